Source: an optimization exercise on an open RTL-to-GDS flow (aim: small area). Production flows keep margins and buffers that such runs may drop. At most, simulation tests tie the RTL to the original design; equivalence was not proved. The runs stand in the order in which they began. Some may have run side by side, so a run need not build on the results above it, and the first need not be the original design. Not every run is shown, and edits may drop behaviour that the tests do not exercise. No functional check of the RTL was part of run 3. Power and IR drop assume default switching activity.

==> design/flow/design.v <==
module modbus_rtu_master (
	input         clk,
	input         reset,
	input         RX,
	input  [15:0] data_300_1,
	input  [15:0] data_301_1,
	input  [15:0] data_302_1,
	input  [15:0] data_303_1,
	input  [15:0] data_304_1,
	input  [15:0] data_305_1,
	input  [15:0] data_306_1,
	input  [15:0] data_307_1,
	input  [15:0] data_308_1,
	input  [15:0] data_309_1,
	input  [15:0] data_300_2,
	input  [15:0] data_301_2,
	input  [15:0] data_302_2,
	input  [15:0] data_303_2,
	input  [15:0] data_304_2,
	input  [15:0] data_305_2,
	input  [15:0] data_306_2,
	input  [15:0] data_307_2,
	input  [15:0] data_308_2,
	input  [15:0] data_309_2,
	output [15:0] data_340_1,
	output [15:0] data_341_1,
	output [15:0] data_342_1,
	output [15:0] data_343_1,
	output [15:0] data_344_1,
	output [15:0] data_345_1,
	output [15:0] data_346_1,
	output [15:0] data_347_1,
	output [15:0] data_348_1,
	output [15:0] data_349_1,
	output [15:0] data_340_2,
	output [15:0] data_341_2,
	output [15:0] data_342_2,
	output [15:0] data_343_2,
	output [15:0] data_344_2,
	output [15:0] data_345_2,
	output [15:0] data_346_2,
	output [15:0] data_347_2,
	output [15:0] data_348_2,
	output [15:0] data_349_2,
	output        TX,
	output        DE,
	output        connection,
	output [15:0] error_code,
	output [15:0] error_cnt
);
reg rx_meta, rx_syn;
always @(posedge clk) begin
	if (reset) begin
		rx_meta <= 1'b0;
		rx_syn  <= 1'b0;
	end
	else begin
		rx_meta <= RX;
		rx_syn  <= rx_meta;
	end
end
reg [4:0] f_pos, f_neg;
reg       rx_f;
always @(posedge clk) begin
	if (reset) begin
		f_pos <= 5'd0;
		f_neg <= 5'd0;
		rx_f  <= 1'b0;
	end
	else begin
		if (rx_syn) begin
			f_neg <= 5'd0;
			f_pos <= f_pos + 5'd1;
		end
		else begin
			f_neg <= f_neg + 5'd1;
			f_pos <= 5'd0;
		end
		if (f_pos > 5'd20) begin
			rx_f  <= 1'b1;
			f_pos <= 5'd20;
		end
		if (f_neg > 5'd20) begin
			rx_f  <= 1'b0;
			f_neg <= 5'd20;
		end
	end
end
reg        DE_r;
reg  [3:0] urx_st;
reg  [6:0] urx_cnt;
reg        urx_prev, urx_run, urx_rf, update_rx;
reg  [7:0] rxb;
reg  [15:0] crc;
reg        crc_init, crc_act;
reg  [2:0] crc_k;
reg  [3:0] rs;
reg  [7:0] adr_rx, n_data, data_hi;
reg  [6:0] nod;
reg  [2:0] ack_cnt;
reg  [3:0] ecb;
reg        lo_ok, crc_validate, reset_crc_rx, answer, rprev0, rprev1, sm, ss;
reg  [15:0] error_code_r, error_cnt_r;
reg        connection_r;
reg [17:0] tC;
reg        tR;
reg  [4:0] ts;
reg        start_tx, reset_crc_tx, start_delay, sdd, tprev0, tprev1, sel;
reg  [3:0] num_reg;
reg  [1:0] dd_cnt;
reg [15:0] dbuf;
reg  [3:0] utx_st;
reg  [6:0] utx_cnt;
reg        TX_r, busy, utx_prev, utx_run;
wire urx_rst = reset | DE_r;
always @(posedge clk) begin
	if (urx_rst) begin
		urx_st    <= 4'd0;
		urx_cnt   <= 7'd0;
		urx_prev  <= 1'b0;
		urx_run   <= 1'b0;
		urx_rf    <= 1'b0;
		update_rx <= 1'b0;
	end
	else begin
		urx_prev <= rx_f;
		urx_cnt  <= urx_run ? urx_cnt + 7'd1 : 7'd0;
		if (urx_cnt == 7'd80) begin
			urx_cnt <= 7'd0;
			urx_st  <= urx_st + 4'd1;
			urx_rf  <= 1'b0;
		end
		case (urx_st)
			4'd0: if (!rx_f && urx_prev) begin
				urx_run <= 1'b1;
				urx_cnt <= 7'd40;
			end
			4'd1: update_rx <= 1'b0;
			4'd2, 4'd3, 4'd4, 4'd5, 4'd6, 4'd7, 4'd8, 4'd9:
				if (!urx_rf) urx_rf <= 1'b1;
			4'd10: begin
				if (rx_f) update_rx <= 1'b1;
				urx_run <= 1'b0;
				urx_st  <= 4'd0;
			end
			default: urx_st <= 4'd0;
		endcase
	end
end
wire urx_sample = !urx_rst && urx_st >= 4'd2 && urx_st <= 4'd9 && !urx_rf;
wire reset_eff = DE_r ? reset_crc_tx : reset_crc_rx;
wire rx_edge   = update_rx && !rprev1;
wire rx_ev     = rx_edge && !reset_crc_rx;
wire utx_bit   = utx_st >= 4'd2 && utx_st <= 4'd9;
wire tx_step   = DE_r && utx_bit && utx_cnt == 7'd0;
wire do_step   = !reset_eff && (crc_act || tx_step);
reg  [7:0] cur_byte;
wire [2:0] utx_idx = utx_st[2:0] - 3'd2;
wire tx_bit    = cur_byte[utx_idx];
wire sbit      = crc_act ? rxb[0] : tx_bit;
wire [15:0] cb = crc_init ? 16'hFFFF : crc;
wire [15:0] cn = {1'b0, cb[15:1]} ^ ((cb[0] ^ sbit) ? 16'hA001 : 16'h0000);
always @(posedge clk) begin
	if (reset || reset_eff) begin
		crc_init <= 1'b1;
		crc_act  <= 1'b0;
	end
	else begin
		if (rx_ev) begin
			crc_act <= 1'b1;
			crc_k   <= 3'd0;
		end
		else if (crc_act) begin
			crc_k <= crc_k + 3'd1;
			if (crc_k == 3'd7) crc_act <= 1'b0;
		end
		if (do_step) crc_init <= 1'b0;
	end
end
always @(posedge clk) begin
	if (do_step) crc <= cn;
end
always @(posedge clk) begin
	if (urx_sample)
		rxb <= {rx_f, rxb[7:1]};
	else if (do_step && crc_act)
		rxb <= {rxb[0], rxb[7:1]};
end
localparam [3:0] R_IDLE = 4'd0, ID_DEF = 4'd1, FUNC_DEF = 4'd2,
                 ERROR_0 = 4'd3, ERROR_1 = 4'd4, ERROR_2 = 4'd5, ACK = 4'd6,
                 READ_0 = 4'd7, READ_1 = 4'd8, READ_2 = 4'd9, READ_3 = 4'd10,
                 READ_4 = 4'd11, READ_5 = 4'd12;
wire symb_clr   = rx_edge && rs >= FUNC_DEF && rs <= READ_4;
wire main_fire  = tR && tC[16] && tC[13] && tC[12] && tC[11] && tC[7] && !tC[0];
wire symb_fire  = !tR && tC[17] && tC[16] && tC[15] && tC[13] && tC[11] && tC[8] && tC[7] && !tC[0];
wire delay_done = &tC[12:8] && tC[6];
always @(posedge clk) begin
	if (reset) begin
		tC <= 18'd0;
		tR <= 1'b0;
	end
	else begin
		tR <= sm;
		if (sm)
			tC <= (tR ? tC : 18'd0) + 18'd1;
		else if (ss)
			tC <= symb_clr ? 18'd0 : (tR ? 18'd0 : tC) + 18'd1;
		else if (start_delay)
			tC <= delay_done ? 18'd0 : tC + 18'd1;
		else
			tC <= 18'd0;
	end
end
always @(posedge clk) begin
	if (reset) begin
		error_cnt_r  <= 16'h0000;
		sm           <= 1'b0;
		ss           <= 1'b0;
		rs           <= R_IDLE;
		adr_rx       <= 8'h00;
		n_data       <= 8'h00;
		crc_validate <= 1'b0;
		reset_crc_rx <= 1'b0;
		error_code_r <= 16'h0000;
		connection_r <= 1'b0;
		answer       <= 1'b0;
		ecb          <= 4'h0;
		lo_ok        <= 1'b0;
		ack_cnt      <= 3'b000;
		nod          <= 7'h00;
		rprev0       <= 1'b0;
		rprev1       <= 1'b0;
	end
	else begin
		answer <= 1'b0;
		rprev0 <= DE_r;
		rprev1 <= update_rx;
		if (main_fire) begin
			error_cnt_r       <= error_cnt_r + 16'h0001;
			rs                <= R_IDLE;
			error_code_r[3:0] <= 4'b0001;
			sm                <= 1'b0;
			connection_r      <= 1'b0;
		end
		if (symb_fire) begin
			error_cnt_r       <= error_cnt_r + 16'h0001;
			rs                <= R_IDLE;
			error_code_r[3:0] <= 4'b0010;
			ss                <= 1'b0;
			connection_r      <= 1'b0;
			n_data            <= 8'h00;
		end
		case (rs)
			R_IDLE: begin
				ss           <= 1'b0;
				crc_validate <= 1'b0;
				answer       <= 1'b1;
				if (!DE_r && rprev0) begin
					rs           <= ID_DEF;
					sm           <= 1'b1;
					reset_crc_rx <= 1'b0;
				end
				else
					reset_crc_rx <= 1'b1;
			end
			ID_DEF: if (rx_edge) begin
				rs     <= FUNC_DEF;
				sm     <= 1'b0;
				ss     <= 1'b1;
				adr_rx <= rxb;
			end
			FUNC_DEF: if (rx_edge) begin
				if (rxb == 8'h10)
					rs <= ACK;
				else if (rxb == 8'h03)
					rs <= READ_0;
				else
					rs <= ERROR_0;
			end
			ERROR_0: if (rx_edge) begin
				ecb <= rxb[3:0];
				rs  <= ERROR_1;
			end
			ERROR_1: if (rx_edge) begin
				lo_ok        <= rxb == crc[7:0];
				reset_crc_rx <= 1'b1;
				rs           <= ERROR_2;
			end
			ERROR_2: if (rx_edge) begin
				if (lo_ok && rxb == crc[15:8])
					error_code_r <= {adr_rx, ecb, 4'b0000};
				else
					error_code_r[3:0] <= 4'b0100;
				error_cnt_r  <= error_cnt_r + 16'h0001;
				connection_r <= 1'b0;
				rs           <= R_IDLE;
			end
			ACK: if (rx_edge) begin
				if (ack_cnt == 3'b101) begin
					ack_cnt      <= 3'b000;
					rs           <= R_IDLE;
					reset_crc_rx <= 1'b1;
				end
				else
					ack_cnt <= ack_cnt + 3'b001;
			end
			READ_0: if (rx_edge) begin
				nod    <= rxb[7:1];
				n_data <= 8'h00;
				rs     <= READ_1;
			end
			READ_1: if (rx_edge) begin
				n_data <= n_data + 8'h01;
				rs     <= READ_2;
			end
			READ_2: if (rx_edge) begin
				if (n_data == {1'b0, nod})
					rs <= READ_3;
				else
					rs <= READ_1;
			end
			READ_3: if (rx_edge) begin
				lo_ok        <= rxb == crc[7:0];
				reset_crc_rx <= 1'b1;
				rs           <= READ_4;
			end
			READ_4: if (rx_edge) begin
				if (lo_ok && rxb == crc[15:8]) begin
					crc_validate <= 1'b1;
					n_data       <= 8'h01;
					error_code_r <= 16'h0000;
					connection_r <= 1'b1;
					rs           <= READ_5;
				end
				else begin
					error_cnt_r       <= error_cnt_r + 16'h0001;
					error_code_r[3:0] <= 4'b0100;
					connection_r      <= 1'b0;
					rs                <= R_IDLE;
				end
			end
			READ_5: begin
				if (n_data == {1'b0, nod})
					rs <= R_IDLE;
				else
					n_data <= n_data + 8'h01;
			end
			default: rs <= R_IDLE;
		endcase
	end
end
always @(posedge clk) begin
	if (rx_edge && rs == READ_1) data_hi <= rxb;
end
reg [159:0] rbuf;
wire buf_we = rx_edge && rs == READ_2 && !symb_fire;
always @(posedge clk) begin
	if (buf_we && n_data == 8'd1) rbuf[15:0] <= {data_hi, rxb};
	if (buf_we && n_data == 8'd2) rbuf[31:16] <= {data_hi, rxb};
	if (buf_we && n_data == 8'd3) rbuf[47:32] <= {data_hi, rxb};
	if (buf_we && n_data == 8'd4) rbuf[63:48] <= {data_hi, rxb};
	if (buf_we && n_data == 8'd5) rbuf[79:64] <= {data_hi, rxb};
	if (buf_we && n_data == 8'd6) rbuf[95:80] <= {data_hi, rxb};
	if (buf_we && n_data == 8'd7) rbuf[111:96] <= {data_hi, rxb};
	if (buf_we && n_data == 8'd8) rbuf[127:112] <= {data_hi, rxb};
	if (buf_we && n_data == 8'd9) rbuf[143:128] <= {data_hi, rxb};
	if (buf_we && n_data == 8'd10) rbuf[159:144] <= {data_hi, rxb};
end
reg [3:0] cp_idx;
reg       cp_sl;
always @(posedge clk) begin
	if (crc_validate && (adr_rx == 8'd1 || adr_rx == 8'd2) && n_data >= 8'd1 && n_data <= 8'd10) begin
		cp_idx <= n_data[3:0];
		cp_sl  <= adr_rx[1];
	end
	else
		cp_idx <= 4'd0;
end
reg [15:0] data_340_1_r;
reg [15:0] data_340_2_r;
reg [15:0] data_341_1_r;
reg [15:0] data_341_2_r;
reg [15:0] data_342_1_r;
reg [15:0] data_342_2_r;
reg [15:0] data_343_1_r;
reg [15:0] data_343_2_r;
reg [15:0] data_344_1_r;
reg [15:0] data_344_2_r;
reg [15:0] data_345_1_r;
reg [15:0] data_345_2_r;
reg [15:0] data_346_1_r;
reg [15:0] data_346_2_r;
reg [15:0] data_347_1_r;
reg [15:0] data_347_2_r;
reg [15:0] data_348_1_r;
reg [15:0] data_348_2_r;
reg [15:0] data_349_1_r;
reg [15:0] data_349_2_r;
always @(posedge clk) begin
	if (reset) data_340_1_r <= 16'h0000;
	else if (cp_idx == 4'd1 && cp_sl == 1'b0) data_340_1_r <= rbuf[15:0];
end
assign data_340_1 = data_340_1_r;
always @(posedge clk) begin
	if (reset) data_340_2_r <= 16'h0000;
	else if (cp_idx == 4'd1 && cp_sl == 1'b1) data_340_2_r <= rbuf[15:0];
end
assign data_340_2 = data_340_2_r;
always @(posedge clk) begin
	if (reset) data_341_1_r <= 16'h0000;
	else if (cp_idx == 4'd2 && cp_sl == 1'b0) data_341_1_r <= rbuf[31:16];
end
assign data_341_1 = data_341_1_r;
always @(posedge clk) begin
	if (reset) data_341_2_r <= 16'h0000;
	else if (cp_idx == 4'd2 && cp_sl == 1'b1) data_341_2_r <= rbuf[31:16];
end
assign data_341_2 = data_341_2_r;
always @(posedge clk) begin
	if (reset) data_342_1_r <= 16'h0000;
	else if (cp_idx == 4'd3 && cp_sl == 1'b0) data_342_1_r <= rbuf[47:32];
end
assign data_342_1 = data_342_1_r;
always @(posedge clk) begin
	if (reset) data_342_2_r <= 16'h0000;
	else if (cp_idx == 4'd3 && cp_sl == 1'b1) data_342_2_r <= rbuf[47:32];
end
assign data_342_2 = data_342_2_r;
always @(posedge clk) begin
	if (reset) data_343_1_r <= 16'h0000;
	else if (cp_idx == 4'd4 && cp_sl == 1'b0) data_343_1_r <= rbuf[63:48];
end
assign data_343_1 = data_343_1_r;
always @(posedge clk) begin
	if (reset) data_343_2_r <= 16'h0000;
	else if (cp_idx == 4'd4 && cp_sl == 1'b1) data_343_2_r <= rbuf[63:48];
end
assign data_343_2 = data_343_2_r;
always @(posedge clk) begin
	if (reset) data_344_1_r <= 16'h0000;
	else if (cp_idx == 4'd5 && cp_sl == 1'b0) data_344_1_r <= rbuf[79:64];
end
assign data_344_1 = data_344_1_r;
always @(posedge clk) begin
	if (reset) data_344_2_r <= 16'h0000;
	else if (cp_idx == 4'd5 && cp_sl == 1'b1) data_344_2_r <= rbuf[79:64];
end
assign data_344_2 = data_344_2_r;
always @(posedge clk) begin
	if (reset) data_345_1_r <= 16'h0000;
	else if (cp_idx == 4'd6 && cp_sl == 1'b0) data_345_1_r <= rbuf[95:80];
end
assign data_345_1 = data_345_1_r;
always @(posedge clk) begin
	if (reset) data_345_2_r <= 16'h0000;
	else if (cp_idx == 4'd6 && cp_sl == 1'b1) data_345_2_r <= rbuf[95:80];
end
assign data_345_2 = data_345_2_r;
always @(posedge clk) begin
	if (reset) data_346_1_r <= 16'h0000;
	else if (cp_idx == 4'd7 && cp_sl == 1'b0) data_346_1_r <= rbuf[111:96];
end
assign data_346_1 = data_346_1_r;
always @(posedge clk) begin
	if (reset) data_346_2_r <= 16'h0000;
	else if (cp_idx == 4'd7 && cp_sl == 1'b1) data_346_2_r <= rbuf[111:96];
end
assign data_346_2 = data_346_2_r;
always @(posedge clk) begin
	if (reset) data_347_1_r <= 16'h0000;
	else if (cp_idx == 4'd8 && cp_sl == 1'b0) data_347_1_r <= rbuf[127:112];
end
assign data_347_1 = data_347_1_r;
always @(posedge clk) begin
	if (reset) data_347_2_r <= 16'h0000;
	else if (cp_idx == 4'd8 && cp_sl == 1'b1) data_347_2_r <= rbuf[127:112];
end
assign data_347_2 = data_347_2_r;
always @(posedge clk) begin
	if (reset) data_348_1_r <= 16'h0000;
	else if (cp_idx == 4'd9 && cp_sl == 1'b0) data_348_1_r <= rbuf[143:128];
end
assign data_348_1 = data_348_1_r;
always @(posedge clk) begin
	if (reset) data_348_2_r <= 16'h0000;
	else if (cp_idx == 4'd9 && cp_sl == 1'b1) data_348_2_r <= rbuf[143:128];
end
assign data_348_2 = data_348_2_r;
always @(posedge clk) begin
	if (reset) data_349_1_r <= 16'h0000;
	else if (cp_idx == 4'd10 && cp_sl == 1'b0) data_349_1_r <= rbuf[159:144];
end
assign data_349_1 = data_349_1_r;
always @(posedge clk) begin
	if (reset) data_349_2_r <= 16'h0000;
	else if (cp_idx == 4'd10 && cp_sl == 1'b1) data_349_2_r <= rbuf[159:144];
end
assign data_349_2 = data_349_2_r;
localparam [4:0] T_IDLE = 5'd0, ST0 = 5'd1, ST1 = 5'd2, ST2 = 5'd3, ST3 = 5'd4,
                 ST4 = 5'd5, ST5 = 5'd6, ST6 = 5'd7, ST7 = 5'd8, ST8 = 5'd9,
                 ST9 = 5'd10, ST10 = 5'd11, ST11 = 5'd12, ST12 = 5'd13,
                 ST13 = 5'd14, ST14 = 5'd15, ST15 = 5'd16, ST16 = 5'd17,
                 ST17 = 5'd18, ST18 = 5'd19, ST19 = 5'd20, ST20 = 5'd21,
                 ST21 = 5'd22;
wire busy_fall = !busy && tprev0;
wire ans_rise  = answer && !tprev1;
always @(posedge clk) begin
	if (reset) begin
		start_tx     <= 1'b0;
		ts           <= T_IDLE;
		DE_r         <= 1'b1;
		num_reg      <= 4'd1;
		reset_crc_tx <= 1'b0;
		dd_cnt       <= 2'b00;
		start_delay  <= 1'b0;
		sdd          <= 1'b0;
		tprev0       <= 1'b0;
		tprev1       <= 1'b0;
		sel          <= 1'b0;
	end
	else begin
		if (start_delay && delay_done)
			start_delay <= 1'b0;
		if (sdd) begin
			if (&dd_cnt) begin
				dd_cnt <= 2'b00;
				sdd    <= 1'b0;
			end
			else
				dd_cnt <= dd_cnt + 2'b01;
		end
		tprev0 <= busy;
		tprev1 <= answer;
		case (ts)
			T_IDLE: begin
				if (!start_delay) ts <= ST0;
				reset_crc_tx <= 1'b0;
			end
			ST0, ST1, ST2, ST3, ST4, ST5, ST6, ST9, ST13, ST14, ST15, ST16, ST17, ST19: begin
				if (busy_fall) begin
					ts       <= ts + 5'd1;
					start_tx <= 1'b0;
				end
				else
					start_tx <= 1'b1;
			end
			ST7: begin
				if (busy_fall) begin
					ts       <= ST8;
					start_tx <= 1'b0;
				end
				else if (!sdd)
					start_tx <= 1'b1;
			end
			ST8: begin
				if (busy_fall) begin
					if (num_reg == 4'd10) begin
						ts           <= ST9;
						num_reg      <= 4'd1;
						reset_crc_tx <= 1'b1;
					end
					else begin
						num_reg <= num_reg + 4'd1;
						sdd     <= 1'b1;
						ts      <= ST7;
					end
					start_tx <= 1'b0;
				end
				else
					start_tx <= 1'b1;
			end
			ST10, ST20: begin
				if (busy_fall) begin
					ts       <= ts + 5'd1;
					start_tx <= 1'b0;
					DE_r     <= 1'b0;
				end
				else
					start_tx <= 1'b1;
			end
			ST11: if (ans_rise) begin
				DE_r        <= 1'b1;
				start_delay <= 1'b1;
				ts          <= ST12;
			end
			ST12: if (!start_delay) begin
				ts           <= ST13;
				reset_crc_tx <= 1'b0;
			end
			ST18: begin
				if (busy_fall) begin
					ts           <= ST19;
					start_tx     <= 1'b0;
					reset_crc_tx <= 1'b1;
				end
				else
					start_tx <= 1'b1;
			end
			ST21: if (ans_rise) begin
				DE_r        <= 1'b1;
				sel         <= ~sel;
				start_delay <= 1'b1;
				ts          <= T_IDLE;
			end
			default: ts <= T_IDLE;
		endcase
	end
end
reg [15:0] din_sel;
always @(*) begin
	case ({sel, num_reg})
	{1'b0, 4'd1}: din_sel = data_300_1;
	{1'b0, 4'd2}: din_sel = data_301_1;
	{1'b0, 4'd3}: din_sel = data_302_1;
	{1'b0, 4'd4}: din_sel = data_303_1;
	{1'b0, 4'd5}: din_sel = data_304_1;
	{1'b0, 4'd6}: din_sel = data_305_1;
	{1'b0, 4'd7}: din_sel = data_306_1;
	{1'b0, 4'd8}: din_sel = data_307_1;
	{1'b0, 4'd9}: din_sel = data_308_1;
	{1'b0, 4'd10}: din_sel = data_309_1;
	{1'b1, 4'd1}: din_sel = data_300_2;
	{1'b1, 4'd2}: din_sel = data_301_2;
	{1'b1, 4'd3}: din_sel = data_302_2;
	{1'b1, 4'd4}: din_sel = data_303_2;
	{1'b1, 4'd5}: din_sel = data_304_2;
	{1'b1, 4'd6}: din_sel = data_305_2;
	{1'b1, 4'd7}: din_sel = data_306_2;
	{1'b1, 4'd8}: din_sel = data_307_2;
	{1'b1, 4'd9}: din_sel = data_308_2;
	{1'b1, 4'd10}: din_sel = data_309_2;
	default: din_sel = 16'h0000;
	endcase
end
wire dsmp = (ts == ST6 && utx_st == 4'd10 && utx_cnt == 7'd80) || (sdd && dd_cnt == 2'd1);
always @(posedge clk) begin
	if (dsmp) dbuf <= din_sel;
end
always @(*) begin
	case (ts)
		ST0, ST13:   cur_byte = sel ? 8'h02 : 8'h01;
		ST1:         cur_byte = 8'h10;
		ST2, ST15:   cur_byte = 8'h01;
		ST3:         cur_byte = 8'h2C;
		ST5, ST18:   cur_byte = 8'h0A;
		ST6:         cur_byte = 8'h14;
		ST7:         cur_byte = dbuf[15:8];
		ST8:         cur_byte = dbuf[7:0];
		ST9, ST19:   cur_byte = crc[7:0];
		ST10, ST20:  cur_byte = crc[15:8];
		ST14:        cur_byte = 8'h03;
		ST16:        cur_byte = 8'h54;
		default:     cur_byte = 8'h00;
	endcase
end
always @(posedge clk) begin
	if (reset) begin
		utx_cnt  <= 7'd0;
		utx_st   <= 4'd0;
		TX_r     <= 1'b1;
		busy     <= 1'b0;
		utx_prev <= 1'b0;
		utx_run  <= 1'b0;
	end
	else begin
		utx_prev <= start_tx;
		utx_cnt  <= utx_run ? utx_cnt + 7'd1 : 7'd0;
		if (utx_cnt == 7'd80) begin
			utx_cnt <= 7'd0;
			utx_st  <= (utx_st == 4'd10) ? 4'd0 : utx_st + 4'd1;
		end
		case (utx_st)
			4'd0: begin
				TX_r <= 1'b1;
				busy <= 1'b0;
				if (start_tx && !utx_prev) begin
					utx_run <= 1'b1;
					utx_st  <= 4'd1;
				end
				else
					utx_run <= 1'b0;
			end
			4'd1: begin
				TX_r <= 1'b0;
				busy <= 1'b1;
			end
			4'd2, 4'd3, 4'd4, 4'd5, 4'd6, 4'd7, 4'd8, 4'd9:
				TX_r <= tx_bit;
			4'd10: TX_r <= 1'b1;
			default: utx_st <= 4'd0;
		endcase
	end
end
assign TX         = TX_r;
assign DE         = DE_r;
assign connection = connection_r;
assign error_code = error_code_r;
assign error_cnt  = error_cnt_r;
endmodule
==> design/flow/run.sh <==
#!/bin/bash
# synth_recipe.tcl (not shown) runs the flow's synth.tcl, then flattens the netlist and writes it again
# the make line also repeats each setting of config.mk as NAME=value (left out here)
make -C /OpenROAD-flow-scripts/flow DESIGN_CONFIG=/design/flow/config.mk WORK_HOME=/design/flow/orfs CLKGATE_MAP_FILE= SYNTH_SCRIPT=/design/flow/synth_recipe.tcl finish
==> design/flow/config.mk <==
export PLATFORM = sky130hd
export DESIGN_NAME = modbus_rtu_master
export DESIGN_NICKNAME = modbus_rtu_master
export VERILOG_FILES = /design/flow/design.v
export SDC_FILE = /design/flow/constraint.sdc
export NUM_CORES = 4
export LEC_CHECK = 0
export ABC_AREA = 1
export CAP_MARGIN = 20
export CORE_MARGIN = 2
export CORE_UTILIZATION = 40
export SLEW_MARGIN = 20
==> design/flow/constraint.sdc <==
create_clock -name core_clock -period 12.5 [get_ports {clk}]
set_input_delay 2.5000 -clock core_clock [delete_from_list [all_inputs] [get_ports {clk}]]
set_output_delay 2.5000 -clock core_clock [all_outputs]
set_load 0.01 [all_outputs]
==> results of run 1 <==
## cells by family (layout without fill, tap and decap cells)
group | after synthesis | in the layout | synth area share, %
other | 0 | 2 | 0
XOR/XNOR | 43 | 43 | 1.24
AO/OA/AOI/OAI | 868 | 868 | 15.8
buffers and inverters | 698 | 1378 | 8.91
adder cells (fa/ha/maj) | 31 | 31 | 1.27
AND/OR/NAND/NOR | 1377 | 1377 | 20.2
flip-flops | 694 | 694 | 52.6
## final cells by class
type	instances	area [sq um]	area share, %
diodes	2	5.00	0.0123
clock buffers	105	2150	5.29
clock inverters	35	465	1.14
inverters	512	1930	4.73
multi-input cells	2319	11800	28.9
flip-flops and latches	694	16000	39.4
well taps	978	1220	3.01
repair buffers	726	7150	17.6
## synthesized netlist by cell type (all sizes together), types with 4 or more instances
cell type	count	area [sq um]
nand2	608	2340
inv	507	1910
dfxtp	482	9650
a21oi	435	2180
nand3	383	1950
o21ai	273	1370
nor2	249	1010
edfxtp	212	6370
clkbuf	146	549
nand4	58	378
buf	40	239
nor3	38	200
o22ai	35	219
ha	31	388
xor2	26	228
a221oi	21	184
xnor2	17	149
a211oi	15	113
or2	15	93.8
a22o	13	114
o2111ai	13	114
a31oi	12	75.1
o211ai	11	87.6
o31ai	11	82.6
nor4	10	68.8
nand3b	6	45.0
a2111oi	5	43.8
a21boi	5	37.5
clkinv	5	18.8
nor3b	5	37.5
o221ai	4	35.0
## through the flow
stage	hold WS [ps]	utilization (%)	area, sq um	cells	setup slack (ps)
after global placement	400	50.3	38100	5229	7570
after floorplan	388	-	30400	3711	8810
after global routing	448	53.8	40700	5369	7990
final	403	53.8	40700	5371	8160
after CTS	406	53.8	40700	5369	8180
after detailed placement	397	50.3	38100	5229	7530
## report_power, final
group	switching, mW	internal [mW]	total (mW)	leakage [nW]
clock	0.953	1.35	2.30	1.27
combinational	0.141	0.138	0.279	7.54
sequential	0.0123	2.32	2.33	5.78
## cells in the final DEF, fill, tap and decap left out, drive strengths merged, types with 17 or more instances in the layout
cell type,n
clkdlybuf4s50,676
o22ai,35
ha,31
a21oi,435
xnor2,17
dfxtp,482
nand3,383
nor3,38
clkinv,26
nand2,608
edfxtp,212
nand4,58
xor2,26
clkbuf,105
nor2,249
buf,50
a221oi,21
o21ai,273
inv,512
## worst min path at each step
stage	slack, ps	cells after the start	end
final	400	2	rx_syn
after detailed placement	400	2	rx_syn
after CTS	410	2	rx_syn
after global placement	400	2	rx_syn
after floorplan	390	2	rx_syn
after global routing	450	2	rx_syn
## worst max-delay path, cell delays in order
cell     delay, ps
buf_6          320
buf_4          890
buf_4          840
a21oi_1         90
## per-layer routing
layer / vias up / global-route usage (%)
li1: 13700 / -
met4: 0 / 8.49
met1: 13100 / 36.1
met3: 138 / 4.15
met5: - / 0
met2: 874 / 45.6
==> results.toml, run 1 <==
[timing]
rsz0062_at_grt = "false"
finalHoldViolations = 0
setup_tns_ps = 0
post-route-period-util_pct = 34.7
slew_headroom_pct = 27.3
timing.fmax_mhz = 231
maxSlewViolCount = 0
fin_crit_ps = 4340
clock_skew_ps = 27.0
setup_viol = 0
tightest_slew_ps = 1090

[hold_path]
hp-class = "register to register"
hold_path.startpoint = "rx_meta"

[grt]
grt_pass1_vias = 26400
grt_overflow_total = 0
grt_max_degree = 97
antenna_found_initial = 0
grt_use_total_pct = 27.2
grt_pass1_wl_um = 164000

[critical_path]
cp-startpoint = "reset"
crit_arrival_ps = 4810
cp-start-kind = "primary input"
cp_max_fo = 96
path_class = "primary input to register"
r2r-end = "dbuf[9]"
r2r-start = "sel"
ff2ff_path_depth = 6
crit_path_end = "data_348_1_r[5]"
regToRegSetupSlack_ps = 8820
cp-end-kind = "register"
cp_data_required_time_ps = 12970

[placement]
port_buffers = 677
gp_congestion = 0.925
dpl.hpwl_um = 79000

[route]
vias_per_cell = 5.18
firstDrtPassIters = 6
met2WireLength_um = 52000
wl_met3_um = 5910
drt_iter0_markers = 2255
wl_per_cell_um = 20.3
top_layer_used = "met4"
antenna_left = 0
drc = 0
wl_um = 109000
vias = 27800
wl_met1_um = 48200

[synth]
synth_ff_type = "dfxtp_1"
synth_edf_count = 212
ys_types = 64
syn_area_sq_um = 30400
syn_avg_cell_area_sq_um = 8.20
ys_ff_latch = 694
synth_nets = 4065
syn_inst = 3711
synth-async-reset-ratio_pct = 0
yosysSeqAreaShare_pct = 52.6
yosys_warnings = 1

[final_layout]
drive_gt1_share_pct = 5.97
top_regs = "rbuf x160, tC x18"
area_growth_pct = 33.7
regMostFlops = "rbuf"
largest_reg_flops = 160
fill_cells = 7147
final_nets = 4682

[die]
ios = 678
dieArea_sq_um = 78300
row_count = 101
core_sq_um = 75700
die_width_um = 280
die_h_um = 280
initial_core_util_pct = 40.2

[clock_network]
cts_hold_buf = 0
clockBufferDepth = 3
clkTransAtPathRegs_ps = 60
cts_tree = "built"
cts_buffers = 75
h-tree-depth = 3
clock_sinks = 694
cts_setup_buffers = 0
clock-root-buffer = "clkbuf_16"
cts-resized-gates = 0
clock_latency_ps = 630

[run_status]
outcome = "complete, no violations"

[power]
p_leak_nw = 14.6
powerDensity_nw_per_um2 = 121
peakVddDrop_mv = 0.0856
power_mw = 4.91

[run]
maxCapViolCount = 0
==> run 2: changes to the inputs <==
==> design/flow/flow/run.sh (new file) <==
#!/bin/bash
set -euo pipefail
export BUFFER_PORTS_ARGS="-buffer_cell sky130_fd_sc_hd__buf_1"
bash standard.sh finish > standard_sh.log 2>&1
==> design/flow/standard.sh (new file) <==
#!/bin/bash
# synth_recipe.tcl (not shown) runs the flow's synth.tcl, then flattens the netlist and writes it again
# the make line also repeats each setting of config.mk as NAME=value (left out here)
make -C /OpenROAD-flow-scripts/flow DESIGN_CONFIG=/design/flow/config.mk WORK_HOME=/design/flow/orfs CLKGATE_MAP_FILE= SYNTH_SCRIPT=/design/flow/synth_recipe.tcl "${@:-finish}"
removed: design/flow/run.sh
==> results.toml, run 2 <==
[run_status]
outcome = "complete, but fails checks"
so.violations = "slew limit"

[synth]
yosysMostFrequentCell = "nand2_1"
yosys_warnings = 1
ys_ff_latch = 694
yosysSeqAreaShare_pct = 52.6
syn_inst = 3711
synth_top_area_share_pct = 31.7
syn_avg_cell_area_sq_um = 8.20
synth_xor_area_share_pct = 1.24
synth_ff_type = "dfxtp_1"
synth-async-reset-ratio_pct = 0
synth_top_cells_by_count = "nand2_1, inv_1, dfxtp_1, a21oi_1, nand3_1"
syn_area_sq_um = 30400
synth_top_cell_by_area = "dfxtp_1"
synth-compound-area-share_pct = 15.8
ys_top_cells_by_area = "dfxtp_1, edfxtp_1, nand2_1"
synth_fa_ha_area_share_pct = 1.27
synth_top_family_by_area = "simple AND/OR/NAND/NOR gates"
synth_edf_count = 212
ys_types = 64
yosys-mux-area-fraction_pct = 0
synthSimpleGateAreaFrac_pct = 20.2
synth_nets = 4065

[final_layout]
regArea_sq_um = 16000
final_common_cell = "buf_1"
layout_common_cells = "buf_1, nand2_1, inv_1, dfxtp_1, a21oi_1"
regMostFlops = "rbuf"
largest_reg_flops = 160
final_nets = 4681
drive_gt1_share_pct = 5.77
fill_cells = 7624
multi_input_area_sq_um = 11800
top_regs = "rbuf x160, tC x18"
area_growth_pct = 19.4

[critical_path]
path_cells = "clkbuf_4, inv_4, buf_4, o21ai_0, a21oi_1"
cp-end-kind = "register"
r2r-start = "tR"
cp_data_required_time_ps = 13040
path_class = "primary input to register"
r2r-end = "rbuf[30]"
regToRegSetupSlack_ps = 9450
ff2ff_path_depth = 9
cp_max_fo = 119
cpPeakStageDelay_ps = 830
critPathSlowestCell = "buf_4"
cp-start-kind = "primary input"
crit_arrival_ps = 4400

[route]
wl_met1_um = 46600
firstDrtPassIters = 6
drc = 0
wl_um = 106000
antenna_left = 0
vias_per_cell = 5.22
vias = 28000
drt_iter0_markers = 2270
wl_met3_um = 6790
wl_per_cell_um = 19.8
met2WireLength_um = 50000
top_layer_used = "met4"

[timing]
clock_skew_ps = 30.9
setup_viol = 0
fin_crit_ps = 3850
post-route-period-util_pct = 30.8
maxSlewViolCount = 130
finalHoldViolations = 0
setup_ws_ps = 8650
tightest_slew_ps = 1600
rsz0062_at_grt = "false"
slew_headroom_pct = -6.42
timing.fmax_mhz = 260
setup_tns_ps = 0

[clock_network]
clock_latency_ps = 630
clkTransAtPathRegs_ps = 60
cts-resized-gates = 0
cts_tree = "built"
cts_setup_buffers = 0
h-tree-depth = 3
clock-root-buffer = "clkbuf_16"
clockBufferDepth = 3
cts_hold_buf = 0
cts_buffers = 74
clock_sinks = 694

[hold_path]
hp-class = "register to register"
hold_end = "rx_syn"
hold_path.startpoint = "rx_meta"
worstHoldPathCells = 2

[die]
ios = 678
dieArea_sq_um = 78300
row_count = 101
die_width_um = 280
die_h_um = 280
core_sq_um = 75700
initial_core_util_pct = 40.2

[placement]
dpl.hpwl_um = 76400
place_ws_ps = 8040
gp_congestion = 0.984
port_buffers = 677

[grt]
grt_max_degree = 216
grt_pass1_vias = 25800
grt_use_total_pct = 26.2
grt_overflow_total = 0
antenna_found_initial = 5
grt_pass1_wl_um = 158000

[run]
maxCapViolCount = 0

[power]
powerDensity_nw_per_um2 = 131
p_leak_nw = 12.9
peakVddDrop_mv = 0.0863
run 2: routing by layer:
layer	GRT usage (%)	up-vias
li1	-	13700
met1	35.1	13200
met2	43.1	976
met3	4.29	155
met4	8.79	0
met5	0	-
run 2: layout make-up:
cell class,count,share of cell area [%]
clock inverters,27,1.06
repair buffers,726,8.05
flip-flops and latches,694,44.0
diodes,2,0.0138
inverters,512,5.30
clock buffers,108,5.80
well taps,978,3.37
multi-input cells,2319,32.4
run 2: worst max path at each step:
stage,start,to,slack (ps),cells after the start
after floorplan,reset,rxb[0],8810,4
after global placement,reset,rxb[4],8070,6
after detailed placement,reset,data_343_1_r[12],8040,5
after CTS,DE_r,DE,8580,1
after global routing,reset,data_343_1_r[14],8400,5
final,reset,data_342_1_r[8],8650,5
run 2: power by group:
group / internal (mW) / switching [mW] / total [mW]
clock network: 1.29 / 0.937 / 2.23
logic: 0.0729 / 0.141 / 0.214
registers: 2.32 / 0.0125 / 2.33
run 2: worst max-delay path: cells and delay by family:
| family | cells | cell delay [ps] |
|---|---|---|
| buffers and inverters | 3 | 1380 |
| AO/OA/AOI/OAI | 2 | 410 |
run 2: cell families after synthesis:
family                     after synthesis
buffers and inverters                  698
adders and majority gates               31
xor gates and xnor gates                43
and+or+nand+nor                       1377
AOI/OAI and AO/OA                      868
DFF                                    694
run 2: through the flow:
| stage | utilization, % | instances | area (sq um) | total power [mW] | hold slack, ps |
|---|---|---|---|---|---|
| 2_1_floorplan | - | 3711 | 30400 | 2.51 | 388 |
| 3_3_place_gp | 44.7 | 5229 | 33900 | 2.59 | 401 |
| 3_5_place_dp | 44.7 | 5229 | 33900 | 2.59 | 403 |
| 4_1_cts | 48.0 | 5364 | 36400 | 4.82 | 411 |
| 5_1_grt | 48.0 | 5366 | 36400 | 4.94 | 428 |
| 6_report | 48.0 | 5366 | 36400 | 4.78 | 406 |
==> run 3: changes to the inputs <==
--- a/design/flow/design.v
+++ b/design/flow/design.v
@@ -88,6 +88,6 @@
 end
 reg        DE_r;
+wire       urx_rst = reset | DE_r;
 reg  [3:0] urx_st;
-reg  [6:0] urx_cnt;
 reg        urx_prev, urx_run, urx_rf, update_rx;
 reg  [7:0] rxb;
@@ -111,11 +111,24 @@
 reg [15:0] dbuf;
 reg  [3:0] utx_st;
-reg  [6:0] utx_cnt;
 reg        TX_r, busy, utx_prev, utx_run;
-wire urx_rst = reset | DE_r;
+reg  [6:0] ucnt;
+wire [6:0] urx_cnt = rprev0 ? 7'd0 : ucnt;
+wire [6:0] utx_cnt = rprev0 ? ucnt : 7'd0;
+reg  [6:0] urx_cnt_n, utx_cnt_n;
+always @(*) begin
+	urx_cnt_n = urx_run ? urx_cnt + 7'd1 : 7'd0;
+	if (urx_cnt == 7'd80) urx_cnt_n = 7'd0;
+	if (urx_st == 4'd0 && !rx_f && urx_prev) urx_cnt_n = 7'd40;
+	if (urx_rst) urx_cnt_n = 7'd0;
+	utx_cnt_n = utx_run ? utx_cnt + 7'd1 : 7'd0;
+	if (utx_cnt == 7'd80) utx_cnt_n = 7'd0;
+	if (reset) utx_cnt_n = 7'd0;
+end
+always @(posedge clk) begin
+	ucnt <= DE_r ? utx_cnt_n : urx_cnt_n;
+end
 always @(posedge clk) begin
 	if (urx_rst) begin
 		urx_st    <= 4'd0;
-		urx_cnt   <= 7'd0;
 		urx_prev  <= 1'b0;
 		urx_run   <= 1'b0;
@@ -125,15 +138,10 @@
 	else begin
 		urx_prev <= rx_f;
-		urx_cnt  <= urx_run ? urx_cnt + 7'd1 : 7'd0;
 		if (urx_cnt == 7'd80) begin
-			urx_cnt <= 7'd0;
 			urx_st  <= urx_st + 4'd1;
 			urx_rf  <= 1'b0;
 		end
 		case (urx_st)
-			4'd0: if (!rx_f && urx_prev) begin
-				urx_run <= 1'b1;
-				urx_cnt <= 7'd40;
-			end
+			4'd0: if (!rx_f && urx_prev) urx_run <= 1'b1;
 			4'd1: update_rx <= 1'b0;
 			4'd2, 4'd3, 4'd4, 4'd5, 4'd6, 4'd7, 4'd8, 4'd9:
@@ -656,5 +664,4 @@
 always @(posedge clk) begin
 	if (reset) begin
-		utx_cnt  <= 7'd0;
 		utx_st   <= 4'd0;
 		TX_r     <= 1'b1;
@@ -665,7 +672,5 @@
 	else begin
 		utx_prev <= start_tx;
-		utx_cnt  <= utx_run ? utx_cnt + 7'd1 : 7'd0;
 		if (utx_cnt == 7'd80) begin
-			utx_cnt <= 7'd0;
 			utx_st  <= (utx_st == 4'd10) ? 4'd0 : utx_st + 4'd1;
 		end
==> design/flow/run.sh (new file) <==
#!/bin/bash
# synth_recipe.tcl (not shown) runs the flow's synth.tcl, then flattens the netlist and writes it again
# the make line also repeats each setting of config.mk as NAME=value (left out here)
make -C /OpenROAD-flow-scripts/flow DESIGN_CONFIG=/design/flow/config.mk WORK_HOME=/design/flow/orfs CLKGATE_MAP_FILE= SYNTH_SCRIPT=/design/flow/synth_recipe.tcl finish
--- a/design/flow/config.mk
+++ b/design/flow/config.mk
@@ -6,5 +6,4 @@
 export NUM_CORES = 4
 export LEC_CHECK = 0
-export ABC_AREA = 1
 export CAP_MARGIN = 20
 export CORE_MARGIN = 2
removed: design/flow/flow/run.sh
removed: design/flow/standard.sh
==> results.toml, run 3 <==
[final_layout]
layout_common_cells = "nand2_1, clkdlybuf4s50_1, dfxtp_1, a21oi_1, edfxtp_1"
final_util_pct = 55.1
largest_reg_flops = 160
final_nets = 4061
final_common_cell = "nand2_1"
top_regs = "rbuf x160, tC x18"
drive_gt1_share_pct = 5.76
regMostFlops = "rbuf"
area_growth_pct = 36.2

[power]
p_leak_nw = 12.7
peakVddDrop_mv = 0.104
powerDensity_nw_per_um2 = 127
power_mw = 4.92

[placement]
gp_congestion = 0.976
port_buffers = 677
dpl.hpwl_um = 82100

[synth]
syn_inst = 3101
synth_top_cell_by_area = "dfxtp_1"
yosys_warnings = 1
ys_ff_latch = 687
ys_top_cells_by_area = "dfxtp_1, edfxtp_1, nand2_1"
ys_types = 86
synth_top_cells_by_count = "nand2_1, dfxtp_1, a21oi_1, edfxtp_1, nor2_1"
synth_nets = 3455
synth_edf_count = 212
yosysSeqAreaShare_pct = 55.8
yosysMostFrequentCell = "nand2_1"
synth_ff_type = "dfxtp_1"
syn_avg_cell_area_sq_um = 9.17
synth_top_area_share_pct = 33.4
syn_area_sq_um = 28400
synth-async-reset-ratio_pct = 0

[route]
vias_per_cell = 5.51
drc = 0
antenna_left = 0
wl_um = 111000
firstDrtPassIters = 7
drt_iter0_markers = 2619
wl_per_cell_um = 23.6
vias = 26000

[critical_path]
cp_data_required_time_ps = 12950
crit_arrival_ps = 6300
cp-start-kind = "primary input"
cp_max_fo = 138
path_class = "primary input to register"
cp-end-kind = "register"

[hold_path]
hp-class = "register to register"

[timing]
slew_headroom_pct = 25.3
rsz0062_at_grt = "false"
setup_tns_ps = 0
finalHoldViolations = 0
post-route-period-util_pct = 46.8
maxSlewViolCount = 0
clock_skew_ps = 50.5
timing.fmax_mhz = 171
fin_crit_ps = 5850
tightest_slew_ps = 1120
setup_viol = 0

[grt]
grt_max_degree = 139
grt_pass1_vias = 24800
grt_pass1_wl_um = 162000
grt_use_total_pct = 29.4
antenna_found_initial = 11
grt_overflow_total = 0

[run]
maxCapViolCount = 0

[clock_network]
cts-resized-gates = 0
cts_tree = "built"
cts_hold_buf = 0
clock-root-buffer = "clkbuf_16"
cts_setup_buffers = 0
h-tree-depth = 3
clock_latency_ps = 640
cts_buffers = 73
clkTransAtPathRegs_ps = 60
clock_sinks = 687
clockBufferDepth = 3

[die]
initial_core_util_pct = 40.5
die_h_um = 271
core_sq_um = 70300
die_width_um = 271
row_count = 97
ios = 678
dieArea_sq_um = 73200

[run_status]
outcome = "complete, no violations"
[run 3: changes by cell type after synthesis, moves of 23 or more]
| cell | change |
|---|---|
| o21ai_0 | -217 |
| nor2b_1 | +32 |
| o22ai_1 | -29 |
| mux2i_1 | +31 |
| nand3_1 | -301 |
| and2_1 | +23 |
| a22oi_1 | +81 |
| nor2_1 | -58 |
| nand2b_1 | +23 |
| nand2_1 | +204 |
| inv_1 | -450 |
[run 3: area by class of cell]
cell class,count,area (sq um)
Timing Repair Buffer,719,7100
Tap cell,940,1180
Clock buffer,104,2130
Inverter,46,173
Clock inverter,32,475
Sequential cell,687,15900
Multi-Input combinational cell,2180,11800
Antenna cell,9,22.5
Fill cell,6169,31500
[run 3: stage by stage]
stage | setup slack, ps | instance area [sq um] | cells | hold slack [ps]
6_report | 6650 | 38700 | 4717 | 441
5_1_grt | 6470 | 38700 | 4714 | 461
4_1_cts | 6850 | 38700 | 4708 | 448
3_5_place_dp | 6170 | 36100 | 4572 | 435
3_3_place_gp | 6260 | 36000 | 4569 | 425
2_1_floorplan | 8520 | 28400 | 3101 | 414
[run 3: kinds of logic after synthesis]
group,Yosys count,synth area share [%]
AOI/OAI and AO/OA,740,16.1
xor gates and xnor gates,77,2.37
muxes,33,1.17
and+or+nand+nor,1299,20.0
DFF,687,55.8
buffers and inverters,234,3.21
adders and majority gates,31,1.36
[run 3: path summary, 6_finish.rpt]
kind	start	endpoint	slack, ps	cells past startpoint
worst max-delay path	reset	data_342_2_r[4]	6650	5
worst max register to register	num_reg[0]	dbuf[15]	9010	6
worst min register to register	rx_meta	rx_syn	440	1
worst min-delay path	rx_meta	rx_syn	440	1
[run 3: per-layer routing]
layer	up-vias	GRT usage (%)	share of wire, %
li1	12100	-	-
met2	1127	47.3	46
met1	12600	38.8	42
met3	188	6.76	7.8
met4	0	10.4	3.3
met5	-	0	0
[run 3: power by group]
part	switching (mW)	total, mW	internal, mW
Combinational	0.158	0.313	0.155
Clock	0.936	2.29	1.35
Sequential	0.0229	2.32	2.30
Total	1.12	4.92	3.81
[run 3: critical path, stage by stage]
cell     delay, ps
buf_8          610
buf_4          930
buf_4          880
buf_4          920
a21oi_1        130
==> run 4: changes to the inputs <==
--- a/design/flow/design.v
+++ b/design/flow/design.v
@@ -90,5 +90,5 @@
 wire       urx_rst = reset | DE_r;
 reg  [3:0] urx_st;
-reg        urx_prev, urx_run, urx_rf, update_rx;
+reg        urx_prev, urx_run, update_rx;
 reg  [7:0] rxb;
 reg  [15:0] crc;
@@ -99,5 +99,4 @@
 reg  [6:0] nod;
 reg  [2:0] ack_cnt;
-reg  [3:0] ecb;
 reg        lo_ok, crc_validate, reset_crc_rx, answer, rprev0, rprev1, sm, ss;
 reg  [15:0] error_code_r, error_cnt_r;
@@ -106,10 +105,10 @@
 reg        tR;
 reg  [4:0] ts;
-reg        start_tx, reset_crc_tx, start_delay, sdd, tprev0, tprev1, sel;
+reg        start_tx, start_delay, sdd, tprev0, tprev1, sel;
 reg  [3:0] num_reg;
 reg  [1:0] dd_cnt;
 reg [15:0] dbuf;
 reg  [3:0] utx_st;
-reg        TX_r, busy, utx_prev, utx_run;
+reg        TX_r, busy, utx_prev;
 reg  [6:0] ucnt;
 wire [6:0] urx_cnt = rprev0 ? 7'd0 : ucnt;
@@ -121,5 +120,5 @@
 	if (urx_st == 4'd0 && !rx_f && urx_prev) urx_cnt_n = 7'd40;
 	if (urx_rst) urx_cnt_n = 7'd0;
-	utx_cnt_n = utx_run ? utx_cnt + 7'd1 : 7'd0;
+	utx_cnt_n = (utx_st != 4'd0) ? utx_cnt + 7'd1 : 7'd0;
 	if (utx_cnt == 7'd80) utx_cnt_n = 7'd0;
 	if (reset) utx_cnt_n = 7'd0;
@@ -133,5 +132,4 @@
 		urx_prev  <= 1'b0;
 		urx_run   <= 1'b0;
-		urx_rf    <= 1'b0;
 		update_rx <= 1'b0;
 	end
@@ -140,11 +138,9 @@
 		if (urx_cnt == 7'd80) begin
 			urx_st  <= urx_st + 4'd1;
-			urx_rf  <= 1'b0;
 		end
 		case (urx_st)
 			4'd0: if (!rx_f && urx_prev) urx_run <= 1'b1;
 			4'd1: update_rx <= 1'b0;
-			4'd2, 4'd3, 4'd4, 4'd5, 4'd6, 4'd7, 4'd8, 4'd9:
-				if (!urx_rf) urx_rf <= 1'b1;
+			4'd2, 4'd3, 4'd4, 4'd5, 4'd6, 4'd7, 4'd8, 4'd9: ;
 			4'd10: begin
 				if (rx_f) update_rx <= 1'b1;
@@ -156,5 +152,6 @@
 	end
 end
-wire urx_sample = !urx_rst && urx_st >= 4'd2 && urx_st <= 4'd9 && !urx_rf;
+wire urx_sample = !urx_rst && urx_st >= 4'd2 && urx_st <= 4'd9 && urx_cnt == 7'd0;
+wire reset_crc_tx = ts >= 5'd10 && ts <= 5'd13 || ts >= 5'd20;
 wire reset_eff = DE_r ? reset_crc_tx : reset_crc_rx;
 wire rx_edge   = update_rx && !rprev1;
@@ -233,5 +230,4 @@
 		connection_r <= 1'b0;
 		answer       <= 1'b0;
-		ecb          <= 4'h0;
 		lo_ok        <= 1'b0;
 		ack_cnt      <= 3'b000;
@@ -286,8 +282,5 @@
 					rs <= ERROR_0;
 			end
-			ERROR_0: if (rx_edge) begin
-				ecb <= rxb[3:0];
-				rs  <= ERROR_1;
-			end
+			ERROR_0: if (rx_edge) rs <= ERROR_1;
 			ERROR_1: if (rx_edge) begin
 				lo_ok        <= rxb == crc[7:0];
@@ -297,5 +290,5 @@
 			ERROR_2: if (rx_edge) begin
 				if (lo_ok && rxb == crc[15:8])
-					error_code_r <= {adr_rx, ecb, 4'b0000};
+					error_code_r <= {adr_rx, data_hi[3:0], 4'b0000};
 				else
 					error_code_r[3:0] <= 4'b0100;
@@ -359,5 +352,5 @@
 end
 always @(posedge clk) begin
-	if (rx_edge && rs == READ_1) data_hi <= rxb;
+	if (rx_edge && (rs == READ_1 || rs == ERROR_0)) data_hi <= rxb;
 end
 reg [159:0] rbuf;
@@ -519,5 +512,4 @@
 		DE_r         <= 1'b1;
 		num_reg      <= 4'd1;
-		reset_crc_tx <= 1'b0;
 		dd_cnt       <= 2'b00;
 		start_delay  <= 1'b0;
@@ -543,5 +535,4 @@
 			T_IDLE: begin
 				if (!start_delay) ts <= ST0;
-				reset_crc_tx <= 1'b0;
 			end
 			ST0, ST1, ST2, ST3, ST4, ST5, ST6, ST9, ST13, ST14, ST15, ST16, ST17, ST19: begin
@@ -566,5 +557,4 @@
 						ts           <= ST9;
 						num_reg      <= 4'd1;
-						reset_crc_tx <= 1'b1;
 					end
 					else begin
@@ -594,5 +584,4 @@
 			ST12: if (!start_delay) begin
 				ts           <= ST13;
-				reset_crc_tx <= 1'b0;
 			end
 			ST18: begin
@@ -600,5 +589,4 @@
 					ts           <= ST19;
 					start_tx     <= 1'b0;
-					reset_crc_tx <= 1'b1;
 				end
 				else
@@ -668,5 +656,4 @@
 		busy     <= 1'b0;
 		utx_prev <= 1'b0;
-		utx_run  <= 1'b0;
 	end
 	else begin
@@ -679,10 +666,5 @@
 				TX_r <= 1'b1;
 				busy <= 1'b0;
-				if (start_tx && !utx_prev) begin
-					utx_run <= 1'b1;
-					utx_st  <= 4'd1;
-				end
-				else
-					utx_run <= 1'b0;
+				if (start_tx && !utx_prev) utx_st <= 4'd1;
 			end
 			4'd1: begin
==> design/flow/flow/run.sh (new file) <==
#!/bin/bash
set -euo pipefail
export BUFFER_PORTS_ARGS="-buffer_cell sky130_fd_sc_hd__buf_1"
export CTS_ARGS="-sink_clustering_enable -repair_clock_nets -dont_use_dummy_load"
bash standard.sh finish > standard_sh.log 2>&1
==> design/flow/standard.sh (new file) <==
#!/bin/bash
# synth_recipe.tcl (not shown) runs the flow's synth.tcl, then flattens the netlist and writes it again
# the make line also repeats each setting of config.mk as NAME=value (left out here)
make -C /OpenROAD-flow-scripts/flow DESIGN_CONFIG=/design/flow/config.mk WORK_HOME=/design/flow/orfs CLKGATE_MAP_FILE= SYNTH_SCRIPT=/design/flow/synth_recipe.tcl "${@:-finish}"
--- a/design/flow/config.mk
+++ b/design/flow/config.mk
@@ -8,4 +8,4 @@
 export CAP_MARGIN = 20
 export CORE_MARGIN = 2
-export CORE_UTILIZATION = 40
-export SLEW_MARGIN = 20
+export CORE_UTILIZATION = 65
+export SLEW_MARGIN = 40
removed: design/flow/run.sh
==> results.toml, run 4 <==
[synth]
yosys-mux-area-fraction_pct = 0.939
synth_top_cells_by_count = "nand2_1, dfxtp_1, a21oi_1, edfxtp_1, nor2_1"
ys_types = 81
synthSimpleGateAreaFrac_pct = 19.4
syn_inst = 3011
synth-async-reset-ratio_pct = 0
synth_top_area_share_pct = 33.5
synth_ff_type = "dfxtp_1"
syn_area_sq_um = 28000
synth-compound-area-share_pct = 16.4
yosysSeqAreaShare_pct = 56.2
synth_xor_area_share_pct = 2.53
ys_top_cells_by_area = "dfxtp_1, edfxtp_1, nand2_1"
yosysMostFrequentCell = "nand2_1"
ys_ff_latch = 680
synth_edf_count = 212
synth_nets = 3365
synth_top_cell_by_area = "dfxtp_1"
yosys_warnings = 1
synth_top_family_by_area = "simple AND/OR/NAND/NOR gates"
syn_avg_cell_area_sq_um = 9.29
synth_fa_ha_area_share_pct = 1.39

[clock_network]
cts_hold_buf = 0
clockBufferDepth = 3
cts_buffers = 66
clock-root-buffer = "clkbuf_16"
cts-resized-gates = 0
h-tree-depth = 3
clock_sinks = 680
cts_setup_buffers = 0

[run_status]
outcome = "stopped before the end"
stop_stage = "5_1_grt"
stop_error = "[ERROR GRT-0116] Global routing finished with congestion. Check the congestion regions in the DRC Viewer."

[die]
ios = 678
die_h_um = 212
die_width_um = 212
initial_core_util_pct = 65.4
row_count = 76

[placement]
dpl.hpwl_um = 84400
gp_congestion = 1.16
port_buffers = 677
place_ws_ps = 7640

[grt]
grt_use_total_pct = 62.0
grt_overflow_total = 20
grt_max_degree = 130
grt_pass1_wl_um = 200000
grt_pass1_vias = 30900
-- run 4: cell types whose count changed after synthesis, moves of 9 or more --
cell,change
a21oi_1,-28
a221oi_1,+17
a22o_1,+43
a22oi_1,-13
clkbuf_1,-9
nand2_1,-43
nand3_1,-15
o21ai_0,-14
xnor2_1,+12
-- run 4: power groups by stage --
stage,logic [mW],registers (mW),clock network [mW]
after floorplan,0.180,2.33,0
after global placement,0.265,2.35,0
after detailed placement,0.274,2.35,0
after CTS,0.277,2.30,1.70
-- run 4: layer usage --
metal | overflow | GRT usage [%]
met3 | 2 | 42.6
met2 | 11 | 81.7
met4 | 5 | 50.3
met5 | 0 | 19.1
met1 | 2 | 66.3
-- run 4: worst max-delay path by stage --
stage,endpoint,cells after the start
detailed placement,rs[2],7
CTS,rs[2],7
floorplan,crc_k[0],5
global placement,data_343_1_r[10],4
-- run 4: per-stage QoR --
step | std cells | area (sq um)
4_1_cts | 4179 | 32800
3_5_place_dp | 4113 | 31100
3_3_place_gp | 4109 | 31000
2_1_floorplan | 3011 | 28000
-- run 4: kinds of logic after synthesis --
| logic type | Yosys count |
|---|---|
| compound gates | 727 |
| flops | 680 |
| simple gates | 1246 |
| buf+inv | 220 |
| xor+xnor | 81 |
| mux | 26 |
| fa+ha+maj | 31 |
==> run 5: changes to the inputs <==
==> design/flow/flow/run.sh (replaced) <==
#!/bin/bash
set -euo pipefail
export BUFFER_PORTS_ARGS="-buffer_cell sky130_fd_sc_hd__buf_1"
export CTS_ARGS="-sink_clustering_enable -repair_clock_nets -dont_use_dummy_load -buf_list {sky130_fd_sc_hd__clkbuf_8} -sink_clustering_size 15 -sink_clustering_max_diameter 60"
bash standard.sh finish > standard_sh.log 2>&1
--- a/design/flow/config.mk
+++ b/design/flow/config.mk
@@ -8,4 +8,4 @@
 export CAP_MARGIN = 20
 export CORE_MARGIN = 2
-export CORE_UTILIZATION = 65
+export CORE_UTILIZATION = 40
 export SLEW_MARGIN = 40
==> results.toml, run 5 <==
[synth]
synth_ff_type = "dfxtp_1"
synth_edf_count = 212
yosysMostFrequentCell = "nand2_1"
synth_nets = 3365
synth_top_cells_by_count = "nand2_1, dfxtp_1, a21oi_1, edfxtp_1, nor2_1"
syn_inst = 3011
syn_avg_cell_area_sq_um = 9.29
yosysSeqAreaShare_pct = 56.2
yosys_warnings = 1
ys_top_cells_by_area = "dfxtp_1, edfxtp_1, nand2_1"
synth-async-reset-ratio_pct = 0
ys_ff_latch = 680
syn_area_sq_um = 28000
synth_top_area_share_pct = 33.5
synth_top_cell_by_area = "dfxtp_1"
ys_types = 81

[critical_path]
cp-start-kind = "register"
cp-end-kind = "output port"
ff2ff_path_depth = 8
r2r-start = "ts[2]"
cpPeakStageDelay_ps = 570
cp_data_required_time_ps = 10000
r2r-end = "crc[15]"
critPathSlowestCell = "dfxtp_1"
path_class = "register to output port"
crit_buf_inv = 1
critPathTopFamily = "flip-flops"
cp_max_fo = 10
path_cells = "buf_1"
crit_arrival_ps = 1450
regToRegSetupSlack_ps = 9290

[run]
maxCapViolCount = 0

[power]
powerDensity_nw_per_um2 = 112
p_leak_nw = 9.64
peakVddDrop_mv = 0.0707

[clock_network]
cts_setup_buffers = 0
clkTransAtPathRegs_ps = 100
cts_hold_buf = 0
h-tree-depth = 2
cts_buffers = 54
clock_latency_ps = 710
cts_tree = "built"
cts-resized-gates = 0
clock-root-buffer = "clkbuf_8"
clock_sinks = 680
clockBufferDepth = 3

[route]
wl_um = 106000
vias = 25300
antenna_left = 0
firstDrtPassIters = 5
drc = 0
vias_per_cell = 5.54
wl_per_cell_um = 23.2
drt_iter0_markers = 2689

[run_status]
outcome = "complete, no violations"

[hold_path]
hold_end = "data_348_1_r[15]"
hold_path.startpoint = "rbuf[143]"
hp-class = "register to register"
worstHoldPathCells = 2

[grt]
grt_max_degree = 110
grt_pass1_wl_um = 153000
grt_overflow_total = 0
antenna_found_initial = 4
grt_pass1_vias = 23300
grt_use_total_pct = 28.4

[die]
initial_core_util_pct = 40.6
row_count = 96
die_width_um = 269
dieArea_sq_um = 72100
die_h_um = 269
core_sq_um = 68900
ios = 678

[final_layout]
layoutNonFillerInstCount = 4570
regMostFlops = "rbuf"
final_common_cell = "nand2_1"
top_regs = "rbuf x160, tC x18"
final_nets = 3991
layout_common_cells = "nand2_1, buf_1, dfxtp_1, a21oi_1, edfxtp_1"
drive_gt1_share_pct = 4.95
area_growth_pct = 16.2
largest_reg_flops = 160

[timing]
maxSlewViolCount = 0
rsz0062_at_grt = "false"
timing.fmax_mhz = 253
fin_crit_ps = 3950
setup_viol = 0
setup_tns_ps = 0
slew_headroom_pct = 41.2
finalHoldViolations = 0
post-route-period-util_pct = 31.6
clock_skew_ps = 126
tightest_slew_ps = 878

[placement]
gp_congestion = 0.987
dp_cells = 4512
dpl.hpwl_um = 77900
port_buffers = 677
-- run 5: cell counts after synthesis --
Identical to the previous run, type by type.
-- run 5: where the power goes --
part	leakage (nW)	internal, mW	switching, mW	total, mW
clock network	0.388	0.385	0.685	1.07
logic	4.15	0.107	0.176	0.283
registers	5.10	2.27	0.0224	2.30
total	9.64	2.77	0.883	3.65
-- run 5: stage by stage --
step | util [%] | hold slack, ps | power, mW | cell area, sq um | setup WS, ps
2_1_floorplan | - | 414 | 2.51 | 28000 | 8690
3_3_place_gp | 45.8 | 442 | 2.62 | 31600 | 7720
3_5_place_dp | 46.0 | 446 | 2.62 | 31700 | 7900
4_1_cts | 47.1 | 459 | 3.68 | 32500 | 8470
5_1_grt | 47.1 | 479 | 3.79 | 32500 | 8440
6_report | 47.2 | 452 | 3.65 | 32500 | 8550
-- run 5: cells by family after synthesis --
family	count (synthesis)	share of synthesized area, %
flops	680	56.2
fa+ha+maj	31	1.39
simple gates	1246	19.4
xor+xnor	81	2.53
mux	26	0.939
compound gates	727	16.4
buf+inv	220	3.08
-- run 5: how the worst max path moves through the flow --
stage / startpoint / to / slack, ps / depth (start not counted)
after global routing: DE_r / DE / 8440 / 1
after CTS: DE_r / DE / 8470 / 1
after floorplan: reset / crc_k[0] / 8690 / 5
final: DE_r / DE / 8550 / 1
after global placement: reset / data_341_1_r[3] / 7720 / 4
after detailed placement: reset / data_344_1_r[12] / 7900 / 5
-- run 5: layout make-up --
class                   count  area (sq um)
inverters                  49           184
repair buffers            741          3100
well taps                 931          1160
multi-input cells        2111         11600
flip-flops and latches    680         15700
diodes                      4          10.0
clock buffers              54           743
fillers                  6907         36400
-- run 5: layer usage --
layer / track usage, % / vias up / wire length [um]
met1: 41.4 / 12300 / 47300
met2: 44.5 / 1081 / 48100
met3: 4.70 / 108 / 8690
li1: - / 11800 / -
met4: 5.83 / 2 / 1930
met5: 0 / - / 13
==> run 6: changes to the inputs <==
==> design/flow/flow/run.sh (replaced) <==
#!/bin/bash
set -euo pipefail
export BUFFER_PORTS_ARGS="-buffer_cell sky130_fd_sc_hd__buf_1"
export CTS_ARGS="-sink_clustering_enable -repair_clock_nets -dont_use_dummy_load -buf_list {sky130_fd_sc_hd__clkbuf_4} -sink_clustering_size 8 -sink_clustering_max_diameter 50"
bash standard.sh finish > standard_sh.log 2>&1
==> results.toml, run 6 <==
[route]
drt_iter0_markers = 2491
wl_per_cell_um = 23.1
vias = 25600
drc = 0
firstDrtPassIters = 6
wl_um = 107000
antenna_left = 0
vias_per_cell = 5.55

[final_layout]
drive_gt1_share_pct = 6.12
layout_common_cells = "nand2_1, buf_1, dfxtp_1, a21oi_1, edfxtp_1"
final_nets = 4035
regMostFlops = "rbuf"
largest_reg_flops = 160
area_growth_pct = 16.2
multi_input_area_sq_um = 11600
final_common_cell = "nand2_1"
final_area_sq_um = 32500
regArea_sq_um = 15700
top_regs = "rbuf x160, tC x18"
fill_cells = 6932

[clock_network]
cts_tree = "built"
clockBufferDepth = 3
clock-root-buffer = "clkbuf_4"
cts_buffers = 98
cts-resized-gates = 0
clock_latency_ps = 890
clock_sinks = 680
clkTransAtPathRegs_ps = 90
h-tree-depth = 3
cts_hold_buf = 0
cts_setup_buffers = 0

[placement]
dpl.hpwl_um = 77900
port_buffers = 677
place_ws_ps = 7900
gp_congestion = 0.987
dpl_cell_area_sq_um = 31700

[synth]
yosysSeqAreaShare_pct = 56.2
synth_top_cell_by_area = "dfxtp_1"
ys_types = 81
syn_avg_cell_area_sq_um = 9.29
synth_top_cells_by_count = "nand2_1, dfxtp_1, a21oi_1, edfxtp_1, nor2_1"
ys_top_cells_by_area = "dfxtp_1, edfxtp_1, nand2_1"
yosysMostFrequentCell = "nand2_1"
synth_top_area_share_pct = 33.5
yosys_warnings = 1
synth_ff_type = "dfxtp_1"
synth_nets = 3365
ys_ff_latch = 680
synth_edf_count = 212
syn_area_sq_um = 28000
synth-async-reset-ratio_pct = 0
syn_inst = 3011

[timing]
slew_headroom_pct = 40.9
post-route-period-util_pct = 33.7
clock_skew_ps = 125
setup_tns_ps = 0
setup_ws_ps = 8290
fin_crit_ps = 4210
timing.fmax_mhz = 238
tightest_slew_ps = 878
rsz0062_at_grt = "false"
maxSlewViolCount = 0
setup_viol = 0
finalHoldViolations = 0

[run_status]
outcome = "complete, no violations"

[power]
peakVddDrop_mv = 0.0481
p_leak_nw = 9.70
powerDensity_nw_per_um2 = 112
power_mw = 3.65

[die]
dieArea_sq_um = 72100
initial_core_util_pct = 40.6
row_count = 96
die_h_um = 269
die_width_um = 269
ios = 678
core_sq_um = 68900

[hold_path]
hp-class = "register to register"

[grt]
antenna_found_initial = 3
grt_max_degree = 110
grt_use_total_pct = 28.7
grt_overflow_total = 0
grt_pass1_wl_um = 154000
grt_pass1_vias = 23700

[critical_path]
critPathSlowestCell = "dfxtp_1"
cp_max_fo = 10
cp-end-kind = "output port"
crit_buf_inv = 1
critPathTopFamily = "flip-flops"
cpPeakStageDelay_ps = 580
cp-start-kind = "register"
crit_arrival_ps = 1710
path_class = "register to output port"
cp_data_required_time_ps = 10000
path_cells = "buf_1"

[run]
maxCapViolCount = 0
-- run 6: path summary, 6_finish.rpt --
check / startpoint / endpoint / slack [ps] / depth (start not counted)
worst max-delay path: DE_r / DE / 8290 / 1
worst min-delay path: answer / tprev1 / 430 / 1
worst max register to register: tR / rbuf[36] / 9250 / 7
worst min register to register: answer / tprev1 / 430 / 1
-- run 6: kinds of logic (layout without fill, tap and decap cells) --
| group | count (synthesis) | count (layout) | share of synthesized area, % |
|---|---|---|---|
| flip-flops | 680 | 680 | 56.2 |
| multiplexers | 26 | 26 | 0.939 |
| XOR/XNOR | 81 | 81 | 2.53 |
| AO/OA/AOI/OAI | 727 | 727 | 16.4 |
| AND/OR/NAND/NOR | 1246 | 1246 | 19.4 |
| other | 0 | 6 | 0 |
| buffers and inverters | 220 | 888 | 3.08 |
| adder cells (fa/ha/maj) | 31 | 31 | 1.39 |
-- run 6: layout make-up --
cell class                 count  area share, %
clock buffer                  98           2.26
tap                          931           3.58
sequential                   680           48.4
multi-input combinational   2111           35.6
inverter                      49          0.566
antenna                        6         0.0462
timing repair buffer         741           9.53
-- run 6: power by group --
part           total [mW]  switching (mW)  internal, mW
Clock                1.07           0.716         0.358
Sequential           2.30          0.0220          2.27
Combinational       0.282           0.175         0.107
Total                3.65           0.912          2.74
-- run 6: through the flow --
step / utilization [%] / hold slack (ps) / cells
6_report: 47.2 / 430 / 4616
5_1_grt: 47.1 / 449 / 4611
4_1_cts: 47.1 / 430 / 4610
3_5_place_dp: 46.0 / 446 / 4512
3_3_place_gp: 45.8 / 442 / 4505
2_1_floorplan: - / 414 / 3011
-- run 6: routing by layer --
layer | share of wire (%) | track usage [%] | vias to the layer above | wire length (um)
met5 | 0 | 0 | - | 0
met3 | 8.4 | 4.63 | 157 | 8920
li1 | - | - | 11900 | -
met4 | 2.4 | 7.49 | 0 | 2540
met1 | 44 | 41.5 | 12400 | 47000
met2 | 45 | 44.5 | 1170 | 48200
==> run 7: changes to the inputs <==
==> design/flow/flow/run.sh (replaced) <==
#!/bin/bash
set -euo pipefail
export BUFFER_PORTS_ARGS="-buffer_cell sky130_fd_sc_hd__buf_1"
export CTS_ARGS="-sink_clustering_enable -repair_clock_nets -dont_use_dummy_load"
bash standard.sh finish > standard_sh.log 2>&1
==> results.toml, run 7 <==
[run_status]
outcome = "complete, no violations"

[route]
top_layer_used = "met4"
drt_iter0_markers = 2662
met2WireLength_um = 47800
wl_met3_um = 8420
drc = 0
wl_met1_um = 47700
antenna_left = 0
wl_um = 107000
vias_per_cell = 5.53
wl_per_cell_um = 23.2
vias = 25400
firstDrtPassIters = 6

[die]
ios = 678
die_width_um = 269
die_h_um = 269
row_count = 96
dieArea_sq_um = 72100
initial_core_util_pct = 40.6
core_sq_um = 68900

[synth]
ys_types = 81
ys_top_cells_by_area = "dfxtp_1, edfxtp_1, nand2_1"
synth_top_cells_by_count = "nand2_1, dfxtp_1, a21oi_1, edfxtp_1, nor2_1"
syn_area_sq_um = 28000
syn_inst = 3011
ys_ff_latch = 680
synth_top_area_share_pct = 33.5
yosysMostFrequentCell = "nand2_1"
synth_top_cell_by_area = "dfxtp_1"
synth_nets = 3365
syn_avg_cell_area_sq_um = 9.29
synth-async-reset-ratio_pct = 0
synth_edf_count = 212
yosys_warnings = 1
synth_ff_type = "dfxtp_1"
yosysSeqAreaShare_pct = 56.2

[critical_path]
cp_data_required_time_ps = 12940
cp-start-kind = "primary input"
path_class = "primary input to register"
cp_max_fo = 109
ff2ff_path_depth = 9
cpPeakStageDelay_ps = 640
cp-end-kind = "register"
crit_arrival_ps = 4450
path_cells = "clkbuf_4, buf_12, buf_16, buf_6, a21oi_1"
critPathSlowestCell = "buf_6"

[run]
maxCapViolCount = 0

[grt]
antenna_found_initial = 5
grt_overflow_total = 0
grt_max_degree = 110
grt_use_total_pct = 28.7
grt_pass1_vias = 23500
grt_pass1_wl_um = 154000

[power]
powerDensity_nw_per_um2 = 131
switching_share_pct = 22.5
peakVddDrop_mv = 0.0680
p_comb_share_pct = 6.4
p_clk_share_pct = 41.1
power_mw = 4.38
p_leak_nw = 10.1
internal-power_mw = 3.39
power_frac_seq_pct = 52.5
p_switching_mw = 0.988

[clock_network]
clockBufferDepth = 3
cts_tree = "built"
h-tree-depth = 3
clkTransAtPathRegs_ps = 60
cts_setup_buffers = 0
cts_hold_buf = 0
clock_sinks = 680
clock-root-buffer = "clkbuf_16"
cts_buffers = 72
cts-resized-gates = 0
clock_latency_ps = 610

[final_layout]
regMostFlops = "rbuf"
final_common_cell = "nand2_1"
largest_reg_flops = 160
area_growth_pct = 20.0
final_nets = 4009
top_regs = "rbuf x160, tC x18"
drive_gt1_share_pct = 5.42
layout_common_cells = "nand2_1, buf_1, dfxtp_1, a21oi_1, edfxtp_1"

[timing]
rsz0062_at_grt = "false"
setup_viol = 0
finalHoldViolations = 0
post-route-period-util_pct = 32.1
timing.fmax_mhz = 249
setup_tns_ps = 0
maxSlewViolCount = 0
fin_crit_ps = 4010
slew_headroom_pct = 42.0
tightest_slew_ps = 862
clock_skew_ps = 53.5

[placement]
dpl.hpwl_um = 77900
port_buffers = 677
gp_congestion = 0.987

[hold_path]
hp-class = "register to register"
worstHoldPathCells = 2
==> run 7: cell counts after synthesis <==
No cell type changed its count.
==> run 7: routing by layer <==
metal / vias up / global-route usage [%]
met5: - / 0
met4: 0 / 7.58
met3: 166 / 4.97
met2: 1048 / 44.2
met1: 12300 / 41.5
li1: 11900 / -
==> run 7: layout make-up <==
type,instances,area (sq um)
fillers,6754,35400
flip-flops and latches,680,15700
multi-input cells,2111,11600
repair buffers,741,3100
clock buffers,72,1800
well taps,931,1160
inverters,49,184
diodes,7,17.5
==> run 7: final timing paths <==
path / start / endpoint / slack (ps)
min reg2reg: data_341_2_r[9] / data_341_2_r[9] / 450
max reg2reg: ts[1] / crc[15] / 9290
min: data_341_2_r[9] / data_341_2_r[9] / 450
max: reset / data_346_1_r[14] / 8490
==> run 7: power by group through the flow <==
stage          clock [mW]  combinational, mW  sequential, mW
4_1_cts              1.83              0.275            2.30
3_3_place_gp            0              0.272            2.35
6_report             1.80              0.282            2.30
3_5_place_dp            0              0.274            2.35
5_1_grt              1.92              0.305            2.30
2_1_floorplan           0              0.180            2.33
==> run 7: worst max-delay path: cells and delay by family <==
family,cells,cell delay (ps)
buf+inv,4,1640
compound gates,1,90
==> run 7: stage by stage <==
stage | instance area (sq um) | instances | setup WS (ps) | hold slack (ps) | utilization [%]
6_report | 33600 | 4591 | 8490 | 452 | 48.7
5_1_grt | 33600 | 4585 | 8370 | 469 | 48.7
4_1_cts | 33500 | 4584 | 8540 | 451 | 48.6
3_5_place_dp | 31700 | 4512 | 7900 | 446 | 46.0
3_3_place_gp | 31600 | 4505 | 7720 | 442 | 45.8
2_1_floorplan | 28000 | 3011 | 8690 | 414 | -
==> run 7: logic make-up (layout without fill, tap and decap cells) <==
group | Yosys count | after routing | synth area share [%]
multiplexers | 26 | 26 | 0.939
XOR/XNOR | 81 | 81 | 2.53
AO/OA/AOI/OAI | 727 | 727 | 16.4
flip-flops | 680 | 680 | 56.2
other | 0 | 7 | 0
buffers and inverters | 220 | 862 | 3.08
adder cells (fa/ha/maj) | 31 | 31 | 1.39
AND/OR/NAND/NOR | 1246 | 1246 | 19.4
==> run 8: changes to the inputs <==
==> design/flow/flow/run.sh (replaced) <==
#!/bin/bash
set -euo pipefail
export BUFFER_PORTS_ARGS="-buffer_cell sky130_fd_sc_hd__buf_1"
export CTS_ARGS="-sink_clustering_enable -repair_clock_nets -dont_use_dummy_load -buf_list {sky130_fd_sc_hd__clkbuf_8} -sink_clustering_size 15 -sink_clustering_max_diameter 60"
bash standard.sh finish > standard_sh.log 2>&1
--- a/design/flow/config.mk
+++ b/design/flow/config.mk
@@ -8,4 +8,4 @@
 export CAP_MARGIN = 20
 export CORE_MARGIN = 2
-export CORE_UTILIZATION = 40
-export SLEW_MARGIN = 40
+export CORE_UTILIZATION = 50
+export SLEW_MARGIN = 25
==> results.toml, run 8 <==
[run_status]
outcome = "complete, no violations"

[synth]
synth_top_family_by_area = "simple AND/OR/NAND/NOR gates"
syn_avg_cell_area_sq_um = 9.29
yosys_warnings = 1
synth_top_area_share_pct = 33.5
synth_xor_area_share_pct = 2.53
yosysSeqAreaShare_pct = 56.2
synth_fa_ha_area_share_pct = 1.39
synth_ff_type = "dfxtp_1"
yosysMostFrequentCell = "nand2_1"
synth_nets = 3365
ys_ff_latch = 680
yosys-mux-area-fraction_pct = 0.939
syn_area_sq_um = 28000
synth_top_cells_by_count = "nand2_1, dfxtp_1, a21oi_1, edfxtp_1, nor2_1"
ys_types = 81
synthSimpleGateAreaFrac_pct = 19.4
synth-async-reset-ratio_pct = 0
synth_top_cell_by_area = "dfxtp_1"
synth_edf_count = 212
synth-compound-area-share_pct = 16.4
ys_top_cells_by_area = "dfxtp_1, edfxtp_1, nand2_1"
syn_inst = 3011

[final_layout]
final_nets = 3974
fill_cells = 5054
area_growth_pct = 14.6
regMostFlops = "rbuf"
layoutNonFillerInstCount = 4375
top_regs = "rbuf x160, tC x18"
layout_common_cells = "nand2_1, buf_1, dfxtp_1, a21oi_1, edfxtp_1"
largest_reg_flops = 160
drive_gt1_share_pct = 4.48
final_common_cell = "nand2_1"

[timing]
finalHoldViolations = 0
setup_tns_ps = 0
rsz0062_at_grt = "false"
fin_crit_ps = 5290
slew_headroom_pct = 27.7
timing.fmax_mhz = 189
tightest_slew_ps = 1080
hold_slack_ps = 456
maxSlewViolCount = 0
clock_skew_ps = 58.6
setup_ws_ps = 7210
setup_viol = 0
post-route-period-util_pct = 42.3

[clock_network]
cts-resized-gates = 0
clock_sinks = 680
cts_buffers = 54
clkTransAtPathRegs_ps = 90
cts_hold_buf = 0
clock_latency_ps = 660
h-tree-depth = 2
cts_setup_buffers = 0
cts_tree = "built"
clock-root-buffer = "clkbuf_8"
clockBufferDepth = 3

[critical_path]
path_cells = "clkbuf_4, buf_4, buf_4, buf_4, a21oi_1"
cp-start-kind = "primary input"
crit_path_end = "data_341_1_r[11]"
cp-startpoint = "reset"
cp-end-kind = "register"
cp_data_required_time_ps = 12990
crit_arrival_ps = 5770
regToRegSetupSlack_ps = 8930
ff2ff_path_depth = 7
r2r-start = "ts[2]"
cp_max_fo = 100
path_class = "primary input to register"
cpPeakStageDelay_ps = 930
r2r-end = "crc[15]"
cp_common_cell = "buf_4"
critPathSlowestCell = "buf_4"

[die]
core_sq_um = 55200
row_count = 86
ios = 678
dieArea_sq_um = 57900
die_h_um = 241
die_width_um = 241
initial_core_util_pct = 50.7

[power]
powerDensity_nw_per_um2 = 114
p_leak_nw = 9.52
peakVddDrop_mv = 0.0664

[placement]
dp_cells = 4312
place_ws_ps = 6650
dpl.hpwl_um = 80300
port_buffers = 677
gp_congestion = 1.03

[grt]
grt_max_degree = 115
grt_use_total_pct = 35.6
grt_pass1_wl_um = 153000
grt_overflow_total = 0
antenna_found_initial = 11
grt_pass1_vias = 23800

[route]
antenna_left = 0
drt_iter0_markers = 2601
wl_per_cell_um = 24.4
vias = 25900
wl_um = 107000
firstDrtPassIters = 8
drc = 0
vias_per_cell = 5.92

[run]
maxCapViolCount = 0

[hold_path]
hp-class = "register to register"
[run 8: worst min path at each step]
stage | start | to | slack, ps | cells past startpoint
finish | data_341_2_r[2] | data_341_2_r[2] | 460 | 2
global route | data_343_2_r[10] | data_343_2_r[10] | 470 | 2
CTS | data_341_2_r[2] | data_341_2_r[2] | 460 | 2
detailed placement | data_343_1_r[7] | data_343_1_r[7] | 450 | 2
global placement | f_pos[0] | f_pos[0] | 440 | 1
floorplan | rx_meta | rx_syn | 410 | 1
[run 8: layer usage]
metal	up-vias	global-route usage (%)	part of all wire (%)	wire length [um]
li1	11800	-	-	-
met2	1341	56.0	45	48400
met3	194	8.91	11	11200
met4	8	9.88	2.9	3120
met5	-	0	0.042	45
met1	12600	48.9	41	44100
[run 8: logic make-up (layout without fill, tap and decap cells)]
| kind of cell | count (synthesis) | count (layout) |
|---|---|---|
| simple gates | 1246 | 1246 |
| compound gates | 727 | 727 |
| flops | 680 | 680 |
| buf+inv | 220 | 827 |
| xor+xnor | 81 | 81 |
| fa+ha+maj | 31 | 31 |
| mux | 26 | 26 |
| other cells | 0 | 9 |
[run 8: area by class of cell]
type / instances / area [sq um] / area share, %
Timing Repair Buffer: 724 / 2900 / 9.05
Antenna cell: 9 / 22.5 / 0.0702
Tap cell: 748 / 936 / 2.92
Sequential cell: 680 / 15700 / 49.1
Multi-Input combinational cell: 2111 / 11500 / 36.0
Inverter: 49 / 184 / 0.574
Clock buffer: 54 / 743 / 2.32
[run 8: power by group]
group | total, mW | leakage (nW) | switching [mW] | internal [mW]
Clock | 1.07 | 0.388 | 0.683 | 0.385
Sequential | 2.30 | 5.10 | 0.0249 | 2.27
Combinational | 0.272 | 4.04 | 0.168 | 0.104
[run 8: metrics by stage]
| step | utilization [%] | power, mW | area, sq um |
|---|---|---|---|
| 2_1_floorplan | - | 2.51 | 28000 |
| 5_1_grt | 58.0 | 3.76 | 32000 |
| 4_1_cts | 58.0 | 3.65 | 32000 |
| 3_5_place_dp | 56.6 | 2.61 | 31300 |
| 6_report | 58.1 | 3.64 | 32100 |
| 3_3_place_gp | 56.6 | 2.60 | 31200 |
[run 8: critical path: cells and delay by family]
kind                   cells  cell delay, ps
buffers and inverters      4            3020
AOI/OAI and AO/OA          1             120
==> run 9: changes to the inputs <==
--- a/design/flow/design.v
+++ b/design/flow/design.v
@@ -115,10 +115,11 @@
 wire [6:0] utx_cnt = rprev0 ? ucnt : 7'd0;
 reg  [6:0] urx_cnt_n, utx_cnt_n;
+wire [6:0] ucnt_inc = ucnt + 7'd1;
 always @(*) begin
-	urx_cnt_n = urx_run ? urx_cnt + 7'd1 : 7'd0;
+	urx_cnt_n = urx_run ? (rprev0 ? 7'd1 : ucnt_inc) : 7'd0;
 	if (urx_cnt == 7'd80) urx_cnt_n = 7'd0;
 	if (urx_st == 4'd0 && !rx_f && urx_prev) urx_cnt_n = 7'd40;
 	if (urx_rst) urx_cnt_n = 7'd0;
-	utx_cnt_n = (utx_st != 4'd0) ? utx_cnt + 7'd1 : 7'd0;
+	utx_cnt_n = (utx_st != 4'd0) ? (rprev0 ? ucnt_inc : 7'd1) : 7'd0;
 	if (utx_cnt == 7'd80) utx_cnt_n = 7'd0;
 	if (reset) utx_cnt_n = 7'd0;
@@ -200,4 +201,6 @@
 wire symb_fire  = !tR && tC[17] && tC[16] && tC[15] && tC[13] && tC[11] && tC[8] && tC[7] && !tC[0];
 wire delay_done = &tC[12:8] && tC[6];
+wire t_keep = sm ? tR : ss ? !tR : 1'b1;
+wire t_clr  = sm ? 1'b0 : ss ? symb_clr : !(start_delay && !delay_done);
 always @(posedge clk) begin
 	if (reset) begin
@@ -207,12 +210,5 @@
 	else begin
 		tR <= sm;
-		if (sm)
-			tC <= (tR ? tC : 18'd0) + 18'd1;
-		else if (ss)
-			tC <= symb_clr ? 18'd0 : (tR ? 18'd0 : tC) + 18'd1;
-		else if (start_delay)
-			tC <= delay_done ? 18'd0 : tC + 18'd1;
-		else
-			tC <= 18'd0;
+		tC <= t_clr ? 18'd0 : (t_keep ? tC : 18'd0) + 18'd1;
 	end
 end
@@ -356,16 +352,24 @@
 reg [159:0] rbuf;
 wire buf_we = rx_edge && rs == READ_2 && !symb_fire;
-always @(posedge clk) begin
-	if (buf_we && n_data == 8'd1) rbuf[15:0] <= {data_hi, rxb};
-	if (buf_we && n_data == 8'd2) rbuf[31:16] <= {data_hi, rxb};
-	if (buf_we && n_data == 8'd3) rbuf[47:32] <= {data_hi, rxb};
-	if (buf_we && n_data == 8'd4) rbuf[63:48] <= {data_hi, rxb};
-	if (buf_we && n_data == 8'd5) rbuf[79:64] <= {data_hi, rxb};
-	if (buf_we && n_data == 8'd6) rbuf[95:80] <= {data_hi, rxb};
-	if (buf_we && n_data == 8'd7) rbuf[111:96] <= {data_hi, rxb};
-	if (buf_we && n_data == 8'd8) rbuf[127:112] <= {data_hi, rxb};
-	if (buf_we && n_data == 8'd9) rbuf[143:128] <= {data_hi, rxb};
-	if (buf_we && n_data == 8'd10) rbuf[159:144] <= {data_hi, rxb};
-end
+wire bw_1 = buf_we && n_data == 8'd1;
+always @(posedge clk) rbuf[15:0] <= ({16{bw_1}} & {data_hi, rxb}) | ({16{!bw_1}} & rbuf[15:0]);
+wire bw_2 = buf_we && n_data == 8'd2;
+always @(posedge clk) rbuf[31:16] <= ({16{bw_2}} & {data_hi, rxb}) | ({16{!bw_2}} & rbuf[31:16]);
+wire bw_3 = buf_we && n_data == 8'd3;
+always @(posedge clk) rbuf[47:32] <= ({16{bw_3}} & {data_hi, rxb}) | ({16{!bw_3}} & rbuf[47:32]);
+wire bw_4 = buf_we && n_data == 8'd4;
+always @(posedge clk) rbuf[63:48] <= ({16{bw_4}} & {data_hi, rxb}) | ({16{!bw_4}} & rbuf[63:48]);
+wire bw_5 = buf_we && n_data == 8'd5;
+always @(posedge clk) rbuf[79:64] <= ({16{bw_5}} & {data_hi, rxb}) | ({16{!bw_5}} & rbuf[79:64]);
+wire bw_6 = buf_we && n_data == 8'd6;
+always @(posedge clk) rbuf[95:80] <= ({16{bw_6}} & {data_hi, rxb}) | ({16{!bw_6}} & rbuf[95:80]);
+wire bw_7 = buf_we && n_data == 8'd7;
+always @(posedge clk) rbuf[111:96] <= ({16{bw_7}} & {data_hi, rxb}) | ({16{!bw_7}} & rbuf[111:96]);
+wire bw_8 = buf_we && n_data == 8'd8;
+always @(posedge clk) rbuf[127:112] <= ({16{bw_8}} & {data_hi, rxb}) | ({16{!bw_8}} & rbuf[127:112]);
+wire bw_9 = buf_we && n_data == 8'd9;
+always @(posedge clk) rbuf[143:128] <= ({16{bw_9}} & {data_hi, rxb}) | ({16{!bw_9}} & rbuf[143:128]);
+wire bw_10 = buf_we && n_data == 8'd10;
+always @(posedge clk) rbuf[159:144] <= ({16{bw_10}} & {data_hi, rxb}) | ({16{!bw_10}} & rbuf[159:144]);
 reg [3:0] cp_idx;
 reg       cp_sl;
@@ -398,103 +402,103 @@
 reg [15:0] data_349_1_r;
 reg [15:0] data_349_2_r;
-always @(posedge clk) begin
-	if (reset) data_340_1_r <= 16'h0000;
-	else if (cp_idx == 4'd1 && cp_sl == 1'b0) data_340_1_r <= rbuf[15:0];
-end
+wire ow_1_1 = cp_idx == 4'd1 && cp_sl == 1'b0;
+wire ol_1_1 = ow_1_1 && !reset;
+wire oh_1_1 = !ow_1_1 && !reset;
+always @(posedge clk) data_340_1_r <= ({16{ol_1_1}} & rbuf[15:0]) | ({16{oh_1_1}} & data_340_1_r);
 assign data_340_1 = data_340_1_r;
-always @(posedge clk) begin
-	if (reset) data_340_2_r <= 16'h0000;
-	else if (cp_idx == 4'd1 && cp_sl == 1'b1) data_340_2_r <= rbuf[15:0];
-end
+wire ow_1_2 = cp_idx == 4'd1 && cp_sl == 1'b1;
+wire ol_1_2 = ow_1_2 && !reset;
+wire oh_1_2 = !ow_1_2 && !reset;
+always @(posedge clk) data_340_2_r <= ({16{ol_1_2}} & rbuf[15:0]) | ({16{oh_1_2}} & data_340_2_r);
 assign data_340_2 = data_340_2_r;
-always @(posedge clk) begin
-	if (reset) data_341_1_r <= 16'h0000;
-	else if (cp_idx == 4'd2 && cp_sl == 1'b0) data_341_1_r <= rbuf[31:16];
-end
+wire ow_2_1 = cp_idx == 4'd2 && cp_sl == 1'b0;
+wire ol_2_1 = ow_2_1 && !reset;
+wire oh_2_1 = !ow_2_1 && !reset;
+always @(posedge clk) data_341_1_r <= ({16{ol_2_1}} & rbuf[31:16]) | ({16{oh_2_1}} & data_341_1_r);
 assign data_341_1 = data_341_1_r;
-always @(posedge clk) begin
-	if (reset) data_341_2_r <= 16'h0000;
-	else if (cp_idx == 4'd2 && cp_sl == 1'b1) data_341_2_r <= rbuf[31:16];
-end
+wire ow_2_2 = cp_idx == 4'd2 && cp_sl == 1'b1;
+wire ol_2_2 = ow_2_2 && !reset;
+wire oh_2_2 = !ow_2_2 && !reset;
+always @(posedge clk) data_341_2_r <= ({16{ol_2_2}} & rbuf[31:16]) | ({16{oh_2_2}} & data_341_2_r);
 assign data_341_2 = data_341_2_r;
-always @(posedge clk) begin
-	if (reset) data_342_1_r <= 16'h0000;
-	else if (cp_idx == 4'd3 && cp_sl == 1'b0) data_342_1_r <= rbuf[47:32];
-end
+wire ow_3_1 = cp_idx == 4'd3 && cp_sl == 1'b0;
+wire ol_3_1 = ow_3_1 && !reset;
+wire oh_3_1 = !ow_3_1 && !reset;
+always @(posedge clk) data_342_1_r <= ({16{ol_3_1}} & rbuf[47:32]) | ({16{oh_3_1}} & data_342_1_r);
 assign data_342_1 = data_342_1_r;
-always @(posedge clk) begin
-	if (reset) data_342_2_r <= 16'h0000;
-	else if (cp_idx == 4'd3 && cp_sl == 1'b1) data_342_2_r <= rbuf[47:32];
-end
+wire ow_3_2 = cp_idx == 4'd3 && cp_sl == 1'b1;
+wire ol_3_2 = ow_3_2 && !reset;
+wire oh_3_2 = !ow_3_2 && !reset;
+always @(posedge clk) data_342_2_r <= ({16{ol_3_2}} & rbuf[47:32]) | ({16{oh_3_2}} & data_342_2_r);
 assign data_342_2 = data_342_2_r;
-always @(posedge clk) begin
-	if (reset) data_343_1_r <= 16'h0000;
-	else if (cp_idx == 4'd4 && cp_sl == 1'b0) data_343_1_r <= rbuf[63:48];
-end
+wire ow_4_1 = cp_idx == 4'd4 && cp_sl == 1'b0;
+wire ol_4_1 = ow_4_1 && !reset;
+wire oh_4_1 = !ow_4_1 && !reset;
+always @(posedge clk) data_343_1_r <= ({16{ol_4_1}} & rbuf[63:48]) | ({16{oh_4_1}} & data_343_1_r);
 assign data_343_1 = data_343_1_r;
-always @(posedge clk) begin
-	if (reset) data_343_2_r <= 16'h0000;
-	else if (cp_idx == 4'd4 && cp_sl == 1'b1) data_343_2_r <= rbuf[63:48];
-end
+wire ow_4_2 = cp_idx == 4'd4 && cp_sl == 1'b1;
+wire ol_4_2 = ow_4_2 && !reset;
+wire oh_4_2 = !ow_4_2 && !reset;
+always @(posedge clk) data_343_2_r <= ({16{ol_4_2}} & rbuf[63:48]) | ({16{oh_4_2}} & data_343_2_r);
 assign data_343_2 = data_343_2_r;
-always @(posedge clk) begin
-	if (reset) data_344_1_r <= 16'h0000;
-	else if (cp_idx == 4'd5 && cp_sl == 1'b0) data_344_1_r <= rbuf[79:64];
-end
+wire ow_5_1 = cp_idx == 4'd5 && cp_sl == 1'b0;
+wire ol_5_1 = ow_5_1 && !reset;
+wire oh_5_1 = !ow_5_1 && !reset;
+always @(posedge clk) data_344_1_r <= ({16{ol_5_1}} & rbuf[79:64]) | ({16{oh_5_1}} & data_344_1_r);
 assign data_344_1 = data_344_1_r;
-always @(posedge clk) begin
-	if (reset) data_344_2_r <= 16'h0000;
-	else if (cp_idx == 4'd5 && cp_sl == 1'b1) data_344_2_r <= rbuf[79:64];
-end
+wire ow_5_2 = cp_idx == 4'd5 && cp_sl == 1'b1;
+wire ol_5_2 = ow_5_2 && !reset;
+wire oh_5_2 = !ow_5_2 && !reset;
+always @(posedge clk) data_344_2_r <= ({16{ol_5_2}} & rbuf[79:64]) | ({16{oh_5_2}} & data_344_2_r);
 assign data_344_2 = data_344_2_r;
-always @(posedge clk) begin
-	if (reset) data_345_1_r <= 16'h0000;
-	else if (cp_idx == 4'd6 && cp_sl == 1'b0) data_345_1_r <= rbuf[95:80];
-end
+wire ow_6_1 = cp_idx == 4'd6 && cp_sl == 1'b0;
+wire ol_6_1 = ow_6_1 && !reset;
+wire oh_6_1 = !ow_6_1 && !reset;
+always @(posedge clk) data_345_1_r <= ({16{ol_6_1}} & rbuf[95:80]) | ({16{oh_6_1}} & data_345_1_r);
 assign data_345_1 = data_345_1_r;
-always @(posedge clk) begin
-	if (reset) data_345_2_r <= 16'h0000;
-	else if (cp_idx == 4'd6 && cp_sl == 1'b1) data_345_2_r <= rbuf[95:80];
-end
+wire ow_6_2 = cp_idx == 4'd6 && cp_sl == 1'b1;
+wire ol_6_2 = ow_6_2 && !reset;
+wire oh_6_2 = !ow_6_2 && !reset;
+always @(posedge clk) data_345_2_r <= ({16{ol_6_2}} & rbuf[95:80]) | ({16{oh_6_2}} & data_345_2_r);
 assign data_345_2 = data_345_2_r;
-always @(posedge clk) begin
-	if (reset) data_346_1_r <= 16'h0000;
-	else if (cp_idx == 4'd7 && cp_sl == 1'b0) data_346_1_r <= rbuf[111:96];
-end
+wire ow_7_1 = cp_idx == 4'd7 && cp_sl == 1'b0;
+wire ol_7_1 = ow_7_1 && !reset;
+wire oh_7_1 = !ow_7_1 && !reset;
+always @(posedge clk) data_346_1_r <= ({16{ol_7_1}} & rbuf[111:96]) | ({16{oh_7_1}} & data_346_1_r);
 assign data_346_1 = data_346_1_r;
-always @(posedge clk) begin
-	if (reset) data_346_2_r <= 16'h0000;
-	else if (cp_idx == 4'd7 && cp_sl == 1'b1) data_346_2_r <= rbuf[111:96];
-end
+wire ow_7_2 = cp_idx == 4'd7 && cp_sl == 1'b1;
+wire ol_7_2 = ow_7_2 && !reset;
+wire oh_7_2 = !ow_7_2 && !reset;
+always @(posedge clk) data_346_2_r <= ({16{ol_7_2}} & rbuf[111:96]) | ({16{oh_7_2}} & data_346_2_r);
 assign data_346_2 = data_346_2_r;
-always @(posedge clk) begin
-	if (reset) data_347_1_r <= 16'h0000;
-	else if (cp_idx == 4'd8 && cp_sl == 1'b0) data_347_1_r <= rbuf[127:112];
-end
+wire ow_8_1 = cp_idx == 4'd8 && cp_sl == 1'b0;
+wire ol_8_1 = ow_8_1 && !reset;
+wire oh_8_1 = !ow_8_1 && !reset;
+always @(posedge clk) data_347_1_r <= ({16{ol_8_1}} & rbuf[127:112]) | ({16{oh_8_1}} & data_347_1_r);
 assign data_347_1 = data_347_1_r;
-always @(posedge clk) begin
-	if (reset) data_347_2_r <= 16'h0000;
-	else if (cp_idx == 4'd8 && cp_sl == 1'b1) data_347_2_r <= rbuf[127:112];
-end
+wire ow_8_2 = cp_idx == 4'd8 && cp_sl == 1'b1;
+wire ol_8_2 = ow_8_2 && !reset;
+wire oh_8_2 = !ow_8_2 && !reset;
+always @(posedge clk) data_347_2_r <= ({16{ol_8_2}} & rbuf[127:112]) | ({16{oh_8_2}} & data_347_2_r);
 assign data_347_2 = data_347_2_r;
-always @(posedge clk) begin
-	if (reset) data_348_1_r <= 16'h0000;
-	else if (cp_idx == 4'd9 && cp_sl == 1'b0) data_348_1_r <= rbuf[143:128];
-end
+wire ow_9_1 = cp_idx == 4'd9 && cp_sl == 1'b0;
+wire ol_9_1 = ow_9_1 && !reset;
+wire oh_9_1 = !ow_9_1 && !reset;
+always @(posedge clk) data_348_1_r <= ({16{ol_9_1}} & rbuf[143:128]) | ({16{oh_9_1}} & data_348_1_r);
 assign data_348_1 = data_348_1_r;
-always @(posedge clk) begin
-	if (reset) data_348_2_r <= 16'h0000;
-	else if (cp_idx == 4'd9 && cp_sl == 1'b1) data_348_2_r <= rbuf[143:128];
-end
+wire ow_9_2 = cp_idx == 4'd9 && cp_sl == 1'b1;
+wire ol_9_2 = ow_9_2 && !reset;
+wire oh_9_2 = !ow_9_2 && !reset;
+always @(posedge clk) data_348_2_r <= ({16{ol_9_2}} & rbuf[143:128]) | ({16{oh_9_2}} & data_348_2_r);
 assign data_348_2 = data_348_2_r;
-always @(posedge clk) begin
-	if (reset) data_349_1_r <= 16'h0000;
-	else if (cp_idx == 4'd10 && cp_sl == 1'b0) data_349_1_r <= rbuf[159:144];
-end
+wire ow_10_1 = cp_idx == 4'd10 && cp_sl == 1'b0;
+wire ol_10_1 = ow_10_1 && !reset;
+wire oh_10_1 = !ow_10_1 && !reset;
+always @(posedge clk) data_349_1_r <= ({16{ol_10_1}} & rbuf[159:144]) | ({16{oh_10_1}} & data_349_1_r);
 assign data_349_1 = data_349_1_r;
-always @(posedge clk) begin
-	if (reset) data_349_2_r <= 16'h0000;
-	else if (cp_idx == 4'd10 && cp_sl == 1'b1) data_349_2_r <= rbuf[159:144];
-end
+wire ow_10_2 = cp_idx == 4'd10 && cp_sl == 1'b1;
+wire ol_10_2 = ow_10_2 && !reset;
+wire oh_10_2 = !ow_10_2 && !reset;
+always @(posedge clk) data_349_2_r <= ({16{ol_10_2}} & rbuf[159:144]) | ({16{oh_10_2}} & data_349_2_r);
 assign data_349_2 = data_349_2_r;
 localparam [4:0] T_IDLE = 5'd0, ST0 = 5'd1, ST1 = 5'd2, ST2 = 5'd3, ST3 = 5'd4,
==> results.toml, run 9 <==
[die]
ios = 678
die_h_um = 233
row_count = 83
dieArea_sq_um = 54300
initial_core_util_pct = 50.8
core_sq_um = 51600
die_width_um = 233

[route]
wl_um = 98900
vias = 22300
drt_iter0_markers = 2408
firstDrtPassIters = 6
wl_per_cell_um = 27.5
vias_per_cell = 6.20
antenna_left = 0
drc = 0

[synth]
yosysSeqAreaShare_pct = 60.0
synth_ff_type = "dfxtp_1"
synth_top_cell_by_area = "dfxtp_1"
synth_top_area_share_pct = 35.8
syn_area_sq_um = 26200
syn_inst = 2253
synth_edf_count = 212
synth_top_cells_by_count = "dfxtp_1, a22o_1, edfxtp_1, nor2_1, nand2_1"
syn_avg_cell_area_sq_um = 11.6
ys_top_cells_by_area = "dfxtp_1, edfxtp_1, a22o_1"
ys_ff_latch = 680
yosys_warnings = 1
ys_types = 84
synth-async-reset-ratio_pct = 0
synth_nets = 2602
yosysMostFrequentCell = "dfxtp_1"

[clock_network]
cts_tree = "built"
clock-root-buffer = "clkbuf_8"
cts_setup_buffers = 0
cts-resized-gates = 0
clock_latency_ps = 680
clkTransAtPathRegs_ps = 90
clockBufferDepth = 3
cts_hold_buf = 0
cts_buffers = 53
h-tree-depth = 2
clock_sinks = 680

[final_layout]
area_growth_pct = 15.6
multi_input_area_sq_um = 9940
final_common_cell = "buf_1"
layout_common_cells = "buf_1, dfxtp_1, a22o_1, edfxtp_1, nor2_1"
fill_cells = 4411
drive_gt1_share_pct = 5.86
regArea_sq_um = 15700
final_util_pct = 58.7
layoutNonFillerInstCount = 3593
final_nets = 3252

[run_status]
outcome = "complete, no violations"

[placement]
port_buffers = 677
dp_cells = 3528
dpl.hpwl_um = 75600
gp_congestion = 1.05

[grt]
grt_use_total_pct = 35.3
grt_max_degree = 63
grt_overflow_total = 0
grt_pass1_vias = 20600
antenna_found_initial = 13
grt_pass1_wl_um = 140000

[timing]
setup_tns_ps = 0
fin_crit_ps = 4880
hold_slack_ps = 432
post-route-period-util_pct = 39.0
timing.fmax_mhz = 205
setup_viol = 0
maxSlewViolCount = 0
clock_skew_ps = 89.8
finalHoldViolations = 0
slew_headroom_pct = 25.0
rsz0062_at_grt = "false"
tightest_slew_ps = 1120

[critical_path]
cp-end-kind = "register"
cp_max_fo = 43
path_class = "primary input to register"
crit_arrival_ps = 5360
cp_data_required_time_ps = 12990
regToRegSetupSlack_ps = 9180
cp-start-kind = "primary input"

[power]
p_leak_nw = 10.3
power_mw = 3.62
peakVddDrop_mv = 0.0975
powerDensity_nw_per_um2 = 119

[run]
maxCapViolCount = 0

[hold_path]
hp-class = "register to register"
[run 9: through the flow]
step	setup WS (ps)	area, sq um
floorplan	8680	26200
global route	7540	30300
CTS	7840	30200
finish	7620	30300
global placement	7260	29500
detailed placement	7120	29500
[run 9: per-layer routing]
| layer | share of wire [%] | GRT usage [%] | vias up |
|---|---|---|---|
| li1 | - | - | 9880 |
| met1 | 40 | 46.7 | 10900 |
| met2 | 47 | 57.8 | 1268 |
| met3 | 9.2 | 6.68 | 201 |
| met4 | 3.6 | 12.4 | 4 |
| met5 | 0.016 | 0 | - |
[run 9: where the power goes]
part	internal [mW]	leakage [nW]	switching [mW]	total, mW
Clock	0.378	0.381	0.666	1.04
Combinational	0.103	4.23	0.177	0.280
Sequential	2.27	5.67	0.0202	2.29
Total	2.75	10.3	0.864	3.62
[run 9: layout make-up]
| cell class | count | share of cell area [%] |
|---|---|---|
| flip-flops and latches | 680 | 51.9 |
| multi-input cells | 1409 | 32.8 |
| repair buffers | 719 | 9.44 |
| well taps | 680 | 2.81 |
| clock buffers | 53 | 2.41 |
| inverters | 40 | 0.496 |
| diodes | 12 | 0.0991 |
[run 9: path summary, 6_finish.rpt]
| path | from | endpoint | cells past startpoint |
|---|---|---|---|
| worst max-delay path | reset | data_342_2_r[1] | 5 |
| worst min-delay path | register | data_342_1_r[13] | 1 |
| worst max register to register | ts[3] | ts[2] | 7 |
| worst min register to register | register | data_342_1_r[13] | 1 |
[run 9: worst max-delay path, cell delays in order]
cell and delay, ps:
clkbuf_4 500, clkinv_1 690, nand2_1 860, nor2_1 480, a22o_1 300
[run 9: kinds of logic (layout without fill, tap and decap cells)]
logic type,Yosys count,count (layout),synth area share (%)
compound gates,706,706,21.7
flops,680,680,60.0
simple gates,579,579,11.1
buf+inv,164,812,2.50
xor+xnor,67,67,2.24
mux,31,31,1.19
fa+ha+maj,26,26,1.24
other cells,0,12,0
==> run 10: changes to the inputs <==
--- a/design/flow/config.mk
+++ b/design/flow/config.mk
@@ -8,4 +8,5 @@
 export CAP_MARGIN = 20
 export CORE_MARGIN = 2
-export CORE_UTILIZATION = 50
+export CORE_UTILIZATION = 57
+export GPL_TIMING_DRIVEN = 0
 export SLEW_MARGIN = 25
==> results.toml, run 10 <==
[critical_path]
cpPeakStageDelay_ps = 660
ff2ff_path_depth = 5
cp-start-kind = "primary input"
cp-end-kind = "register"
r2r-start = "update_rx"
cp_max_fo = 10
critPathSlowestCell = "clkbuf_1"
path_cells = "buf_1, clkbuf_1, clkbuf_1, buf_1, clkbuf_1, nor2_1"
path_class = "primary input to register"
cp_data_required_time_ps = 12970
regToRegSetupSlack_ps = 8860
cp_common_cell = "clkbuf_1"
crit_arrival_ps = 5450

[timing]
setup_tns_ps = 0
clock_skew_ps = 130
finalHoldViolations = 0
tightest_slew_ps = 1060
rsz0062_at_grt = "false"
setup_viol = 0
timing.fmax_mhz = 201
hold_slack_ps = 444
post-route-period-util_pct = 39.8
slew_headroom_pct = 29.0
fin_crit_ps = 4970
maxSlewViolCount = 0

[die]
row_count = 78
dieArea_sq_um = 47700
core_sq_um = 45400
die_h_um = 218
die_width_um = 218
initial_core_util_pct = 57.7
ios = 678

[clock_network]
clkTransAtPathRegs_ps = 90
cts_hold_buf = 0
cts_buffers = 53
cts_tree = "built"
cts-resized-gates = 0
cts_setup_buffers = 0
clock_latency_ps = 690
clock_sinks = 680
clock-root-buffer = "clkbuf_8"
h-tree-depth = 2
clockBufferDepth = 3

[synth]
ys_types = 84
synth_top_cells_by_count = "dfxtp_1, a22o_1, edfxtp_1, nor2_1, nand2_1"
synth_top_area_share_pct = 35.8
synth-async-reset-ratio_pct = 0
synth_top_cell_by_area = "dfxtp_1"
yosysSeqAreaShare_pct = 60.0
syn_avg_cell_area_sq_um = 11.6
syn_area_sq_um = 26200
synth_ff_type = "dfxtp_1"
ys_ff_latch = 680
ys_top_cells_by_area = "dfxtp_1, edfxtp_1, a22o_1"
yosysMostFrequentCell = "dfxtp_1"
synth_nets = 2602
syn_inst = 2253
yosys_warnings = 1
synth_edf_count = 212

[grt]
grt_overflow_total = 0
grt_pass1_vias = 22500
grt_pass1_wl_um = 152000
antenna_found_initial = 8
grt_max_degree = 19
grt_use_total_pct = 43.8

[placement]
port_buffers = 677
dpl_cell_area_sq_um = 29600
dpl.hpwl_um = 82900
gp_congestion = 1.16

[run_status]
outcome = "complete, no violations"

[power]
p_leak_nw = 10.3
powerDensity_nw_per_um2 = 120
peakVddDrop_mv = 0.107

[route]
firstDrtPassIters = 6
antenna_left = 0
drc = 0
wl_per_cell_um = 30.0
vias_per_cell = 6.63
vias = 23900
drt_iter0_markers = 3439
wl_um = 108000

[final_layout]
area_growth_pct = 15.8
final_nets = 3341
final_area_sq_um = 30300
final_util_pct = 66.9
drive_gt1_share_pct = 4.11
layout_common_cells = "buf_1, dfxtp_1, a22o_1, edfxtp_1, nor2_1"
final_common_cell = "buf_1"

[hold_path]
worstHoldPathCells = 1
hp-class = "register to register"
hold_end = "data_346_2_r[15]"

[run]
maxCapViolCount = 0
[run 10: how the worst max path moves through the flow]
stage | startpoint | end | slack, ps
4_1_cts | reset | num_reg[2] | 7710
2_1_floorplan | reset | adr_rx[7] | 8680
3_3_place_gp | reset | num_reg[1] | 7140
5_1_grt | reset | num_reg[2] | 7540
3_5_place_dp | reset | num_reg[2] | 7070
6_report | reset | num_reg[2] | 7530
[run 10: area by class of cell]
type / instances / area [sq um]
clock buffer: 53 / 729
multi-input combinational: 1409 / 9850
antenna: 6 / 15.0
inverter: 40 / 150
sequential: 680 / 15700
fill: 3332 / 15000
tap: 600 / 751
buffer: 124 / 505
timing repair buffer: 684 / 2610
[run 10: worst max-delay path, delay by kind of cell]
family	cells	cell delay (ps)
buffers and inverters	5	2810
and+or+nand+nor	1	120
[run 10: logic make-up after synthesis]
| kind of cell | share of synthesized area [%] |
|---|---|
| adder cells (fa/ha/maj) | 1.24 |
| multiplexers | 1.19 |
| XOR/XNOR | 2.24 |
| flip-flops | 60.0 |
| AND/OR/NAND/NOR | 11.1 |
| AO/OA/AOI/OAI | 21.7 |
| buffers and inverters | 2.50 |
[run 10: metal layers]
metal | up-vias | GRT usage, % | share of wire, %
met5 | - | 0 | 0.014
met4 | 2 | 25.5 | 6.8
met3 | 343 | 11.5 | 11
met1 | 11700 | 54.7 | 37
met2 | 1803 | 68.7 | 45
li1 | 10000 | - | -
[run 10: per-stage QoR]
| step | cells | worst slack [ps] | power, mW |
|---|---|---|---|
| global route | 3593 | 7540 | 3.74 |
| finish | 3596 | 7530 | 3.65 |
| CTS | 3589 | 7710 | 3.63 |
| detailed placement | 3536 | 7070 | 2.64 |
| floorplan | 2253 | 8680 | 2.51 |
| global placement | 3530 | 7140 | 2.63 |
[run 10: power breakdown]
part / switching [mW] / internal (mW)
clock network: 0.672 / 0.379
registers: 0.0116 / 2.27
logic: 0.208 / 0.107
==> run 11: changes to the inputs <==
--- a/design/flow/design.v
+++ b/design/flow/design.v
@@ -93,6 +93,5 @@
 reg  [7:0] rxb;
 reg  [15:0] crc;
-reg        crc_init, crc_act;
-reg  [2:0] crc_k;
+reg        crc_init, crc_pend;
 reg  [3:0] rs;
 reg  [7:0] adr_rx, n_data, data_hi;
@@ -160,9 +159,10 @@
 wire utx_bit   = utx_st >= 4'd2 && utx_st <= 4'd9;
 wire tx_step   = DE_r && utx_bit && utx_cnt == 7'd0;
-wire do_step   = !reset_eff && (crc_act || tx_step);
+wire rx_step   = crc_pend && urx_sample;
+wire do_step   = !reset_eff && (rx_step || tx_step);
 reg  [7:0] cur_byte;
 wire [2:0] utx_idx = utx_st[2:0] - 3'd2;
 wire tx_bit    = cur_byte[utx_idx];
-wire sbit      = crc_act ? rxb[0] : tx_bit;
+wire sbit      = crc_pend ? rxb[0] : tx_bit;
 wire [15:0] cb = crc_init ? 16'hFFFF : crc;
 wire [15:0] cn = {1'b0, cb[15:1]} ^ ((cb[0] ^ sbit) ? 16'hA001 : 16'h0000);
@@ -170,15 +170,11 @@
 	if (reset || reset_eff) begin
 		crc_init <= 1'b1;
-		crc_act  <= 1'b0;
+		crc_pend <= 1'b0;
 	end
 	else begin
-		if (rx_ev) begin
-			crc_act <= 1'b1;
-			crc_k   <= 3'd0;
-		end
-		else if (crc_act) begin
-			crc_k <= crc_k + 3'd1;
-			if (crc_k == 3'd7) crc_act <= 1'b0;
-		end
+		if (rx_ev)
+			crc_pend <= 1'b1;
+		else if (rx_step && urx_st == 4'd9)
+			crc_pend <= 1'b0;
 		if (do_step) crc_init <= 1'b0;
 	end
@@ -188,8 +184,5 @@
 end
 always @(posedge clk) begin
-	if (urx_sample)
-		rxb <= {rx_f, rxb[7:1]};
-	else if (do_step && crc_act)
-		rxb <= {rxb[0], rxb[7:1]};
+	if (urx_sample) rxb <= {rx_f, rxb[7:1]};
 end
 localparam [3:0] R_IDLE = 4'd0, ID_DEF = 4'd1, FUNC_DEF = 4'd2,
==> results.toml, run 11 <==
[critical_path]
r2r-end = "dbuf[6]"
regToRegSetupSlack_ps = 8880
cp-start-kind = "primary input"
r2r-start = "sel"
cp-end-kind = "register"
cp_data_required_time_ps = 12970
ff2ff_path_depth = 7
path_class = "primary input to register"
cp_max_fo = 10
crit_arrival_ps = 5750

[die]
initial_core_util_pct = 57.5
die_h_um = 217
core_sq_um = 45100
ios = 678
row_count = 78
dieArea_sq_um = 47200
die_width_um = 217

[grt]
grt_max_degree = 19
grt_pass1_vias = 22700
antenna_found_initial = 13
grt_use_total_pct = 44.3
grt_overflow_total = 0
grt_pass1_wl_um = 154000

[route]
firstDrtPassIters = 7
wl_per_cell_um = 30.2
vias_per_cell = 6.71
drt_iter0_markers = 2781
vias = 24000
wl_um = 108000
antenna_left = 0
drc = 0

[final_layout]
area_growth_pct = 16.5
final_common_cell = "buf_1"
fill_cells = 3305
final_nets = 3317
layout_common_cells = "buf_1, dfxtp_1, a22o_1, edfxtp_1, nor2_1"
drive_gt1_share_pct = 4.31

[timing]
fin_crit_ps = 5270
setup_viol = 0
finalHoldViolations = 0
maxSlewViolCount = 0
tightest_slew_ps = 1130
post-route-period-util_pct = 42.2
timing.fmax_mhz = 190
slew_headroom_pct = 24.8
rsz0062_at_grt = "false"
setup_tns_ps = 0
clock_skew_ps = 115

[clock_network]
clock_sinks = 677
cts_setup_buffers = 0
cts_buffers = 55
cts_hold_buf = 0
cts-resized-gates = 0
clockBufferDepth = 3
clock_latency_ps = 700
clkTransAtPathRegs_ps = 90
h-tree-depth = 2
cts_tree = "built"
clock-root-buffer = "clkbuf_8"

[placement]
port_buffers = 677
gp_congestion = 1.17
dpl.hpwl_um = 81400

[synth]
syn_avg_cell_area_sq_um = 11.7
yosysMostFrequentCell = "dfxtp_1"
yosys-mux-area-fraction_pct = 0.932
yosys_warnings = 1
ys_ff_latch = 677
syn_area_sq_um = 25900
ys_top_cells_by_area = "dfxtp_1, edfxtp_1, a22o_1"
synthSimpleGateAreaFrac_pct = 11.1
synth_top_family_by_area = "compound AO/OA/AOI/OAI gates"
synth_top_area_share_pct = 36.2
synth_xor_area_share_pct = 2.67
yosysSeqAreaShare_pct = 60.4
synth-compound-area-share_pct = 21.4
synth_top_cell_by_area = "dfxtp_1"
ys_types = 78
synth_nets = 2570
syn_inst = 2223
synth_top_cells_by_count = "dfxtp_1, a22o_1, edfxtp_1, nor2_1, clkbuf_1"
synth-async-reset-ratio_pct = 0
synth_edf_count = 209
synth_fa_ha_area_share_pct = 1.16
synth_ff_type = "dfxtp_1"

[hold_path]
worstHoldPathCells = 1
hold_end = "data_342_2_r[1]"
hp-class = "register to register"

[power]
p_switching_mw = 0.900
internal-power_mw = 2.76
switching_share_pct = 24.6
p_comb_share_pct = 8.5
p_leak_nw = 9.98
power_frac_seq_pct = 62.1
powerDensity_nw_per_um2 = 121
p_clk_share_pct = 29.4
peakVddDrop_mv = 0.101
power_mw = 3.66

[run_status]
outcome = "complete, no violations"

[run]
maxCapViolCount = 0
run 11: cells by family (layout without fill, tap and decap cells):
group                      count (synthesis)  in the layout
muxes                                     24             24
xor gates and xnor gates                  79             79
DFF                                      677            677
other                                      0              8
and+or+nand+nor                          577            577
buffers and inverters                    157            902
AOI/OAI and AO/OA                        685            685
adders and majority gates                 24             24
run 11: area by class of cell:
type	count	area (sq um)	area share, %
inverter	38	143	0.473
antenna	8	20.0	0.0663
tap	600	751	2.49
clock buffer	55	757	2.51
sequential	677	15600	51.8
buffer	119	468	1.55
multi-input combinational	1389	9740	32.3
timing repair buffer	690	2660	8.80
run 11: how the worst max path moves through the flow:
stage | start | endpoint | slack (ps)
after floorplan | reset | crc[0] | 7030
after global placement | reset | crc[0] | 5760
after detailed placement | reset | sel | 6750
after CTS | reset | sel | 7400
after global routing | reset | sel | 7210
final | reset | sel | 7230
run 11: power groups by stage:
| stage | Clock, mW | Combinational (mW) | Sequential (mW) |
|---|---|---|---|
| floorplan | 0 | 0.175 | 2.32 |
| global placement | 0 | 0.293 | 2.32 |
| detailed placement | 0 | 0.298 | 2.32 |
| CTS | 1.07 | 0.300 | 2.27 |
| global route | 1.15 | 0.328 | 2.27 |
| finish | 1.08 | 0.311 | 2.27 |
run 11: stage by stage:
| step | cell area (sq um) | util (%) | hold slack [ps] | instances | setup WS (ps) |
|---|---|---|---|---|---|
| after CTS | 30200 | 66.9 | 442 | 3568 | 7400 |
| after global routing | 30200 | 66.9 | 455 | 3571 | 7210 |
| final | 30200 | 66.9 | 430 | 3576 | 7230 |
| after floorplan | 25900 | - | 414 | 2223 | 7030 |
| after detailed placement | 29400 | 65.2 | 428 | 3513 | 6750 |
| after global placement | 29200 | 64.8 | 421 | 3500 | 5760 |
run 11: critical path, stage by stage:
cell and delay [ps]:
buf_1 150, clkbuf_1 560, buf_1 760, clkbuf_1 530, clkbuf_1 500, clkbuf_1 620
nor2_1 110
run 11: metal layers:
layer / share of wire, % / global-route usage (%)
met3: 12 / 12.5
met5: 0.038 / 0
met4: 6.6 / 24.8
met1: 36 / 53.0
met2: 46 / 72.0
==> run 12: changes to the inputs <==
--- a/design/flow/config.mk
+++ b/design/flow/config.mk
@@ -8,5 +8,4 @@
 export CAP_MARGIN = 20
 export CORE_MARGIN = 2
-export CORE_UTILIZATION = 57
-export GPL_TIMING_DRIVEN = 0
+export CORE_UTILIZATION = 50
 export SLEW_MARGIN = 25
==> results.toml, run 12 <==
[final_layout]
final_common_cell = "buf_1"
drive_gt1_share_pct = 6.07
layout_common_cells = "buf_1, dfxtp_1, a22o_1, edfxtp_1, nor2_1"
final_area_sq_um = 30100
final_nets = 3231
area_growth_pct = 16.1
fill_cells = 4427

[clock_network]
cts_setup_buffers = 0
clockBufferDepth = 3
clock_latency_ps = 700
clkTransAtPathRegs_ps = 90
cts-resized-gates = 0
clock_sinks = 677
clock-root-buffer = "clkbuf_8"
cts_hold_buf = 0
cts_tree = "built"
cts_buffers = 53
h-tree-depth = 2

[synth]
synth_top_cells_by_count = "dfxtp_1, a22o_1, edfxtp_1, nor2_1, clkbuf_1"
ys_ff_latch = 677
syn_avg_cell_area_sq_um = 11.7
synth_xor_area_share_pct = 2.67
yosys-mux-area-fraction_pct = 0.932
ys_top_cells_by_area = "dfxtp_1, edfxtp_1, a22o_1"
synth_edf_count = 209
synth_nets = 2570
synthSimpleGateAreaFrac_pct = 11.1
syn_inst = 2223
yosysMostFrequentCell = "dfxtp_1"
yosysSeqAreaShare_pct = 60.4
synth_ff_type = "dfxtp_1"
syn_area_sq_um = 25900
ys_types = 78
yosys_warnings = 1
synth_top_cell_by_area = "dfxtp_1"
synth_fa_ha_area_share_pct = 1.16
synth_top_family_by_area = "compound AO/OA/AOI/OAI gates"
synth-compound-area-share_pct = 21.4
synth_top_area_share_pct = 36.2
synth-async-reset-ratio_pct = 0

[placement]
dpl.hpwl_um = 76200
gp_congestion = 1.13
place_ws_ps = 7480
port_buffers = 677
dpl_cell_area_sq_um = 29300

[critical_path]
cp-end-kind = "register"
cpPeakStageDelay_ps = 680
critPathTopFamily = "compound AO/OA/AOI/OAI gates"
path_cells = "clkbuf_4, nor2_1, nand2_1, a21oi_1, a22oi_1, a311oi_2, buf_4"
crit_arrival_ps = 4670
cp_data_required_time_ps = 12820
critPathSlowestCell = "a21oi_1"
path_class = "primary input to register"
cp-start-kind = "primary input"
cp_max_fo = 24
crit_buf_inv = 2

[timing]
finalHoldViolations = 0
clock_skew_ps = 86.5
setup_tns_ps = 0
timing.fmax_mhz = 230
setup_viol = 0
maxSlewViolCount = 0
setup_ws_ps = 8150
rsz0062_at_grt = "false"
post-route-period-util_pct = 34.8
slew_headroom_pct = 26.5
fin_crit_ps = 4350
tightest_slew_ps = 1100

[route]
antenna_left = 0
firstDrtPassIters = 7
drt_iter0_markers = 2323
vias = 22400
drc = 0
wl_per_cell_um = 28.2
vias_per_cell = 6.27
wl_um = 101000

[power]
peakVddDrop_mv = 0.0788
p_leak_nw = 9.96
powerDensity_nw_per_um2 = 120

[grt]
grt_overflow_total = 0
grt_pass1_vias = 20700
grt_max_degree = 90
antenna_found_initial = 15
grt_pass1_wl_um = 143000
grt_use_total_pct = 36.4

[run]
maxCapViolCount = 0

[die]
die_h_um = 232
row_count = 83
initial_core_util_pct = 50.5
ios = 678
die_width_um = 232
dieArea_sq_um = 53700
core_sq_um = 51300

[run_status]
outcome = "complete, no violations"

[hold_path]
hp-class = "register to register"
## run 12: cell counts after synthesis
No cell type changed its count.
## run 12: final timing paths
| check | start | to | slack [ps] | cells past startpoint |
|---|---|---|---|---|
| setup reg to reg | ts[1] | crc[0] | 9120 | 8 |
| hold / removal | register | data_341_1_r[9] | 440 | 1 |
| hold reg to reg | register | data_341_1_r[9] | 440 | 1 |
| setup / recovery | reset | crc[2] | 8150 | 7 |
## run 12: layout make-up
cell class	instances	area (sq um)	share of cell area [%]
flip-flops and latches	677	15600	52.0
repair buffers	725	2910	9.65
well taps	680	851	2.83
multi-input cells	1389	9790	32.5
diodes	10	25.0	0.0832
clock buffers	53	729	2.42
inverters	38	143	0.474
## run 12: cells by family after synthesis
family,Yosys count
AOI/OAI and AO/OA,685
xor gates and xnor gates,79
adders and majority gates,24
buffers and inverters,157
DFF,677
muxes,24
and+or+nand+nor,577
## run 12: metal layers
metal	wire, um	global-route usage, %
met1	41400	50.0
met2	45100	56.3
met3	10000	8.23
met4	4100	13.7
met5	56	0
## run 12: power breakdown
part,total [mW],internal [mW],switching [mW],leakage [nW]
Clock,1.05,0.378,0.670,0.381
Combinational,0.277,0.105,0.172,4.21
Sequential,2.29,2.26,0.0252,5.36
Total,3.61,2.74,0.867,9.96
## run 12: stage by stage
step	util, %	std cells	hold slack, ps	power (mW)
global placement	57.0	3509	418	2.60
floorplan	-	2223	414	2.49
global route	58.6	3565	464	3.73
finish	58.7	3572	440	3.61
detailed placement	57.2	3509	445	2.61
CTS	58.6	3562	425	3.62
==> run 13: changes to the inputs <==
--- a/design/flow/design.v
+++ b/design/flow/design.v
@@ -191,17 +191,20 @@
                  READ_4 = 4'd11, READ_5 = 4'd12;
 wire symb_clr   = rx_edge && rs >= FUNC_DEF && rs <= READ_4;
-wire main_fire  = tR && tC[16] && tC[13] && tC[12] && tC[11] && tC[7] && !tC[0];
-wire symb_fire  = !tR && tC[17] && tC[16] && tC[15] && tC[13] && tC[11] && tC[8] && tC[7] && !tC[0];
-wire delay_done = &tC[12:8] && tC[6];
+localparam [17:0] T_0 = 18'h00001, T_1 = 18'h00002,
+                  T_8000 = 18'h0F25F, T_80000 = 18'h3A6EB, T_240000 = 18'h03931;
+wire main_fire  = tR && tC == T_80000;
+wire symb_fire  = !tR && tC == T_240000;
+wire delay_done = tC == T_8000;
 wire t_keep = sm ? tR : ss ? !tR : 1'b1;
 wire t_clr  = sm ? 1'b0 : ss ? symb_clr : !(start_delay && !delay_done);
+wire [17:0] t_step = {tC[16:0], tC[17] ^ tC[10]};
 always @(posedge clk) begin
 	if (reset) begin
-		tC <= 18'd0;
+		tC <= T_0;
 		tR <= 1'b0;
 	end
 	else begin
 		tR <= sm;
-		tC <= t_clr ? 18'd0 : (t_keep ? tC : 18'd0) + 18'd1;
+		tC <= t_clr ? T_0 : t_keep ? t_step : T_1;
 	end
 end
==> results.toml, run 13 <==
[synth]
synth_edf_count = 209
ys_types = 77
syn_avg_cell_area_sq_um = 11.7
yosys_warnings = 1
syn_inst = 2202
synth_nets = 2548
syn_area_sq_um = 25800
synth_top_cell_by_area = "dfxtp_1"
synth_top_cells_by_count = "dfxtp_1, a22o_1, edfxtp_1, nor2_1, clkbuf_1"
synth_ff_type = "dfxtp_1"
synth-async-reset-ratio_pct = 0
ys_top_cells_by_area = "dfxtp_1, edfxtp_1, a22o_1"
yosysMostFrequentCell = "dfxtp_1"
ys_ff_latch = 677
synth_top_area_share_pct = 36.4
yosysSeqAreaShare_pct = 60.7

[route]
wl_um = 99100
vias = 22200
vias_per_cell = 6.27
firstDrtPassIters = 5
antenna_left = 0
drc = 0
drt_iter0_markers = 2473
wl_per_cell_um = 28.0

[power]
powerDensity_nw_per_um2 = 121
internal-power_mw = 2.74
p_leak_nw = 10.2
switching_share_pct = 24.0
power_frac_seq_pct = 63.3
p_switching_mw = 0.866
power_mw = 3.61
p_comb_share_pct = 8.1
peakVddDrop_mv = 0.0882
p_clk_share_pct = 28.6

[timing]
tightest_slew_ps = 1080
setup_tns_ps = 0
slew_headroom_pct = 28.0
timing.fmax_mhz = 231
finalHoldViolations = 0
post-route-period-util_pct = 34.6
rsz0062_at_grt = "false"
maxSlewViolCount = 0
fin_crit_ps = 4330
clock_skew_ps = 96.4
setup_viol = 0

[final_layout]
drive_gt1_share_pct = 5.98
layout_common_cells = "buf_1, dfxtp_1, a22o_1, edfxtp_1, nor2_1"
area_growth_pct = 16.2
final_common_cell = "buf_1"
final_nets = 3209

[critical_path]
critPathSlowestCell = "nor2_1"
r2r-end = "start_tx"
cp_data_required_time_ps = 12810
r2r-start = "ts[4]"
ff2ff_path_depth = 8
path_cells = "clkbuf_4, nor2_1, nand2_1, nor2_1, a22oi_1, a311oi_2, buf_4"
cp_max_fo = 29
cp_common_cell = "nor2_1"
cp-start-kind = "primary input"
crit_arrival_ps = 4640
regToRegSetupSlack_ps = 8970
crit_buf_inv = 2
path_class = "primary input to register"
critPathTopFamily = "simple AND/OR/NAND/NOR gates"
cpPeakStageDelay_ps = 600
cp-end-kind = "register"

[placement]
gp_congestion = 1.05
dpl.hpwl_um = 74900
port_buffers = 677

[grt]
grt_max_degree = 91
grt_pass1_wl_um = 142000
globalRouteMet2Util_pct = 57.0
grtUsageMet1_pct = 50.1
use_met3_pct = 6.56
grt_overflow_total = 0
grt_use_total_pct = 36.0
top_usage_layer = "met2"
grt_pass1_vias = 20800
antenna_found_initial = 12

[die]
row_count = 83
ios = 678
core_sq_um = 51100
dieArea_sq_um = 53400
die_width_um = 231
initial_core_util_pct = 50.4
die_h_um = 231

[run_status]
outcome = "complete, no violations"

[clock_network]
h-tree-depth = 2
clockBufferDepth = 3
cts_setup_buffers = 0
cts-resized-gates = 0
clkTransAtPathRegs_ps = 100
cts_tree = "built"
cts_buffers = 52
clock-root-buffer = "clkbuf_8"
cts_hold_buf = 0
clock_latency_ps = 700
clock_sinks = 677

[run]
maxCapViolCount = 0

[hold_path]
worstHoldPathCells = 1
hp-class = "register to register"
hold_end = "data_348_2_r[8]"
==> run 13: changes by cell type after synthesis, moves of 14 or more <==
| cell | previous run | this run |
|---|---|---|
| xor2_1 | 38 | 21 |
| o21ai_0 | 41 | 56 |
| nand4_1 | 39 | 25 |
| and2_1 | 14 | 35 |
| nor2_1 | 190 | 150 |
| a21oi_1 | 54 | 73 |
==> run 13: worst max path at each step <==
| stage | from | end | slack (ps) | depth (start not counted) |
|---|---|---|---|---|
| after floorplan | reset | crc[0] | 7140 | 6 |
| after CTS | reset | crc[1] | 8190 | 7 |
| after global placement | reset | crc[4] | 7710 | 7 |
| after global routing | reset | crc[15] | 7940 | 7 |
| after detailed placement | reset | crc[1] | 7550 | 7 |
| final | reset | crc[0] | 8170 | 7 |
==> run 13: cell type report <==
class / count / area (sq um)
Antenna cell: 6 / 15.0
Clock buffer: 52 / 716
Fill cell: 4552 / 21200
Inverter: 39 / 146
Multi-Input combinational cell: 1362 / 9610
Sequential cell: 677 / 15600
Tap cell: 680 / 851
Timing Repair Buffer: 731 / 2950
==> run 13: cell families (layout without fill, tap and decap cells) <==
kind of cell / count (synthesis) / after routing / share of synthesized area [%]
xor gates and xnor gates: 49 / 49 / 1.67
muxes: 17 / 17 / 0.670
other: 0 / 6 / 0
DFF: 677 / 677 / 60.7
adders and majority gates: 23 / 23 / 1.12
and+or+nand+nor: 544 / 544 / 11.0
AOI/OAI and AO/OA: 729 / 729 / 22.4
buffers and inverters: 163 / 822 / 2.42
==> run 13: per-stage QoR <==
stage	worst slack (ps)	area, sq um	hold slack (ps)	std cells	util, %
2_1_floorplan	7140	25800	414	2202	-
3_3_place_gp	7710	29100	423	3489	57.0
3_5_place_dp	7550	29200	457	3489	57.1
4_1_cts	8190	29900	442	3541	58.5
5_1_grt	7940	29900	470	3542	58.6
6_report	8170	29900	444	3547	58.6
==> run 13: power by group through the flow <==
stage / registers [mW] / clock network, mW / logic [mW]
2_1_floorplan: 2.32 / 0 / 0.190
3_3_place_gp: 2.33 / 0 / 0.281
3_5_place_dp: 2.33 / 0 / 0.286
4_1_cts: 2.28 / 1.04 / 0.287
5_1_grt: 2.29 / 1.12 / 0.316
6_report: 2.28 / 1.03 / 0.294
==> run 13: routing by layer <==
layer	part of all wire, %	vias up
met3	9.3	154
met2	46	1239
met5	0.050	-
li1	-	9764
met1	42	11100
met4	3.4	8
==> run 13: worst reg2reg max path: cells and delay by family, from the launching register on <==
family	cells	cell delay (ps)
buffers and inverters	1	280
AOI/OAI and AO/OA	4	730
DFF	1	1010
adders and majority gates	1	330
and+or+nand+nor	2	990

[what the ideal ports hide]
How much do the figures lean on ideal ports? The routed layouts below were timed once more, with nothing changed but the port constraints. Step 1: set_driving_cell puts a clkbuf_16 on clk and a buf_2 on each other input, an assumption about the parent block. Step 2, shift: input delay + t, output delay - t, t = (earliest + latest rising clock arrival at the registers) / 2. This alone moves slack from input paths to output paths. Three values: ideal, step 1, step 2; two values: the first two.
run | shift t [ns] | setup slack, ns | latest minus earliest clock arrival (ns) | cell pins on the clock port's net
run 1 | 0.686 | 8.162 / 8.153 / 7.467 | 0.032 / 0.032 | 1
run 2 | 0.684 | 8.647 / 8.586 / 7.969 | 0.041 / 0.041 | 1
run 3 | 0.678 | 6.648 / 6.662 / 5.984 | 0.052 / 0.051 | 1
run 5 | 0.711 | 8.553 / 8.492 / 7.919 | 0.126 / 0.126 | 1
run 6 | 0.893 | 8.290 / 8.229 / 7.897 | 0.125 / 0.125 | 1
run 7 | 0.649 | 8.485 / 8.517 / 7.869 | 0.056 / 0.057 | 1
run 8 | 0.704 | 7.213 / 7.245 / 6.541 | 0.077 / 0.078 | 1
run 9 | 0.691 | 7.623 / 7.643 / 6.952 | 0.099 / 0.099 | 1
run 10 | 0.682 | 7.526 / 7.558 / 6.876 | 0.138 / 0.137 | 1
run 11 | 0.692 | 7.226 / 7.184 / 6.492 | 0.116 / 0.116 | 1
run 12 | 0.710 | 8.154 / 8.189 / 7.479 | 0.087 / 0.087 | 1
run 13 | 0.705 | 8.171 / 8.205 / 7.501 | 0.097 / 0.097 | 1
For run 11, which loses most, drivers alone change the setup slack by -0.042 ns; drivers and shift together by -0.734 ns.
